Background: an optimization exercise with open tools, aiming at small area and a short achievable clock period. Do not read the settings as production practice.
Where RTL was checked, it was by simulation tests only, not by an equivalence proof against the original.
Order is by start time. A run may have started before the one above it ended, and the first run may already hold edits.
The series may have gaps, and a smaller design here may also do less where the tests do not look.
Function not checked in runs 5 to 8: the RTL went through the layout flow alone.
Power is estimated from default activity; no workload was simulated.

`config.mk`:
```
export PLATFORM = sky130hd
export DESIGN_NAME = arbiter
export DESIGN_NICKNAME = arbiter
export VERILOG_FILES = /design/flow/design.v
export SDC_FILE = /design/flow/constraint.sdc
export NUM_CORES = 4
export LEC_CHECK = 0
export CAP_MARGIN = 20
export CORE_MARGIN = 2
export CORE_UTILIZATION = 40
export SLEW_MARGIN = 20
```
`run.sh`:
```
#!/bin/bash
# synth_recipe.tcl (not shown) runs the flow's synth.tcl, then flattens the netlist and writes it again
# the make line also repeats each setting of config.mk as NAME=value (left out here)
make -C /OpenROAD-flow-scripts/flow DESIGN_CONFIG=/design/flow/config.mk WORK_HOME=/design/flow/orfs CLKGATE_MAP_FILE= SYNTH_SCRIPT=/design/flow/synth_recipe.tcl finish
```
`design.v`:
```
module arbiter
  #(
 	parameter NUM_REQ = 64
   ) (
 	input clk,
 	input rst,
 	input [NUM_REQ-1:0] req,
 	output reg [NUM_REQ-1:0]grant
   );
  reg [$clog2(NUM_REQ)-1:0] grant_pointer;
  reg [$clog2(NUM_REQ)-1:0] grant_pointer_last;
  always @ (*) begin
  	grant_pointer = grant_pointer_last;
    	for (int i=0; i <= NUM_REQ-1; i++) begin
      	   if (req[((i + 1 + grant_pointer_last) % NUM_REQ)] == 1 &&
                  (grant_pointer == grant_pointer_last)) begin
   	          grant_pointer = (i + 1 + grant_pointer_last) % NUM_REQ;
      	   end
        	end	 
  end
  always @ (posedge clk) begin
	if (rst) begin
       	     grant_pointer_last <= 'b0;
	end
	else begin
    	     grant_pointer_last <= grant_pointer;
	end   	 
  end
  always @ (*) begin
    for (int i =0; i<= NUM_REQ-1; i++)begin
      grant[i]= 'b0;
    end
    if (|req) begin
      grant[grant_pointer] = 'b1;
    end
  end
endmodule
```
`constraint.sdc`:
```
create_clock -name core_clock -period 50.0 [get_ports {clk}]
set_input_delay 10.0000 -clock core_clock [delete_from_list [all_inputs] [get_ports {clk}]]
set_output_delay 10.0000 -clock core_clock [all_outputs]
set_load 0.01 [all_outputs]
```
==> results of run 1 <==
==> critical path, delay by kind of cell <==
family | cells | cell delay, ns
xor gates and xnor gates | 1 | 0.21
buffers and inverters | 7 | 2.09
muxes | 7 | 2.85
and+or+nand+nor | 33 | 11.12
AOI/OAI and AO/OA | 38 | 12.39
==> cells in the final DEF, fill, tap and decap left out, types with 13 or more instances in the layout <==
cell type and n:
a211oi_1 35, mux2_2 55, o31ai_1 25, nor2b_1 14, and3_1 35, o211ai_1 46
nor3_2 25, and4_1 13, nor2_1 261, o31a_1 21, o21a_1 20, nand4_1 43
ha_1 16, or3_1 24, o21ai_1 26, a211o_1 17, and2_1 36, nor4_1 40
mux4_2 66, a21o_1 22, mux2_1 35, or4_1 15, a22o_1 13, a21oi_1 160
clkdlybuf4s50_1 129, inv_1 38, buf_4 122, a22oi_1 16, nor3_1 92, mux2i_1 193
nand2_1 261, o22ai_1 19, o21ai_0 143, nand3_1 73, a31oi_1 23, xnor2_1 79
==> how the worst max path moves through the flow <==
stage,endpoint,slack [ns]
after floorplan,grant[47],6.80
after global placement,grant[51],1.18
after detailed placement,grant[49],0.84
after CTS,grant[20],0.77
after global routing,grant[20],-0.0001
final,grant[35],1.23
==> through the flow <==
step / instance area, sq um / utilization [%] / std cells
floorplan: 18600 / - / 2589
global placement: 20800 / 44.9 / 3267
detailed placement: 20800 / 44.9 / 3267
CTS: 20900 / 45.1 / 3271
global route: 21000 / 45.4 / 3279
finish: 21000 / 45.4 / 3280
==> kinds of logic after synthesis <==
| family | count (synthesis) |
|---|---|
| adder cells (fa/ha/maj) | 17 |
| AND/OR/NAND/NOR | 1053 |
| multiplexers | 353 |
| buffers and inverters | 219 |
| AO/OA/AOI/OAI | 848 |
| XOR/XNOR | 93 |
| flip-flops | 6 |
==> layer usage <==
metal	share of wire (%)	wire length [um]
met1	39	44600
met2	41	46400
met3	11	12400
met4	8.8	9960
met5	0.049	56
==> final cells by class <==
class | count | area (sq um)
diodes | 1 | 2.50
fillers | 4749 | 25200
flip-flops and latches | 6 | 133
well taps | 607 | 759
clock buffers | 4 | 78.8
repair buffers | 251 | 2210
multi-input cells | 2364 | 17700
inverters | 47 | 176
==> repair_timing <==
action / 4_1_cts / 5_1_grt
setup endpoints to repair: 0 / 64
setup buffers: 0 / 7
gates resized for setup: 0 / 18
==> key figures, run 1 <==
Outcome
  • Status: finished clean

GRT
  • Vias in the first global route: 22300
  • GR Util met3: 9.48%
  • Met1 Usage GRT: between 50% and 60%
  • Grt ovf: 0
  • First-pass GRT wire length: 159000 um
  • Pin count of the biggest net entering global routing: between 60 and 70
  • Met2 Usage GRT: 67.4%
  • Initial antenna violation count: 6
  • Most Crowded Layer GR: met2
  • GRT Resource Usage Total: 45.4%

Hold path
  • Hold depth: 3
  • Worst Hold Launch: grant_pointer_last[0]
  • Hold endpoint: grant_pointer_last[0]
  • Hold Crit Class: register to register

Clock network
  • CTS Hold Bufs: 0
  • H-tree levels: 1
  • Sink Count: 6
  • Clock latency (worst-skew pair): roughly 0.23 ns
  • CTS max path bufs: 2
  • CTS tree: done
  • Root buffer cell: clkbuf_16
  • Clock slew at reported path FFs: about 0.040 ns
  • Clock buffer count from CTS: 3

Timing
  • Final Skew: a little under 0.003 ns
  • Final Max Tran Viols: 0
  • Worst-Margin Slew: about 1.3 ns
  • Period utilization: 97.5%
  • Max-slew headroom: around a tenth
  • Setup_tns: 0 ns
  • Hold WS: between 1 and 1.5 ns
  • FMAX: slightly above 20 MHz
  • Setup violators final: 0
  • Worst setup margin: between 1 and 1.5 ns
  • Final min period: 48.77 ns
  • Hold Vio Cnt, Final: 0

Synth
  • Seq/Total Area, Yosys: less than 1%
  • Xor and xnor area share after synthesis: 4.63%
  • Synth warn: 1
  • Simple-gate area share of the yosys netlist: about 30%
  • Synth cell count leaders: nor2_1, nand2_1, mux2i_1, a21oi_1, o21ai_0
  • Mapped Area: 18600 sq um
  • Top-count cell post-synth: nor2_1
  • Share of the synthesized area in the top cell type: between 10% and 20%
  • Compound-cell area share of the yosys netlist: roughly a third
  • Syn Nets: roughly 2700
  • Post-synthesis cell type count: 138
  • Post-Syn Instances: approximately 2600
  • Most used DFF post-synth: dfxtp_1
  • Mean Syn Cell Area: about 7.2 sq um
  • Asr flop ratio synth: 0%
  • Area contributors post-synth: mux2i_1, mux4_2, nor2_1
  • Post-synthesis mux area share: roughly 24%
  • FF+latch count, synth: 6
  • Adder-cell area share of the yosys netlist: ~1.1%
  • Number of flops mapped to enable cells by yosys: 0
  • Largest family of logic cells by synthesized area: compound AO/OA/AOI/OAI gates
  • Synth area leader: mux2i_1

Layout
  • Max FFs per register: 6
  • Layout Nets: 2756
  • Biggest register: grant_pointer_last
  • Layout cells sized above 1: roughly 17%
  • Top flop regs: grant_pointer_last: 6 flops
  • Area delta synth->final: 12.7%

Worst setup path
  • Required @ worst endpoint: 40.00 ns
  • R2r endpoint: grant_pointer_last[4]
  • R2R Setup Slk: 20.46 ns
  • Cells on worst reg2reg path: slightly below 90
  • CP max-delay cell: or4_1
  • Critical Path Start: req[3]
  • CP max FO: 16
  • Crit. End Element: primary output
  • WS Path Type: primary input to primary output
  • Delay of the slowest critical-path stage: roughly 0.9 ns
  • Crit path DAT: about 39 ns
  • R2R Path Start: grant_pointer_last[3]
  • CP Launch Type: primary input

Routing
  • Initial DRC Count: 3375
  • Drt pass-1 iters: 8
  • Final antenna-violating net count: 0
  • Vias/cell: 7.41
  • DRT Wirelength: around 110000 um
  • DR WL/cell: around 35 um
  • DRC errors left: 0
  • Vias: between 20000 and 25000

Floorplanning
  • Die W: 220 um
  • Full die area: 48400 sq um
  • Die height: around 220 um
  • Starting Density: between 40% and 50%
  • Core box area: 46300 sq um
  • FP Rows: slightly below 80
  • I/O pin cnt: between 100 and 150

Placement
  • Quantity of I/O buffers inserted on ports: 129
  • Detailed placer's ending HPWL: ~90000 um
  • Place WS: 0.840 ns
  • RD Place Congestion: approximately 1.1

Flow run
  • Max-cap violations: 0
Power of run 1 is not shown: default switching activity piles up to over one toggle a cycle in this logic, so the estimate is an artifact.
==> run 2, diff against run 1 <==
==> design.v (replaced) <==
module arbiter
  #(
    parameter NUM_REQ = 64
  ) (
    input clk,
    input rst,
    input [NUM_REQ-1:0] req,
    output reg [NUM_REQ-1:0] grant
  );
  localparam W  = $clog2(NUM_REQ);
  localparam BW = 3;                
  localparam B  = 1 << BW;          
  localparam NB = NUM_REQ / B;      
  reg [W-1:0] last;
  wire [W-1:0] st = last + 1'b1;    
  wire [W-BW-1:0] sh = st[W-1:BW];
  wire [BW-1:0]   sl = st[BW-1:0];
  reg [NUM_REQ-1:0] e;      
  reg [NUM_REQ-1:0] kin;    
  reg [NUM_REQ-1:0] sloc;   
  reg [NB-1:0] g, k;        
  reg [NB:0] c;             
  reg [NB:0] a;             
  reg any_hi;
  reg [NB-1:0] bg;
  reg [B-1:0] lg;
  reg any;
  reg [W-1:0] nxt;
  integer i, b, j;
  always @(*) begin
    for (i = 0; i < NUM_REQ; i = i + 1) begin
      e[i]   = (i[W-1:BW] == sh) && (i[BW-1:0] == sl);
      kin[i] = (i[W-1:BW] == sh) && (i[BW-1:0] >= sl);
    end
    for (b = 0; b < NB; b = b + 1) begin
      sloc[b*B] = 1'b0;
      for (j = 1; j < B; j = j + 1)
        sloc[b*B+j] = (sloc[b*B+j-1] | req[b*B+j-1]) & ~e[b*B+j];
      g[b] = (sloc[b*B+B-1] | req[b*B+B-1]);
      k[b] = kin[b*B+B-1];
    end
    a[0] = 1'b0;
    for (b = 0; b < NB; b = b + 1)
      a[b+1] = g[b] | (a[b] & ~k[b]);
    any_hi = a[NB];
    c[0] = any_hi;
    for (b = 0; b < NB; b = b + 1)
      c[b+1] = g[b] | (c[b] & ~k[b]);
    for (i = 0; i < NUM_REQ; i = i + 1)
      grant[i] = req[i] & ~sloc[i] & ~(c[i/B] & ~kin[i]);
    for (b = 0; b < NB; b = b + 1)
      bg[b] = |grant[b*B +: B];
    for (j = 0; j < B; j = j + 1) begin
      lg[j] = 1'b0;
      for (b = 0; b < NB; b = b + 1)
        lg[j] = lg[j] | grant[b*B+j];
    end
    any = |bg;
    nxt = '0;
    for (b = 0; b < NB; b = b + 1)
      if (bg[b]) nxt[W-1:BW] = nxt[W-1:BW] | b[W-BW-1:0];
    for (j = 0; j < B; j = j + 1)
      if (lg[j]) nxt[BW-1:0] = nxt[BW-1:0] | j[BW-1:0];
  end
  always @(posedge clk) begin
    if (rst) last <= '0;
    else if (any) last <= nxt;
  end
endmodule
--- a/config.mk
+++ b/config.mk
@@ -5,6 +5,7 @@
 export SDC_FILE = /design/flow/constraint.sdc
 export NUM_CORES = 4
 export LEC_CHECK = 0
+export ABC_AREA = 1
 export CAP_MARGIN = 20
 export CORE_MARGIN = 2
 export CORE_UTILIZATION = 40
==> key figures, run 2 <==
Worst setup path
  • Crit path DAT: 14.22 ns (was 38.77 ns)
  • CP Launch Type: primary input (unchanged)
  • Critical Path Start: req[24] (was req[3])
  • CP max FO: 8 (was 16)
  • Delay of the slowest critical-path stage: 0.54 ns (was 0.88 ns)
  • Most used cell along the critical path: nand2_1
  • Cells on worst reg2reg path: 43 (was 88)
  • R2R Path Start: last[0] (was grant_pointer_last[3])
  • WS Path Type: primary input to primary output (unchanged)
  • Crit. End Element: primary output (unchanged)
  • CP max-delay cell: clkdlybuf4s50_1 (was or4_1)
  • Required @ worst endpoint: 40.00 ns (about the same)

Synth
  • Seq/Total Area, Yosys: 3.88% (was 0.644%)
  • Mean Syn Cell Area: 4.87 sq um (was 7.20 sq um)
  • Synth cell count leaders: nand2_1, inv_1, nand3_1, nor2_1, nand2_4 (was nor2_1, nand2_1, mux2i_1, a21oi_1, o21ai_0)
  • Most used DFF post-synth: dfxtp_1 (unchanged)
  • Syn Nets: 706 (was 2672)
  • Synth warn: 1 (unchanged)
  • FF+latch count, synth: 6 (unchanged)
  • Synth area leader: nand2_1 (was mux2i_1)
  • Post-synthesis cell type count: 39 (was 138)
  • Top-count cell post-synth: nand2_1 (was nor2_1)
  • Post-Syn Instances: 636 (was 2589)
  • Area contributors post-synth: nand2_1, inv_1, nand3_1 (was mux2i_1, mux4_2, nor2_1)
  • Share of the synthesized area in the top cell type: 29.1% (was 10.4%)
  • Mapped Area: 3100 sq um (was 18600 sq um)
  • Asr flop ratio synth: 0% (unchanged)
  • Number of flops mapped to enable cells by yosys: 0 (unchanged)

Layout
  • Layout cells sized above 1: 9.29% (was 16.9%)
  • Antenna diodes: 0 (was 1)
  • Layout Nets: 836 (was 2756)
  • Max FFs per register: 6 (unchanged)
  • Finished Cell Area: 4520 sq um (was 21000 sq um)
  • Area delta synth->final: 46.0% (was 12.7%)
  • Biggest register: last (was grant_pointer_last)
  • Most frequent cells in the layout: nand2_1, inv_1, clkdlybuf4s50_1 (was nand2_1, nor2_1, mux2i_1)
  • Most common cell after layout, fill and taps aside: nand2_1
  • Top flop regs: last: 6 flops (was grant_pointer_last: 6 flops)

Placement
  • RD Place Congestion: 0.983 (was 1.12)
  • Quantity of I/O buffers inserted on ports: 129 (unchanged)
  • Detailed placer's ending HPWL: 11900 um (was 89900 um)
  • Instance area at placement: 4480 sq um (was 20800 sq um)
  • Place WS: 25.85 ns (was 0.840 ns)

Timing
  • Final Skew: 0.000334 ns (was 0.00292 ns)
  • Hold WS: 0.554 ns (was 1.16 ns)
  • Period utilization: 48.4% (was 97.5%)
  • Setup_tns: 0 ns (unchanged)
  • Hold Vio Cnt, Final: 0 (unchanged)
  • Worst-Margin Slew: 0.887 ns (was 1.33 ns)
  • RSZ-0062 raised after global routing: false
  • Final min period: 24.22 ns (was 48.77 ns)
  • Max-slew headroom: 40.6% (was 10.5%)
  • Worst setup margin: 25.78 ns (was 1.23 ns)
  • Setup violators final: 0 (unchanged)
  • FMAX: 41.3 MHz (was 20.5 MHz)
  • Final Max Tran Viols: 0 (unchanged)

Clock network
  • H-tree levels: 1 (unchanged)
  • CTS tree: done (unchanged)
  • CTS Hold Bufs: 0 (unchanged)
  • Clock latency (worst-skew pair): 0.23 ns (about the same)
  • Clock buffer count from CTS: 3 (unchanged)
  • Root buffer cell: clkbuf_8 (was clkbuf_16)
  • Clock slew at reported path FFs: 0.04 ns (about the same)
  • CTS max path bufs: 2 (unchanged)
  • Post-CTS Setup Inserts: 0 (unchanged)
  • CTS-repair resized insts: 0 (unchanged)
  • Sink Count: 6 (unchanged)

Floorplanning
  • FP Rows: 32 (was 79)
  • Die height: 92.0 um (was 220 um)
  • I/O pin cnt: 130 (unchanged)
  • Full die area: 8470 sq um (was 48400 sq um)
  • Die W: 92.0 um (was 220 um)
  • Core box area: 7610 sq um (was 46300 sq um)
  • Starting Density: 40.7% (was 40.3%)

Hold path
  • Hold depth: 2 (was 3)
  • Hold Crit Class: register to register (unchanged)
  • Worst Hold Launch: last[4] (was grant_pointer_last[0])

GRT
  • Pin count of the biggest net entering global routing: 13 (was 66)
  • Most Crowded Layer GR: met2 (unchanged)
  • Initial antenna violation count: 1 (was 6)
  • Met1 Usage GRT: 42.3% (was 58.1%)
  • GRT Resource Usage Total: 34.1% (was 45.4%)
  • Vias in the first global route: 4267 (was 22300)
  • GR Util met3: 6.24% (was 9.48%)
  • First-pass GRT wire length: 22600 um (was 159000 um)
  • Grt ovf: 0 (unchanged)
  • Met2 Usage GRT: 60.5% (was 67.4%)

Routing
  • Vias/cell: 5.22 (was 7.41)
  • Drt pass-1 iters: 5 (was 8)
  • Final antenna-violating net count: 0 (unchanged)
  • DR WL/cell: 16.6 um (was 34.6 um)
  • Vias: 4517 (was 24300)
  • DRC errors left: 0 (unchanged)
  • Initial DRC Count: 298 (was 3375)
  • DRT Wirelength: 14400 um (was 113000 um)

Flow run
  • Max-cap violations: 0 (unchanged)

Pwr
  • Pwr/cell area: between 20 and 25 nW/um^2
  • Worst VDD drop: roughly 27 uV
  • Pleak: slightly below 3 nW

Outcome
  • Status: finished clean (unchanged)
==> run 2: layout make-up <==
cell class,instances,area (sq um)
flip-flops and latches,6,120
repair buffers,129,1290
well taps,102,128
inverters,151,569
multi-input cells,475,2370
clock buffers,3,41.3
fillers,783,3080
==> run 2: worst paths after layout <==
check             slack, ns         to
hold reg to reg        0.55    last[4]
setup reg to reg      44.26    last[0]
setup / recovery      25.78  grant[62]
hold / removal         0.55    last[4]
==> run 2: report_power, final <==
group | internal, mW | switching, mW
sequential | 0.00633 | 0.00276
combinational | 0.0294 | 0.0636
clock | 0.00519 | 0.00233
total | 0.0409 | 0.0687
==> run 2: routing by layer <==
layer	vias to the layer above	routed length, um	part of all wire (%)
met5	-	15	0.10
met3	41	1460	10
met1	1993	5770	40
met4	2	458	3.2
li1	2215	-	-
met2	266	6680	46
==> run 2: cell families after synthesis <==
family,after synthesis,synth area share (%)
DFF,6,3.88
buffers and inverters,155,19.5
adders and majority gates,4,1.61
and+or+nand+nor,402,61.5
AOI/OAI and AO/OA,69,13.5
==> run 2: stage by stage <==
step	cells	power [mW]	util, %
floorplan	636	0.0669	-
global placement	863	0.0986	58.9
detailed placement	863	0.0997	58.9
CTS	866	0.108	59.5
global route	866	0.119	59.5
finish	866	0.110	59.5
==> run 2: worst max-delay path: cells and delay by family <==
family                 cells  cell delay, ns
AOI/OAI and AO/OA          6            0.78
buffers and inverters      4            1.11
and+or+nand+nor           31            2.31
==> run 3, diff against run 2 <==
==> flow/run.sh (new file) <==
#!/bin/bash
# Own layout flow: the standard ORFS flow, with two changes:
#  - synthesis maps the logic with an area-oriented ABC script (flow/area.abc)
#    instead of ORFS's speed/area scripts; everything else in synthesis is the
#    standard script (synth_recipe.tcl), so registers keep their names and cells;
#  - port buffers use the smallest buffer, sky130_fd_sc_hd__buf_1.
# Each step's output goes to a log file in the work folder.
set -euo pipefail
here=$(pwd)
flowdir=$here/flow
# synthesis script: synth_recipe.tcl with the abc call pointed at our script
{
  echo "proc abc {args} {"
  echo "  set i [lsearch -exact \$args -script]"
  echo "  if {\$i >= 0} { set args [lreplace \$args \$i [expr {\$i+1}] -script $flowdir/area.abc] }"
  echo "  set i [lsearch -exact \$args -D]"
  echo "  if {\$i >= 0} { set args [lreplace \$args \$i [expr {\$i+1}]] }"
  echo "  yosys abc {*}\$args"
  echo "}"
  cat "$here/synth_recipe.tcl"
} > "$here/own_synth.tcl"
sed "s#SYNTH_SCRIPT=[^ ]*#SYNTH_SCRIPT=$here/own_synth.tcl#" "$here/standard.sh" > "$here/own_standard.sh"
export BUFFER_PORTS_ARGS="-buffer_cell sky130_fd_sc_hd__buf_1"
bash "$here/own_standard.sh" synth > "$here/synth.log" 2>&1
bash "$here/own_standard.sh" floorplan > "$here/floorplan.log" 2>&1
bash "$here/own_standard.sh" place > "$here/place.log" 2>&1
bash "$here/own_standard.sh" cts > "$here/cts.log" 2>&1
bash "$here/own_standard.sh" route > "$here/route.log" 2>&1
bash "$here/own_standard.sh" finish > "$here/finish.log" 2>&1
==> flow/area.abc (new file) <==
strash
dc2
&get -n
&dch -f
&nf -R 1000
&put
==> standard.sh (new file) <==
#!/bin/bash
# synth_recipe.tcl (not shown) runs the flow's synth.tcl, then flattens the netlist and writes it again
# the make line also repeats each setting of config.mk as NAME=value (left out here)
make -C /OpenROAD-flow-scripts/flow DESIGN_CONFIG=/design/flow/config.mk WORK_HOME=/design/flow/orfs CLKGATE_MAP_FILE= SYNTH_SCRIPT=/design/flow/synth_recipe.tcl "${@:-finish}"
--- a/config.mk
+++ b/config.mk
@@ -5,7 +5,6 @@
 export SDC_FILE = /design/flow/constraint.sdc
 export NUM_CORES = 4
 export LEC_CHECK = 0
-export ABC_AREA = 1
 export CAP_MARGIN = 20
 export CORE_MARGIN = 2
 export CORE_UTILIZATION = 40
removed: run.sh
==> key figures, run 3 <==
Clock network
  • Clock slew at reported path FFs: 0.04 ns (about the same)
  • CTS max path bufs: 2 (unchanged)
  • Clock buffer count from CTS: 3 (unchanged)
  • Clock latency (worst-skew pair): 0.22 ns (was 0.23 ns)
  • CTS tree: done (unchanged)
  • Post-CTS Setup Inserts: 0 (unchanged)
  • H-tree levels: 1 (unchanged)
  • CTS-repair resized insts: 0 (unchanged)
  • CTS Hold Bufs: 0 (unchanged)
  • Sink Count: 6 (unchanged)
  • Root buffer cell: clkbuf_8 (unchanged)

GRT
  • GRT Resource Usage Total: 35.5% (was 34.1%)
  • Pin count of the biggest net entering global routing: 18 (was 13)
  • Vias in the first global route: 3164 (was 4267)
  • Initial antenna violation count: 0 (was 1)
  • First-pass GRT wire length: 16600 um (was 22600 um)
  • Grt ovf: 0 (unchanged)

Layout
  • Antenna diodes: 0 (unchanged)
  • Max FFs per register: 6 (unchanged)
  • Fin util: 54.1% (was 59.5%)
  • Area delta synth->final: 28.6% (was 46.0%)
  • Final cell count without fillers: 543 (was 866)
  • Most common cell after layout, fill and taps aside: buf_1 (was nand2_1)
  • Top flop regs: last: 6 flops (unchanged)
  • Most frequent cells in the layout: buf_1, o21ai_0, nand2_1, o22a_1, and3b_1 (was nand2_1, inv_1, clkdlybuf4s50_1)
  • Layout cells sized above 1: 1.06% (was 9.29%)
  • Biggest register: last (unchanged)
  • Layout Nets: 545 (was 836)
  • # fillers: 550 (was 783)

Timing
  • FMAX: 38.2 MHz (was 41.3 MHz)
  • Setup violators final: 0 (unchanged)
  • Setup_tns: 0 ns (unchanged)
  • Final Skew: 0.000148 ns (was 0.000334 ns)
  • Final min period: 26.15 ns (was 24.22 ns)
  • Hold Vio Cnt, Final: 0 (unchanged)
  • Final Max Tran Viols: 0 (unchanged)
  • Worst setup margin: 23.85 ns (was 25.78 ns)
  • RSZ-0062 raised after global routing: false (unchanged)
  • Worst-Margin Slew: 1.07 ns (was 0.887 ns)
  • Max-slew headroom: 27.9% (was 40.6%)
  • Hold WS: 0.517 ns (was 0.554 ns)
  • Period utilization: 52.3% (was 48.4%)

Synth
  • Post-synthesis cell type count: 35 (was 39)
  • Top-count cell post-synth: o21ai_0 (was nand2_1)
  • Mean Syn Cell Area: 6.44 sq um (was 4.87 sq um)
  • Seq/Total Area, Yosys: 5.48% (was 3.88%)
  • Syn Nets: 410 (was 706)
  • Synth area leader: o22a_1 (was nand2_1)
  • Asr flop ratio synth: 0% (unchanged)
  • Mapped Area: 2190 sq um (was 3100 sq um)
  • Share of the synthesized area in the top cell type: 15.2% (was 29.1%)
  • FF+latch count, synth: 6 (unchanged)
  • Most used DFF post-synth: dfxtp_1 (unchanged)
  • Synth warn: 1 (unchanged)
  • Post-Syn Instances: 340 (was 636)
  • Synth cell count leaders: o21ai_0, nand2_1, o22a_1, and3b_1, nor2_1 (was nand2_1, inv_1, nand3_1, nor2_1, nand2_4)
  • Area contributors post-synth: o22a_1, and3b_1, o21ai_0 (was nand2_1, inv_1, nand3_1)
  • Number of flops mapped to enable cells by yosys: 0 (unchanged)

Pwr
  • Psw: 49.6 uW (was 68.7 uW)
  • Switching share of power: 62.1% (was 62.7%)
  • Int Pwr: 30.2 uW (was 40.9 uW)
  • Combinational share of power: 79.2% (was 84.9%)
  • Pwr/cell area: 28.3 nW/um^2 (was 24.2 nW/um^2)
  • Worst VDD drop: 35.7 uV (was 27.0 uV)
  • Pleak: 1.16 nW (was 2.88 nW)
  • Clk network pwr share: 9.1% (was 6.9%)
  • Share of power burned in registers: 11.7% (was 8.3%)

Floorplanning
  • I/O pin cnt: 130 (unchanged)
  • Die height: 78.0 um (was 92.0 um)
  • Full die area: 6080 sq um (was 8470 sq um)
  • FP Rows: 26 (was 32)
  • Starting Density: 42.1% (was 40.7%)
  • Die W: 78.0 um (was 92.0 um)
  • Core box area: 5200 sq um (was 7610 sq um)

Routing
  • Vias/cell: 6.53 (was 5.22)
  • DR WL/cell: 20.9 um (was 16.6 um)
  • Drt pass-1 iters: 5 (unchanged)
  • DRT Wirelength: 11400 um (was 14400 um)
  • Vias: 3544 (was 4517)
  • Initial DRC Count: 444 (was 298)
  • DRC errors left: 0 (unchanged)
  • Final antenna-violating net count: 0 (unchanged)

Worst setup path
  • Crit path DAT: 16.15 ns (was 14.22 ns)
  • R2R Path Start: last[0] (unchanged)
  • Delay of the slowest critical-path stage: 0.48 ns (was 0.54 ns)
  • Required @ worst endpoint: 40.00 ns (about the same)
  • Top delay family on crit path: simple AND/OR/NAND/NOR gates (unchanged)
  • Most used cell along the critical path: nand2_1 (unchanged)
  • CP max-delay cell: or3_1 (was clkdlybuf4s50_1)
  • Critical Path Start: req[0] (was req[24])
  • CP max FO: 9 (was 8)
  • WS Path Type: primary input to primary output (unchanged)
  • Worst path bufs/invs: 3 (was 4)
  • Crit. End Element: primary output (unchanged)
  • CP Launch Type: primary input (unchanged)

Placement
  • RD Place Congestion: 0.960 (was 0.983)
  • Detailed placer's ending HPWL: 8650 um (was 11900 um)
  • Quantity of I/O buffers inserted on ports: 129 (unchanged)
  • Placed cell count: 540 (was 863)
  • Place WS: 24.07 ns (was 25.85 ns)

Hold path
  • Worst Hold Launch: last[4] (unchanged)
  • Hold Crit Class: register to register (unchanged)

Outcome
  • Status: finished clean (unchanged)

Flow run
  • Max-cap violations: 0 (unchanged)
==> run 3: cell count changes after synthesis, sizes merged, moves of 7 or more <==
cell,change
a21oi,-10
and2,+7
and3b,+33
clkinv,+9
inv,-149
nand2,-232
nand3,-39
nand4,-8
nor2,-19
nor4,+12
o21ai,+21
o22a,+38
==> run 3: kinds of logic (layout without fill, tap and decap cells) <==
| group | after synthesis | after routing | synth area share [%] |
|---|---|---|---|
| xor gates and xnor gates | 8 | 8 | 3.20 |
| and+or+nand+nor | 186 | 186 | 49.1 |
| buffers and inverters | 11 | 144 | 1.88 |
| AOI/OAI and AO/OA | 125 | 125 | 38.1 |
| DFF | 6 | 6 | 5.48 |
| adders and majority gates | 4 | 4 | 2.28 |
==> run 3: power by group through the flow <==
stage	sequential, mW	combinational [mW]	clock (mW)
after global routing	0.00933	0.0663	0.00760
after CTS	0.00914	0.0605	0.00728
after floorplan	0.00796	0.0376	0
after detailed placement	0.00916	0.0601	0
after global placement	0.00914	0.0602	0
final	0.00932	0.0632	0.00730
==> run 3: layout make-up <==
cell class | count | area (sq um) | share of cell area (%)
repair buffers | 130 | 492 | 17.5
flip-flops and latches | 6 | 120 | 4.26
clock buffers | 3 | 41.3 | 1.47
inverters | 11 | 41.3 | 1.47
multi-input cells | 323 | 2040 | 72.2
well taps | 70 | 87.6 | 3.11
==> run 3: final timing paths <==
| kind | endpoint | slack (ns) | depth (start not counted) |
|---|---|---|---|
| worst max-delay path | grant[62] | 23.85 | 34 |
| worst min-delay path | last[4] | 0.52 | 2 |
| worst min register to register | last[4] | 0.52 | 2 |
| worst max register to register | last[3] | 40.32 | 42 |
==> run 3: metrics by stage <==
step,power (mW),area [sq um]
4_1_cts,0.0769,2820
3_5_place_dp,0.0692,2780
5_1_grt,0.0833,2820
2_1_floorplan,0.0456,2190
6_report,0.0798,2820
3_3_place_gp,0.0694,2780
==> run 3: worst min-delay path: stages (launching register included) <==
cell	delay (ns)
dfxtp_1	0.34
nand2_1	0.07
a21oi_1	0.06
==> run 3: layer usage <==
layer	vias up	GRT usage, %	part of all wire [%]
met3	50	4.07	10
met2	275	59.7	45
met5	-	0	0
met4	0	12.1	3.0
li1	1607	-	-
met1	1612	46.6	42
==> run 4, diff against run 3 <==
==> flow/area.abc (replaced) <==
strash
&get -n
&st
&dch -f
&nf -R 1000
&put
==> key figures, run 4 <==
Outcome
  • Status: finished clean (unchanged)

Synth
  • Mapped Area: 2180 sq um (was 2190 sq um)
  • Number of flops mapped to enable cells by yosys: 0 (unchanged)
  • Asr flop ratio synth: 0% (unchanged)
  • Xor and xnor area share after synthesis: 3.22% (was 3.20%)
  • Synth warn: 1 (unchanged)
  • Largest family of logic cells by synthesized area: simple AND/OR/NAND/NOR gates (unchanged)
  • Adder-cell area share of the yosys netlist: 2.30% (was 2.28%)
  • Post-synthesis cell type count: 28 (was 35)
  • FF+latch count, synth: 6 (unchanged)
  • Synth area leader: and3b_1 (was o22a_1)
  • Most used DFF post-synth: dfxtp_1 (unchanged)
  • Area contributors post-synth: and3b_1, o22a_1, o21ai_0 (was o22a_1, and3b_1, o21ai_0)
  • Post-Syn Instances: 324 (was 340)
  • Compound-cell area share of the yosys netlist: 39.2% (was 38.1%)
  • Syn Nets: 394 (was 410)
  • Share of the synthesized area in the top cell type: 18.5% (was 15.2%)
  • Post-synthesis mux area share: 0% (unchanged)
  • Simple-gate area share of the yosys netlist: 48.9% (was 49.1%)
  • Seq/Total Area, Yosys: 5.51% (was 5.48%)
  • Top-count cell post-synth: o21ai_0 (unchanged)
  • Mean Syn Cell Area: 6.72 sq um (was 6.44 sq um)
  • Synth cell count leaders: o21ai_0, and3b_1, o22a_1, nand2_1, nor4_1 (was o21ai_0, nand2_1, o22a_1, and3b_1, nor2_1)

Layout
  • Most common cell after layout, fill and taps aside: buf_1 (unchanged)
  • # fillers: 557 (was 550)
  • Area delta synth->final: 28.7% (was 28.6%)
  • Layout Nets: 529 (was 545)
  • Biggest register: last (unchanged)
  • Most frequent cells in the layout: buf_1, o21ai_0, and3b_1 (was buf_1, o21ai_0, nand2_1, o22a_1, and3b_1)
  • Antenna diodes: 0 (unchanged)
  • Top flop regs: last: 6 flops (unchanged)
  • Max FFs per register: 6 (unchanged)
  • Layout cells sized above 1: 1.09% (was 1.06%)

Timing
  • Final Max Tran Viols: 0 (unchanged)
  • Period utilization: 51.4% (was 52.3%)
  • Max-slew headroom: 57.2% (was 27.9%)
  • Final min period: 25.71 ns (was 26.15 ns)
  • RSZ-0062 raised after global routing: false (unchanged)
  • Final Skew: 0.00313 ns (was 0.000148 ns)
  • FMAX: 38.9 MHz (was 38.2 MHz)
  • Hold Vio Cnt, Final: 0 (unchanged)
  • Setup_tns: 0 ns (unchanged)
  • Worst-Margin Slew: 0.638 ns (was 1.07 ns)
  • Worst setup margin: 24.29 ns (was 23.85 ns)
  • Setup violators final: 0 (unchanged)

Clock network
  • Clock slew at reported path FFs: 0.04 ns (about the same)
  • H-tree levels: 1 (unchanged)
  • Clock buffer count from CTS: 3 (unchanged)
  • Post-CTS Setup Inserts: 0 (unchanged)
  • CTS-repair resized insts: 0 (unchanged)
  • Root buffer cell: clkbuf_8 (unchanged)
  • CTS tree: done (unchanged)
  • CTS max path bufs: 2 (unchanged)
  • Clock latency (worst-skew pair): 0.22 ns (about the same)
  • CTS Hold Bufs: 0 (unchanged)
  • Sink Count: 6 (unchanged)

GRT
  • First-pass GRT wire length: 15900 um (was 16600 um)
  • Initial antenna violation count: 0 (unchanged)
  • Grt ovf: 0 (unchanged)
  • Vias in the first global route: 3125 (was 3164)
  • GRT Resource Usage Total: 33.3% (was 35.5%)
  • Pin count of the biggest net entering global routing: 16 (was 18)

Worst setup path
  • Cells on worst reg2reg path: 43 (was 42)
  • CP max-delay cell: nand3b_1 (was or3_1)
  • Crit path DAT: 15.71 ns (was 16.15 ns)
  • WS Path Type: primary input to primary output (unchanged)
  • Worst path bufs/invs: 3 (unchanged)
  • Top delay family on crit path: simple AND/OR/NAND/NOR gates (unchanged)
  • CP Launch Type: primary input (unchanged)
  • Most used cell along the critical path: nand2_1 (unchanged)
  • Required @ worst endpoint: 40.00 ns (about the same)
  • Crit. End Element: primary output (unchanged)
  • CP max FO: 8 (was 9)
  • WP depth: 34 (unchanged)
  • Delay of the slowest critical-path stage: 0.29 ns (was 0.48 ns)

Hold path
  • Hold depth: 2 (unchanged)
  • Hold Crit Class: register to register (unchanged)

Routing
  • DRT Wirelength: 10600 um (was 11400 um)
  • Met2 WL: 4900 um (was 5120 um)
  • Met3 wire len: 884 um (was 1150 um)
  • DR WL/cell: 20.1 um (was 20.9 um)
  • Vias: 3412 (was 3544)
  • Wl on met1: 4510 um (was 4760 um)
  • Initial DRC Count: 344 (was 444)
  • DRC errors left: 0 (unchanged)
  • Highest Signal Layer: met4 (unchanged)
  • Final antenna-violating net count: 0 (unchanged)
  • Vias/cell: 6.47 (was 6.53)
  • Drt pass-1 iters: 5 (unchanged)

Floorplanning
  • Core box area: 5170 sq um (was 5200 sq um)
  • Die W: 77.8 um (was 78.0 um)
  • FP Rows: 26 (unchanged)
  • Die height: 77.8 um (was 78.0 um)
  • Full die area: 6050 sq um (was 6080 sq um)
  • Starting Density: 42.1% (about the same)
  • I/O pin cnt: 130 (unchanged)

Placement
  • Detailed placer's ending HPWL: 8750 um (was 8650 um)
  • Place WS: 24.51 ns (was 24.07 ns)
  • RD Place Congestion: 1.01 (was 0.960)
  • Quantity of I/O buffers inserted on ports: 129 (unchanged)

Pwr
  • Worst VDD drop: 21.3 uV (was 35.7 uV)
  • Pwr/cell area: 28.5 nW/um^2 (was 28.3 nW/um^2)
  • Pleak: 1.23 nW (was 1.16 nW)

Flow run
  • Max-cap violations: 0 (unchanged)
-- run 4: cell types whose count changed in the layout (fill, tap and decap cells not counted), sizes merged, moves of 6 or more --
| cell | previous run | this run |
|---|---|---|
| a21oi | 8 | 2 |
| and2 | 8 | 2 |
| o31a | 6 | 0 |
| nor3b | 6 | 0 |
| clkinv | 11 | 5 |
| nor2 | 32 | 13 |
| a21boi | 3 | 11 |
| and3b | 33 | 46 |
| o21a | 1 | 8 |
| nand3 | 5 | 14 |
-- run 4: final timing paths --
path / endpoint / slack, ns / start
hold / removal: last[5] / 0.58 / last[5]
hold reg to reg: last[5] / 0.58 / last[5]
setup / recovery: grant[58] / 24.29 / req[0]
setup reg to reg: last[1] / 41.38 / last[0]
-- run 4: metal layers --
layer	vias to the layer above	track usage [%]
met5	-	0
li1	1572	-
met4	0	10.2
met2	204	55.5
met3	29	4.65
met1	1607	44.1
-- run 4: report_power, final --
| group | leakage [nW] | internal [mW] | switching, mW |
|---|---|---|---|
| registers | 0.0491 | 0.00614 | 0.00281 |
| logic | 1.16 | 0.0196 | 0.0442 |
| clock network | 0.0216 | 0.00516 | 0.00197 |
| total | 1.23 | 0.0309 | 0.0490 |
-- run 4: through the flow --
step	utilization, %	std cells	hold WS (ns)	cell area, sq um	total power, mW
global route	54.2	527	0.619	2800	0.0853
detailed placement	53.3	524	0.566	2760	0.0695
floorplan	-	324	0.485	2180	0.0480
global placement	53.3	524	0.565	2760	0.0702
CTS	54.1	527	0.573	2800	0.0770
finish	54.2	527	0.577	2800	0.0799
-- run 4: logic make-up (layout without fill, tap and decap cells) --
logic type      count (synthesis)  count (layout)
flops                           6               6
buf+inv                         5             138
compound gates                127             127
simple gates                  174             174
xor+xnor                        8               8
fa+ha+maj                       4               4
-- run 4: final cells by class --
| cell class | count | area, sq um | area share (%) |
|---|---|---|---|
| tap | 70 | 87.6 | 3.12 |
| sequential | 6 | 120 | 4.28 |
| inverter | 5 | 18.8 | 0.669 |
| multi-input combinational | 313 | 2040 | 72.9 |
| timing repair buffer | 130 | 492 | 17.5 |
| clock buffer | 3 | 41.3 | 1.47 |
-- run 4: worst min-delay path, cell delays in order (launching register included) --
cell	delay, ns
dfxtp_1	0.34
a21oi_1	0.14
nor2_1	0.05
==> run 5, diff against run 4 <==
==> design.v (replaced) <==
module arbiter
  #(
    parameter NUM_REQ = 64
  ) (
    input clk,
    input rst,
    input [NUM_REQ-1:0] req,
    output reg [NUM_REQ-1:0] grant
  );
  localparam W  = $clog2(NUM_REQ);
  localparam BW = 3;                
  localparam B  = 1 << BW;          
  localparam NB = NUM_REQ / B;      
  reg [W-1:0] last;
  wire [W-BW-1:0] wh = last[W-1:BW];
  wire [BW-1:0]   wl = last[BW-1:0];
  reg [NB-1:0] h;           
  reg [B-1:0]  l;           
  reg [B-1:0]  le;          
  reg [NB-1:0] mt;          
  reg [NUM_REQ:0] x;        
  reg [NB-1:0] g;           
  reg [NB:0] pg, pm;        
  reg [NB-1:0] cb;          
  reg cw;
  reg [NB-1:0] a;
  reg [B-1:0] z;
  reg [NB-1:0] bg;
  reg [B-1:0] lg;
  reg any;
  reg [W-1:0] nxt;
  integer i, b, k;
  always @(*) begin
    for (b = 0; b < NB; b = b + 1) begin
      h[b]  = (wh == b);
      mt[b] = (b >= wh);
    end
    for (k = 0; k < B; k = k + 1) begin
      l[k]  = (wl == k);
      le[k] = (k <= wl);
    end
    for (b = 0; b < NB; b = b + 1) begin
      x[b*B] = 1'b0;
      for (k = 0; k < B; k = k + 1)
        x[b*B+k+1] = (x[b*B+k] | req[b*B+k]) & ~(h[b] & l[k]);
      g[b] = x[b*B+B];
    end
    pg[0] = 1'b0;
    pm[0] = 1'b0;
    for (b = 0; b < NB; b = b + 1) begin
      pg[b+1] = pg[b] | g[b];
      pm[b+1] = pm[b] | (g[b] & mt[b]);
    end
    cw = pg[NB];
    for (b = 0; b < NB; b = b + 1)
      cb[b] = mt[b] ? pm[b] : (pm[NB] | pg[b]);
    for (b = 0; b < NB; b = b + 1)
      a[b] = cb[b] & ~h[b];
    for (k = 0; k < B; k = k + 1)
      z[k] = cw & le[k];
    for (b = 0; b < NB; b = b + 1)
      for (k = 0; k < B; k = k + 1)
        grant[b*B+k] = req[b*B+k] & ~x[b*B+k] & ~a[b] & ~(h[b] & z[k]);
    for (b = 0; b < NB; b = b + 1)
      bg[b] = |grant[b*B +: B];
    for (k = 0; k < B; k = k + 1) begin
      lg[k] = 1'b0;
      for (b = 0; b < NB; b = b + 1)
        lg[k] = lg[k] | grant[b*B+k];
    end
    any = |req;
    nxt = '0;
    for (b = 0; b < NB; b = b + 1)
      if (bg[b]) nxt[W-1:BW] = nxt[W-1:BW] | b[W-BW-1:0];
    for (k = 0; k < B; k = k + 1)
      if (lg[k]) nxt[BW-1:0] = nxt[BW-1:0] | k[BW-1:0];
  end
  always @(posedge clk) begin
    if (rst) last <= '0;
    else if (any) last <= nxt;
  end
endmodule
==> key figures, run 5 <==
Worst setup path
  • R2R Path Start: last[4] (was last[0])
  • R2R Setup Slk: 43.22 ns (was 41.38 ns)
  • Most used cell along the critical path: o22a_1 (was nand2_1)
  • Crit. End Element: primary output (unchanged)
  • CP Launch Type: primary input (unchanged)
  • Crit path DAT: 15.27 ns (was 15.71 ns)
  • WS Path Type: primary input to primary output (unchanged)
  • CP max-delay cell: a2111oi_0 (was nand3b_1)
  • CP cell instances: buf_1 > o21a_1 > o22a_1 > o22a_1 > o22a_1 > o22a_1 > o22a_1 > o22a_1 > o22ai_1 > o32ai_1 > a21oi_1 > o21ai_0 > o21bai_1 > a21oi_1 > o21ai_0 > nor2b_1 > o22ai_1 > a2111oi_0 > buf_1
  • Required @ worst endpoint: 40.00 ns (about the same)
  • R2r endpoint: last[0] (was last[1])
  • Cells on worst reg2reg path: 22 (was 43)
  • Delay of the slowest critical-path stage: 1.07 ns (was 0.29 ns)
  • CP max FO: 9 (was 8)

Clock network
  • Clock slew at reported path FFs: 0.04 ns (about the same)
  • Post-CTS Setup Inserts: 0 (unchanged)
  • CTS tree: done (unchanged)
  • Root buffer cell: clkbuf_8 (unchanged)
  • CTS Hold Bufs: 0 (unchanged)
  • Clock latency (worst-skew pair): 0.23 ns (was 0.22 ns)
  • CTS max path bufs: 2 (unchanged)
  • Sink Count: 6 (unchanged)
  • Clock buffer count from CTS: 3 (unchanged)
  • CTS-repair resized insts: 0 (unchanged)
  • H-tree levels: 1 (unchanged)

Routing
  • DRC errors left: 0 (unchanged)
  • Vias: 3874 (was 3412)
  • Final antenna-violating net count: 0 (unchanged)
  • DR WL/cell: 21.1 um (was 20.1 um)
  • DRT Wirelength: 11700 um (was 10600 um)
  • Vias/cell: 6.98 (was 6.47)
  • Initial DRC Count: 487 (was 344)
  • Drt pass-1 iters: 5 (unchanged)

Placement
  • Quantity of I/O buffers inserted on ports: 129 (unchanged)
  • RD Place Congestion: 0.990 (was 1.01)
  • Detailed placer's ending HPWL: 8950 um (was 8750 um)
  • Placed cell count: 552 (was 524)

Synth
  • Mean Syn Cell Area: 6.40 sq um (was 6.72 sq um)
  • Mapped Area: 2220 sq um (was 2180 sq um)
  • FF+latch count, synth: 6 (unchanged)
  • Synth area leader: o22a_1 (was and3b_1)
  • Most used DFF post-synth: dfxtp_1 (unchanged)
  • Syn Nets: 413 (was 394)
  • Area contributors post-synth: o22a_1, nor4b_1, nor4_1 (was and3b_1, o22a_1, o21ai_0)
  • Top-count cell post-synth: nor2_1 (was o21ai_0)
  • Synth warn: 1 (unchanged)
  • Post-Syn Instances: 347 (was 324)
  • Synth cell count leaders: nor2_1, o22a_1, nor4b_1, nor4_1, nand2_1 (was o21ai_0, and3b_1, o22a_1, nand2_1, nor4_1)
  • Asr flop ratio synth: 0% (unchanged)
  • Number of flops mapped to enable cells by yosys: 0 (unchanged)
  • Share of the synthesized area in the top cell type: 19.3% (was 18.5%)
  • Seq/Total Area, Yosys: 5.41% (was 5.51%)
  • Post-synthesis cell type count: 32 (was 28)

Pwr
  • Worst VDD drop: 16.1 uV (was 21.3 uV)
  • Pwr/cell area: 22.1 nW/um^2 (was 28.5 nW/um^2)
  • Pleak: 0.703 nW (was 1.23 nW)

Layout
  • Layout cells sized above 1: 1.45% (was 1.09%)
  • Area of the multi-input gates: 2060 sq um (was 2040 sq um)
  • Most common cell after layout, fill and taps aside: buf_1 (unchanged)
  • Layout Nets: 551 (was 529)
  • # fillers: 601 (was 557)
  • Area delta synth->final: 29.1% (was 28.7%)
  • Storage cell area: 120 sq um (unchanged)
  • Final cell count without fillers: 555 (was 527)
  • Most frequent cells in the layout: buf_1, nor2_1, o22a_1 (was buf_1, o21ai_0, and3b_1)
  • Top flop regs: last: 6 flops (unchanged)
  • Max FFs per register: 6 (unchanged)
  • Biggest register: last (unchanged)
  • Antenna diodes: 0 (unchanged)

Timing
  • FMAX: 39.6 MHz (was 38.9 MHz)
  • Hold Vio Cnt, Final: 0 (unchanged)
  • Final Skew: 0.000881 ns (was 0.00313 ns)
  • Final Max Tran Viols: 0 (unchanged)
  • Max-slew headroom: 21.1% (was 57.2%)
  • Setup violators final: 0 (unchanged)
  • Period utilization: 50.5% (was 51.4%)
  • Worst-Margin Slew: 1.15 ns (was 0.638 ns)
  • Final min period: 25.27 ns (was 25.71 ns)
  • Setup_tns: 0 ns (unchanged)
  • RSZ-0062 raised after global routing: false (unchanged)

Hold path
  • Hold depth: 2 (unchanged)
  • Hold Crit Class: register to register (unchanged)
  • Worst Hold Launch: last[1] (was last[5])
  • Hold endpoint: last[1] (was last[5])

Floorplanning
  • Die height: 78.5 um (was 77.8 um)
  • Full die area: 6160 sq um (was 6050 sq um)
  • Die W: 78.5 um (was 77.8 um)
  • I/O pin cnt: 130 (unchanged)
  • FP Rows: 27 (was 26)
  • Starting Density: 40.8% (was 42.1%)
  • Core box area: 5440 sq um (was 5170 sq um)

GRT
  • Initial antenna violation count: 0 (unchanged)
  • Pin count of the biggest net entering global routing: 18 (was 16)
  • Grt ovf: 0 (unchanged)
  • First-pass GRT wire length: 17400 um (was 15900 um)
  • GRT Resource Usage Total: 36.3% (was 33.3%)
  • Vias in the first global route: 3292 (was 3125)

Outcome
  • Status: finished clean (unchanged)

Flow run
  • Max-cap violations: 0 (unchanged)
run 5: cell types whose count changed in the layout (fill, tap and decap cells not counted), sizes merged, moves of 22 or more:
cell   change
nor4      +22
and3b     -46
nor4b     +40
nor2      +49
o21ai     -32
run 5: metrics by stage:
step / area, sq um / setup WS, ns / hold WS (ns) / total power [mW] / util (%)
3_3_place_gp: 2830 / 24.93 / 0.565 / 0.0535 / 51.9
3_5_place_dp: 2830 / 24.90 / 0.572 / 0.0535 / 52.0
5_1_grt: 2870 / 24.47 / 0.625 / 0.0652 / 52.7
6_report: 2870 / 24.73 / 0.589 / 0.0632 / 52.7
4_1_cts: 2870 / 24.88 / 0.576 / 0.0608 / 52.7
2_1_floorplan: 2220 / 25.94 / 0.518 / 0.0327 / -
run 5: per-layer routing:
| metal | vias up | track usage, % | share of wire [%] |
|---|---|---|---|
| met5 | - | 0 | 0 |
| met1 | 1775 | 49.4 | 39 |
| met3 | 48 | 2.87 | 12 |
| li1 | 1737 | - | - |
| met4 | 0 | 11.9 | 4.0 |
| met2 | 314 | 60.3 | 45 |
run 5: layout make-up:
class / count / share of cell area (%)
Multi-Input combinational cell: 330 / 71.9
Timing Repair Buffer: 133 / 17.9
Tap cell: 72 / 3.14
Clock buffer: 3 / 1.44
Inverter: 11 / 1.44
Sequential cell: 6 / 4.19
run 5: where the power goes:
part | switching [mW] | internal [mW] | leakage [nW]
sequential | 0.00288 | 0.00599 | 0.0490
clock | 0.00218 | 0.00518 | 0.0216
combinational | 0.0336 | 0.0134 | 0.632
run 5: worst max-delay path: cells and delay by family:
| kind | cells | cell delay, ns |
|---|---|---|
| compound gates | 16 | 4.33 |
| buf+inv | 2 | 0.32 |
| simple gates | 1 | 0.62 |
run 5: worst max-delay path by stage:
stage | from | end | slack (ns) | cells past startpoint
2_1_floorplan | req[0] | grant[11] | 25.94 | 17
3_3_place_gp | req[0] | grant[11] | 24.93 | 19
3_5_place_dp | req[0] | grant[11] | 24.90 | 19
4_1_cts | req[0] | grant[11] | 24.88 | 19
5_1_grt | req[0] | grant[11] | 24.47 | 19
6_report | req[0] | grant[11] | 24.73 | 19
run 5: cells by family after synthesis:
family / Yosys count / share of synthesized area (%)
and+or+nand+nor: 220 / 56.6
AOI/OAI and AO/OA: 110 / 36.1
buffers and inverters: 11 / 1.86
DFF: 6 / 5.41
==> run 6, diff against run 5 <==
--- a/design.v
+++ b/design.v
@@ -11,6 +11,7 @@
   localparam BW = 3;                
   localparam B  = 1 << BW;          
   localparam NB = NUM_REQ / B;      
+  localparam LNB = W - BW;
   reg [W-1:0] last;
   wire [W-BW-1:0] wh = last[W-1:BW];
   wire [BW-1:0]   wl = last[BW-1:0];
@@ -19,17 +20,16 @@
   reg [B-1:0]  le;          
   reg [NB-1:0] mt;          
   reg [NUM_REQ:0] x;        
-  reg [NB-1:0] g;           
-  reg [NB:0] pg, pm;        
+  reg [NB-1:0] g, gm;       
+  reg [NB-1:0] sg [0:LNB];  
+  reg [NB-1:0] sm [0:LNB];  
   reg [NB-1:0] cb;          
-  reg cw;
-  reg [NB-1:0] a;
-  reg [B-1:0] z;
+  reg cw, mall;
   reg [NB-1:0] bg;
   reg [B-1:0] lg;
   reg any;
   reg [W-1:0] nxt;
-  integer i, b, k;
+  integer i, b, k, s;
   always @(*) begin
     for (b = 0; b < NB; b = b + 1) begin
       h[b]  = (wh == b);
@@ -44,23 +44,27 @@
       for (k = 0; k < B; k = k + 1)
         x[b*B+k+1] = (x[b*B+k] | req[b*B+k]) & ~(h[b] & l[k]);
       g[b] = x[b*B+B];
+      gm[b] = g[b] & mt[b];
     end
-    pg[0] = 1'b0;
-    pm[0] = 1'b0;
-    for (b = 0; b < NB; b = b + 1) begin
-      pg[b+1] = pg[b] | g[b];
-      pm[b+1] = pm[b] | (g[b] & mt[b]);
+    sg[0] = g;
+    sm[0] = gm;
+    for (s = 0; s < LNB; s = s + 1) begin
+      sg[s+1] = sg[s];
+      sm[s+1] = sm[s];
+      for (b = 0; b < NB; b = b + 1)
+        if (b & (1 << s)) begin
+          sg[s+1][b] = sg[s][b] | sg[s][(b >> s << s) - 1];
+          sm[s+1][b] = sm[s][b] | sm[s][(b >> s << s) - 1];
+        end
     end
-    cw = pg[NB];
-    for (b = 0; b < NB; b = b + 1)
-      cb[b] = mt[b] ? pm[b] : (pm[NB] | pg[b]);
-    for (b = 0; b < NB; b = b + 1)
-      a[b] = cb[b] & ~h[b];
-    for (k = 0; k < B; k = k + 1)
-      z[k] = cw & le[k];
+    cw = sg[LNB][NB-1];
+    mall = sm[LNB][NB-1];
+    cb[0] = mall;
+    for (b = 1; b < NB; b = b + 1)
+      cb[b] = mt[b] ? sm[LNB][b-1] : (mall | sg[LNB][b-1]);
     for (b = 0; b < NB; b = b + 1)
       for (k = 0; k < B; k = k + 1)
-        grant[b*B+k] = req[b*B+k] & ~x[b*B+k] & ~a[b] & ~(h[b] & z[k]);
+        grant[b*B+k] = req[b*B+k] & ~x[b*B+k] & ~(h[b] ? (cw & le[k]) : cb[b]);
     for (b = 0; b < NB; b = b + 1)
       bg[b] = |grant[b*B +: B];
     for (k = 0; k < B; k = k + 1) begin
==> flow/area.abc (replaced) <==
strash
&get -n
&fraig -x
&put
scorr
dc2
dretime
strash
&get -n
&dch -f
&nf -R 1000
&put
==> key figures, run 6 <==
Outcome
  • Status: finished clean (unchanged)

Worst setup path
  • CP Launch Type: primary input (unchanged)
  • CP max-delay cell: nor3b_1 (was a2111oi_0)
  • CP cell instances: buf_1 > a21boi_0 > o22a_1 > o22a_1 > o22a_1 > o22a_1 > o22a_1 > o22a_1 > o22ai_1 > or2_0 > o31ai_1 > o21bai_1 > o21bai_1 > a21oi_1 > nor2b_1 > o21ai_0 > nor2b_1 > nand3_1 > a21oi_1 > o21ai_0 > nor3b_1 > buf_1 (was buf_1 > o21a_1 > o22a_1 > o22a_1 > o22a_1 > o22a_1 > o22a_1 > o22a_1 > o22ai_1 > o32ai_1 > a21oi_1 > o21ai_0 > o21bai_1 > a21oi_1 > o21ai_0 > nor2b_1 > o22ai_1 > a2111oi_0 > buf_1)
  • Delay of the slowest critical-path stage: 0.57 ns (was 1.07 ns)
  • Worst path bufs/invs: 2 (unchanged)
  • Crit path DAT: 15.43 ns (was 15.27 ns)
  • WS Path Type: primary input to primary output (unchanged)
  • Required @ worst endpoint: 40.00 ns (about the same)
  • Crit. End Element: primary output (unchanged)
  • Most used cell along the critical path: o22a_1 (unchanged)
  • CP max FO: 9 (unchanged)
  • Top delay family on crit path: compound AO/OA/AOI/OAI gates (unchanged)

Timing
  • Period utilization: 50.9% (was 50.5%)
  • RSZ-0062 raised after global routing: false (unchanged)
  • Final min period: 25.43 ns (was 25.27 ns)
  • Hold Vio Cnt, Final: 0 (unchanged)
  • Final Max Tran Viols: 0 (unchanged)
  • FMAX: 39.3 MHz (was 39.6 MHz)
  • Worst-Margin Slew: 0.979 ns (was 1.15 ns)
  • Hold WS: 1.04 ns (was 0.589 ns)
  • Setup_tns: 0 ns (unchanged)
  • Final Skew: 0.000610 ns (was 0.000881 ns)
  • Setup violators final: 0 (unchanged)
  • Max-slew headroom: 34.1% (was 21.1%)
  • Worst setup margin: 24.57 ns (was 24.73 ns)

Clock network
  • Clock slew at reported path FFs: 0.04 ns (about the same)
  • Post-CTS Setup Inserts: 0 (unchanged)
  • CTS Hold Bufs: 0 (unchanged)
  • Root buffer cell: clkbuf_8 (unchanged)
  • CTS-repair resized insts: 0 (unchanged)
  • Clock buffer count from CTS: 3 (unchanged)
  • CTS tree: done (unchanged)
  • Sink Count: 6 (unchanged)
  • Clock latency (worst-skew pair): 0.23 ns (about the same)
  • CTS max path bufs: 2 (unchanged)
  • H-tree levels: 1 (unchanged)

Placement
  • Quantity of I/O buffers inserted on ports: 129 (unchanged)
  • Detailed placer's ending HPWL: 9860 um (was 8950 um)
  • Place WS: 24.92 ns (was 24.90 ns)
  • Instance area at placement: 2900 sq um (was 2830 sq um)
  • Placed cell count: 576 (was 552)
  • RD Place Congestion: 1.04 (was 0.990)

Routing
  • Vias: 4104 (was 3874)
  • Final antenna-violating net count: 0 (unchanged)
  • Vias/cell: 7.09 (was 6.98)
  • Initial DRC Count: 468 (was 487)
  • DRT Wirelength: 13000 um (was 11700 um)
  • DR WL/cell: 22.4 um (was 21.1 um)
  • DRC errors left: 0 (unchanged)
  • Drt pass-1 iters: 14 (was 5)

Layout
  • Layout Nets: 575 (was 551)
  • Finished Cell Area: 2940 sq um (was 2870 sq um)
  • Area delta synth->final: 27.4% (was 29.1%)
  • Top flop regs: last: 6 flops (unchanged)
  • Most common cell after layout, fill and taps aside: buf_1 (unchanged)
  • Final cell count without fillers: 579 (was 555)
  • Fin util: 53.1% (was 52.7%)
  • Antenna diodes: 0 (unchanged)
  • Most frequent cells in the layout: buf_1, o22a_1, nor2_1 (was buf_1, nor2_1, o22a_1)
  • Biggest register: last (unchanged)
  • Layout cells sized above 1: 0.986% (was 1.45%)
  • Max FFs per register: 6 (unchanged)

Synth
  • FF+latch count, synth: 6 (unchanged)
  • Share of the synthesized area in the top cell type: 16.3% (was 19.3%)
  • Mean Syn Cell Area: 6.19 sq um (was 6.40 sq um)
  • Syn Nets: 439 (was 413)
  • Mapped Area: 2310 sq um (was 2220 sq um)
  • Synth area leader: o22a_1 (unchanged)
  • Asr flop ratio synth: 0% (unchanged)
  • Synth warn: 3 (was 1)
  • Area contributors post-synth: o22a_1, nor4_1, nor2_1 (was o22a_1, nor4b_1, nor4_1)
  • Number of flops mapped to enable cells by yosys: 0 (unchanged)
  • Most used DFF post-synth: dfxtp_1 (unchanged)
  • Top-count cell post-synth: o22a_1 (was nor2_1)
  • Post-Syn Instances: 373 (was 347)
  • Post-synthesis cell type count: 36 (was 32)
  • Synth cell count leaders: o22a_1, nor2_1, nand2_1, clkinv_1, nor4_1 (was nor2_1, o22a_1, nor4b_1, nor4_1, nand2_1)
  • Seq/Total Area, Yosys: 5.20% (was 5.41%)

Pwr
  • Total power: 65.2 uW (was 63.2 uW)
  • Pleak: 0.905 nW (was 0.703 nW)
  • Worst VDD drop: 12.1 uV (was 16.1 uV)
  • Pwr/cell area: 22.2 nW/um^2 (was 22.1 nW/um^2)

Floorplanning
  • Starting Density: 41.7% (was 40.8%)
  • Core box area: 5540 sq um (was 5440 sq um)
  • Die height: 80.0 um (was 78.5 um)
  • Die W: 80.0 um (was 78.5 um)
  • Full die area: 6400 sq um (was 6160 sq um)
  • I/O pin cnt: 130 (unchanged)
  • FP Rows: 27 (unchanged)

GRT
  • Grt ovf: 0 (unchanged)
  • Initial antenna violation count: 0 (unchanged)
  • First-pass GRT wire length: 19000 um (was 17400 um)
  • Pin count of the biggest net entering global routing: 20 (was 18)
  • Vias in the first global route: 3538 (was 3292)
  • GRT Resource Usage Total: 38.5% (was 36.3%)

Flow run
  • Max-cap violations: 0 (unchanged)

Hold path
  • Hold Crit Class: register to register (unchanged)
## run 6: kinds of logic after synthesis
group	Yosys count	share of synthesized area, %
AO/OA/AOI/OAI	132	40.4
AND/OR/NAND/NOR	207	49.9
buffers and inverters	28	4.55
flip-flops	6	5.20
## run 6: report_power, final
group	internal (mW)	leakage [nW]	switching (mW)
Sequential	0.00596	0.0489	0.00451
Combinational	0.0128	0.834	0.0345
Clock	0.00518	0.0216	0.00223
## run 6: final cells by class
| cell class | count | area [sq um] |
|---|---|---|
| tap | 72 | 90.1 |
| fill | 625 | 2600 |
| multi-input combinational | 339 | 2090 |
| timing repair buffer | 131 | 499 |
| inverter | 28 | 105 |
| sequential | 6 | 120 |
| clock buffer | 3 | 41.3 |
## run 6: routing by layer
metal	vias up	GRT usage (%)	wire length (um)
li1	1810	-	-
met1	1854	51.1	5050
met2	370	59.2	5420
met3	70	8.94	1800
met4	0	16.6	680
met5	-	0	0
## run 6: tightest hold or removal path, cell delays in order (launching register included)
cell and delay, ns:
dfxtp_1 0.50, nand2_1 0.15, and4_1 0.23, a31oi_1 0.10
## run 6: final timing paths
path / from / endpoint / slack (ns) / depth (start not counted)
min: last[3] / last[3] / 1.04 / 3
max: req[0] / grant[38] / 24.57 / 22
min reg2reg: last[3] / last[3] / 1.04 / 3
max reg2reg: last[5] / last[1] / 42.89 / 26
==> run 7, diff against run 6 <==
==> flow/area.abc (replaced) <==
strash
&get -n
&st
&dch -f
&nf -R 1000
&put
==> key figures, run 7 <==
Outcome
  • Status: finished clean (unchanged)

Timing
  • Worst-Margin Slew: 1.15 ns (was 0.979 ns)
  • Worst setup margin: 25.55 ns (was 24.57 ns)
  • Max-slew headroom: 22.7% (was 34.1%)
  • RSZ-0062 raised after global routing: false (unchanged)
  • Setup violators final: 0 (unchanged)
  • Final Max Tran Viols: 0 (unchanged)
  • Hold Vio Cnt, Final: 0 (unchanged)
  • Setup_tns: 0 ns (unchanged)
  • Final min period: 24.45 ns (was 25.43 ns)
  • Hold WS: 0.584 ns (was 1.04 ns)
  • FMAX: 40.9 MHz (was 39.3 MHz)
  • Final Skew: 0.000158 ns (was 0.000610 ns)
  • Period utilization: 48.9% (was 50.9%)

Worst setup path
  • Cells on worst reg2reg path: 20 (was 26)
  • CP max FO: 8 (was 9)
  • Required @ worst endpoint: 40.00 ns (about the same)
  • Critical Path Sink: grant[30] (was grant[38])
  • R2r endpoint: last[3] (was last[1])
  • Top delay family on crit path: compound AO/OA/AOI/OAI gates (unchanged)
  • Worst path bufs/invs: 3 (was 2)
  • WP depth: 17 (was 22)
  • WS Path Type: primary input to primary output (unchanged)
  • CP max-delay cell: nor4b_1 (was nor3b_1)
  • R2R Setup Slk: 43.99 ns (was 42.89 ns)
  • Critical Path Start: req[0] (unchanged)
  • CP Launch Type: primary input (unchanged)
  • Most used cell along the critical path: o22a_1 (unchanged)
  • Crit path DAT: 14.45 ns (was 15.43 ns)
  • R2R Path Start: last[5] (unchanged)
  • Delay of the slowest critical-path stage: 0.85 ns (was 0.57 ns)
  • Crit. End Element: primary output (unchanged)
  • CP cell instances: buf_1 > o21a_1 > o22a_1 > o22a_1 > o22a_1 > o22a_1 > o22a_1 > o22a_1 > o22ai_1 > o32a_1 > o211ai_1 > nor3_1 > clkinv_1 > o21ai_0 > nand3_1 > nor4b_1 > buf_1 (was buf_1 > a21boi_0 > o22a_1 > o22a_1 > o22a_1 > o22a_1 > o22a_1 > o22a_1 > o22ai_1 > or2_0 > o31ai_1 > o21bai_1 > o21bai_1 > a21oi_1 > nor2b_1 > o21ai_0 > nor2b_1 > nand3_1 > a21oi_1 > o21ai_0 > nor3b_1 > buf_1)

Routing
  • DRT Wirelength: 11200 um (was 13000 um)
  • DRC errors left: 0 (unchanged)
  • DR WL/cell: 20.2 um (was 22.4 um)
  • Final antenna-violating net count: 0 (unchanged)
  • Initial DRC Count: 345 (was 468)
  • Vias/cell: 6.79 (was 7.09)
  • Vias: 3771 (was 4104)
  • Drt pass-1 iters: 5 (was 14)

Pwr
  • Pwr/cell area: 20.2 nW/um^2 (was 22.2 nW/um^2)
  • Worst VDD drop: 9.35 uV (was 12.1 uV)
  • Int Pwr: 23.3 uW (was 24.0 uW)
  • Pleak: 0.712 nW (was 0.905 nW)
  • Switching share of power: 59.7% (was 63.3%)
  • Share of power burned in registers: 15.1% (was 16.1%)
  • Psw: 34.5 uW (was 41.3 uW)
  • Combinational share of power: 71.7% (was 72.6%)
  • Clk network pwr share: 13.1% (was 11.4%)
  • Total power: 57.8 uW (was 65.2 uW)

GRT
  • Grt ovf: 0 (unchanged)
  • GRT Resource Usage Total: 34.5% (was 38.5%)
  • Initial antenna violation count: 0 (unchanged)
  • Vias in the first global route: 3282 (was 3538)
  • Pin count of the biggest net entering global routing: 19 (was 20)
  • First-pass GRT wire length: 16800 um (was 19000 um)

Synth
  • Post-Syn Instances: 349 (was 373)
  • Synth warn: 3 (unchanged)
  • Compound-cell area share of the yosys netlist: 31.9% (was 40.4%)
  • Mapped Area: 2240 sq um (was 2310 sq um)
  • Asr flop ratio synth: 0% (unchanged)
  • Adder-cell area share of the yosys netlist: 0% (unchanged)
  • Synth cell count leaders: nor2_1, nor4b_1, o22a_1, nor4_1, nand2_1 (was o22a_1, nor2_1, nand2_1, clkinv_1, nor4_1)
  • Area contributors post-synth: nor4b_1, o22a_1, nor2_1 (was o22a_1, nor4_1, nor2_1)
  • Largest family of logic cells by synthesized area: simple AND/OR/NAND/NOR gates (unchanged)
  • Xor and xnor area share after synthesis: 0% (unchanged)
  • Number of flops mapped to enable cells by yosys: 0 (unchanged)
  • Share of the synthesized area in the top cell type: 18.8% (was 16.3%)
  • Top-count cell post-synth: nor2_1 (was o22a_1)
  • Mean Syn Cell Area: 6.41 sq um (was 6.19 sq um)
  • Syn Nets: 415 (was 439)
  • Synth area leader: nor4b_1 (was o22a_1)
  • Most used DFF post-synth: dfxtp_1 (unchanged)
  • Seq/Total Area, Yosys: 5.37% (was 5.20%)
  • Post-synthesis cell type count: 32 (was 36)
  • Post-synthesis mux area share: 0% (unchanged)
  • FF+latch count, synth: 6 (unchanged)
  • Simple-gate area share of the yosys netlist: 61.0% (was 49.9%)

Clock network
  • CTS Hold Bufs: 0 (unchanged)
  • Clock slew at reported path FFs: 0.04 ns (about the same)
  • Clock latency (worst-skew pair): 0.23 ns (about the same)
  • CTS tree: done (unchanged)
  • CTS-repair resized insts: 0 (unchanged)
  • Root buffer cell: clkbuf_8 (unchanged)
  • Clock buffer count from CTS: 3 (unchanged)
  • CTS max path bufs: 2 (unchanged)
  • H-tree levels: 1 (unchanged)
  • Sink Count: 6 (unchanged)
  • Post-CTS Setup Inserts: 0 (unchanged)

Placement
  • Detailed placer's ending HPWL: 8980 um (was 9860 um)
  • Quantity of I/O buffers inserted on ports: 129 (unchanged)
  • Placed cell count: 552 (was 576)
  • Place WS: 25.69 ns (was 24.92 ns)
  • Instance area at placement: 2830 sq um (was 2900 sq um)
  • RD Place Congestion: 1.01 (was 1.04)

Layout
  • Area delta synth->final: 28.2% (was 27.4%)
  • Finished Cell Area: 2870 sq um (was 2940 sq um)
  • Layout Nets: 551 (was 575)
  • Max FFs per register: 6 (unchanged)
  • Most common cell after layout, fill and taps aside: buf_1 (unchanged)
  • Fin util: 52.7% (was 53.1%)
  • Top flop regs: last: 6 flops (unchanged)
  • Biggest register: last (unchanged)
  • Layout cells sized above 1: 1.04% (was 0.986%)
  • Most frequent cells in the layout: buf_1, nor2_1, nor4b_1 (was buf_1, o22a_1, nor2_1)
  • Antenna diodes: 0 (unchanged)
  • Final cell count without fillers: 555 (was 579)

Floorplanning
  • FP Rows: 27 (unchanged)
  • I/O pin cnt: 130 (unchanged)
  • Core box area: 5440 sq um (was 5540 sq um)
  • Die W: 78.8 um (was 80.0 um)
  • Die height: 78.8 um (was 80.0 um)
  • Starting Density: 41.2% (was 41.7%)
  • Full die area: 6210 sq um (was 6400 sq um)

Flow run
  • Max-cap violations: 0 (unchanged)

Hold path
  • Hold depth: 2 (was 3)
  • Hold Crit Class: register to register (unchanged)
run 7: cell count changes after synthesis, sizes merged, moves of 6 or more:
cell and delta:
nand3 -8, a21oi -17, clkinv -18, nand2 -7
a21boi -7, nor4 +10, nor4b +33, nor2 +36
and3 -15, nor3 -6, nand4 -6, a31oi -15
run 7: cell families (layout without fill, tap and decap cells):
group	Yosys count	in the layout
buffers and inverters	10	144
AND/OR/NAND/NOR	237	237
flip-flops	6	6
AO/OA/AOI/OAI	96	96
run 7: final cells by class:
class                      count  area [sq um]
sequential                     6           120
tap                           72          90.1
clock buffer                   3          41.3
fill                         621          2570
timing repair buffer         131           499
multi-input combinational    333          2080
inverter                      10          37.5
run 7: worst register-to-register path, delay by kind of cell, from the launching register on:
| kind | cells | cell delay [ns] |
|---|---|---|
| buffers and inverters | 1 | 0.19 |
| and+or+nand+nor | 7 | 2.71 |
| DFF | 1 | 0.45 |
| AOI/OAI and AO/OA | 12 | 2.59 |
run 7: worst min path at each step:
stage,start,to,slack [ns]
4_1_cts,last[1],last[1],0.58
6_report,last[1],last[1],0.58
3_5_place_dp,last[1],last[1],0.57
5_1_grt,last[0],last[0],0.63
3_3_place_gp,last[0],last[0],0.55
2_1_floorplan,last[0],last[0],0.50
run 7: power by group through the flow:
stage / combinational [mW] / sequential [mW] / clock, mW
after floorplan: 0.0251 / 0.00805 / 0
after CTS: 0.0398 / 0.00867 / 0.00749
after detailed placement: 0.0397 / 0.00872 / 0
after global routing: 0.0442 / 0.00914 / 0.00774
final: 0.0415 / 0.00876 / 0.00759
after global placement: 0.0396 / 0.00867 / 0
run 7: routing by layer:
metal / GRT usage, % / wire length, um
met5: 0 / 0
met4: 10.0 / 325
met3: 3.52 / 1220
met2: 57.9 / 5080
met1: 46.7 / 4590
==> run 8, diff against run 7 <==
--- a/flow/run.sh
+++ b/flow/run.sh
@@ -20,6 +20,7 @@
   cat "$here/synth_recipe.tcl"
 } > "$here/own_synth.tcl"
 sed "s#SYNTH_SCRIPT=[^ ]*#SYNTH_SCRIPT=$here/own_synth.tcl#" "$here/standard.sh" > "$here/own_standard.sh"
+export SETUP_SLACK_MARGIN=26
 export BUFFER_PORTS_ARGS="-buffer_cell sky130_fd_sc_hd__buf_1"
 bash "$here/own_standard.sh" synth > "$here/synth.log" 2>&1
 bash "$here/own_standard.sh" floorplan > "$here/floorplan.log" 2>&1
==> key figures, run 8 <==
Pwr
  • Worst VDD drop: 9.86 uV (was 9.35 uV)
  • Combinational share of power: 72.3% (was 71.7%)
  • Share of power burned in registers: 15.2% (was 15.1%)
  • Total power: 61.1 uW (was 57.8 uW)
  • Switching share of power: 58.4% (was 59.7%)
  • Psw: 35.7 uW (was 34.5 uW)
  • Int Pwr: 25.4 uW (was 23.3 uW)
  • Pleak: 0.810 nW (was 0.712 nW)
  • Clk network pwr share: 12.5% (was 13.1%)
  • Pwr/cell area: 19.0 nW/um^2 (was 20.2 nW/um^2)

Layout
  • Antenna diodes: 0 (unchanged)
  • Layout Nets: 562 (was 551)
  • Area of the multi-input gates: 2350 sq um (was 2080 sq um)
  • Most frequent cells in the layout: buf_1, nor2_1, o22a_1 (was buf_1, nor2_1, nor4b_1)
  • Storage cell area: 120 sq um (unchanged)
  • # fillers: 588 (was 621)
  • Most common cell after layout, fill and taps aside: buf_1 (unchanged)
  • Layout cells sized above 1: 11.7% (was 1.04%)
  • Biggest register: last (unchanged)
  • Final cell count without fillers: 566 (was 555)
  • Area delta synth->final: 43.9% (was 28.2%)
  • Max FFs per register: 6 (unchanged)
  • Top flop regs: last: 6 flops (unchanged)

GRT
  • GRT Resource Usage Total: 35.1% (was 34.5%)
  • Pin count of the biggest net entering global routing: 19 (unchanged)
  • First-pass GRT wire length: 17100 um (was 16800 um)
  • Initial antenna violation count: 0 (unchanged)
  • Grt ovf: 0 (unchanged)
  • Vias in the first global route: 3322 (was 3282)

Routing
  • Drt pass-1 iters: 5 (unchanged)
  • DR WL/cell: 20.7 um (was 20.2 um)
  • DRT Wirelength: 11700 um (was 11200 um)
  • Vias/cell: 6.82 (was 6.79)
  • Vias: 3862 (was 3771)
  • DRC errors left: 0 (unchanged)
  • Final antenna-violating net count: 0 (unchanged)
  • Initial DRC Count: 332 (was 345)

Synth
  • Top-count cell post-synth: nor2_1 (unchanged)
  • Most used DFF post-synth: dfxtp_1 (unchanged)
  • Post-synthesis cell type count: 32 (unchanged)
  • Mapped Area: 2240 sq um (unchanged)
  • Seq/Total Area, Yosys: 5.37% (unchanged)
  • Post-Syn Instances: 349 (unchanged)
  • Synth area leader: nor4b_1 (unchanged)
  • Synth cell count leaders: nor2_1, nor4b_1, o22a_1, nor4_1, nand2_1 (unchanged)
  • Area contributors post-synth: nor4b_1, o22a_1, nor2_1 (unchanged)
  • Synth warn: 3 (unchanged)
  • Share of the synthesized area in the top cell type: 18.8% (unchanged)
  • Asr flop ratio synth: 0% (unchanged)
  • Syn Nets: 415 (unchanged)
  • Mean Syn Cell Area: 6.41 sq um (unchanged)
  • FF+latch count, synth: 6 (unchanged)
  • Number of flops mapped to enable cells by yosys: 0 (unchanged)

Worst setup path
  • Crit path DAT: 14.00 ns (was 14.45 ns)
  • Cells on worst reg2reg path: 19 (was 20)
  • Critical Path Sink: grant[46] (was grant[30])
  • Delay of the slowest critical-path stage: 0.59 ns (was 0.85 ns)
  • Required @ worst endpoint: 40.00 ns (about the same)
  • WS Path Type: primary input to primary output (unchanged)
  • CP Launch Type: primary input (unchanged)
  • CP max FO: 8 (unchanged)
  • Most used cell along the critical path: o22a_1 (unchanged)
  • Worst path bufs/invs: 2 (was 3)
  • R2R Path Start: last[5] (unchanged)
  • R2r endpoint: last[0] (was last[3])
  • R2R Setup Slk: 44.02 ns (was 43.99 ns)
  • CP max-delay cell: nor4b_2 (was nor4b_1)
  • Top delay family on crit path: compound AO/OA/AOI/OAI gates (unchanged)
  • Critical Path Start: req[8] (was req[0])
  • CP cell instances: buf_1 > o21a_1 > o22a_1 > o22a_1 > o22a_1 > o22a_1 > o22a_1 > o22a_1 > o22ai_1 > o32a_1 > o211ai_1 > nor3_2 > a31oi_1 > or3_1 > nor4b_2 > buf_1 (was buf_1 > o21a_1 > o22a_1 > o22a_1 > o22a_1 > o22a_1 > o22a_1 > o22a_1 > o22ai_1 > o32a_1 > o211ai_1 > nor3_1 > clkinv_1 > o21ai_0 > nand3_1 > nor4b_1 > buf_1)
  • WP depth: 16 (was 17)
  • Crit. End Element: primary output (unchanged)

Outcome
  • Status: finished clean (unchanged)

Floorplanning
  • Full die area: 6210 sq um (unchanged)
  • Core box area: 5440 sq um (unchanged)
  • Die W: 78.8 um (unchanged)
  • I/O pin cnt: 130 (unchanged)
  • FP Rows: 27 (unchanged)
  • Die height: 78.8 um (unchanged)
  • Starting Density: 41.2% (unchanged)

Placement
  • Placed cell count: 552 (unchanged)
  • Detailed placer's ending HPWL: 8980 um (unchanged)
  • RD Place Congestion: 1.01 (unchanged)
  • Quantity of I/O buffers inserted on ports: 129 (unchanged)
  • Place WS: 25.69 ns (unchanged)

Clock network
  • CTS tree: done (unchanged)
  • H-tree levels: 1 (unchanged)
  • Clock latency (worst-skew pair): 0.23 ns (about the same)
  • Clock slew at reported path FFs: 0.04 ns (about the same)
  • CTS max path bufs: 2 (unchanged)
  • Sink Count: 6 (unchanged)
  • Clock buffer count from CTS: 3 (unchanged)
  • Root buffer cell: clkbuf_8 (unchanged)

Timing
  • Worst setup margin: 26.00 ns (was 25.55 ns)
  • Setup_tns: 0 ns (unchanged)
  • RSZ-0062 raised after global routing: true (was false)
  • Final Skew: 0.000359 ns (was 0.000158 ns)
  • Period utilization: 48.0% (was 48.9%)
  • Max-slew headroom: 23.3% (was 22.7%)
  • FMAX: 41.7 MHz (was 40.9 MHz)
  • Worst-Margin Slew: 1.14 ns (was 1.15 ns)
  • Final min period: 24.00 ns (was 24.45 ns)
  • Final Max Tran Viols: 0 (unchanged)
  • Setup violators final: 0 (unchanged)
  • Hold Vio Cnt, Final: 0 (unchanged)

Flow run
  • Max-cap violations: 0 (unchanged)

Hold path
  • Hold Crit Class: register to register (unchanged)
## run 8: power groups by stage
| stage | Sequential [mW] | Clock, mW | Combinational [mW] |
|---|---|---|---|
| after floorplan | 0.00805 | 0 | 0.0251 |
| after global placement | 0.00867 | 0 | 0.0396 |
| after detailed placement | 0.00872 | 0 | 0.0397 |
| after CTS | 0.00867 | 0.00749 | 0.0399 |
| after global routing | 0.00961 | 0.00774 | 0.0471 |
| final | 0.00928 | 0.00766 | 0.0442 |
## run 8: cells by family (layout without fill, tap and decap cells)
| group | after synthesis | after routing | share of synthesized area, % |
|---|---|---|---|
| simple gates | 237 | 237 | 61.0 |
| buf+inv | 10 | 155 | 1.68 |
| flops | 6 | 6 | 5.37 |
| compound gates | 96 | 96 | 31.9 |
## run 8: worst min-delay path by stage
stage / from / end / slack, ns / depth (start not counted)
after floorplan: last[0] / last[0] / 0.50 / 2
after global placement: last[0] / last[0] / 0.55 / 2
after detailed placement: last[1] / last[1] / 0.57 / 2
after CTS: last[1] / last[1] / 0.58 / 2
after global routing: last[0] / last[0] / 0.64 / 2
final: last[0] / last[0] / 0.61 / 2
## run 8: timing repair
action / in CTS / in global routing
endpoints found under the setup margin: 26 / 55
gates resized for setup: 14 / 35
setup buffers: 2 / 9
hold buffers: 0 / 0
pin swaps: 2 / 4
## run 8: worst min-delay path: stages, from the launching register on
cell	delay [ns]
dfxtp_1	0.38
nand2_1	0.09
a21oi_1	0.08
## run 8: through the flow
stage                     utilization, %  area (sq um)  hold slack, ns
after floorplan                        -          2240           0.504
after global placement              52.0          2830           0.549
after detailed placement            52.0          2830           0.573
after CTS                           54.6          2970           0.577
after global routing                59.2          3220           0.639
final                               59.2          3220           0.610
## run 8: routing by layer
metal	share of wire, %	global-route usage [%]	vias up	wire length (um)
met1	41	47.0	1806	4780
met3	9.5	3.64	40	1120
met4	3.6	10.0	0	417
met2	46	59.4	261	5420
met5	0	0	-	0
li1	-	-	1755	-
## run 8: cell type report
cell class	instances	area share (%)
repair buffers	142	18.1
well taps	72	2.80
multi-input cells	333	73.0
clock buffers	3	1.28
inverters	10	1.17
flip-flops and latches	6	3.73
==> run 9, diff against run 8 <==
--- a/design.v
+++ b/design.v
@@ -66,21 +66,27 @@
       for (k = 0; k < B; k = k + 1)
         grant[b*B+k] = req[b*B+k] & ~x[b*B+k] & ~(h[b] ? (cw & le[k]) : cb[b]);
     for (b = 0; b < NB; b = b + 1)
-      bg[b] = |grant[b*B +: B];
+      bg[b] = g[b] & ~(cb[b] & ~h[b]);
     for (k = 0; k < B; k = k + 1) begin
       lg[k] = 1'b0;
       for (b = 0; b < NB; b = b + 1)
         lg[k] = lg[k] | grant[b*B+k];
     end
-    any = |req;
-    nxt = '0;
-    for (b = 0; b < NB; b = b + 1)
-      if (bg[b]) nxt[W-1:BW] = nxt[W-1:BW] | b[W-BW-1:0];
-    for (k = 0; k < B; k = k + 1)
-      if (lg[k]) nxt[BW-1:0] = nxt[BW-1:0] | k[BW-1:0];
+    any = |lg;
+    nxt = last;
+    if (|bg) begin
+      nxt[W-1:BW] = '0;
+      for (b = 0; b < NB; b = b + 1)
+        if (bg[b]) nxt[W-1:BW] = nxt[W-1:BW] | b[W-BW-1:0];
+    end
+    if (any) begin
+      nxt[BW-1:0] = '0;
+      for (k = 0; k < B; k = k + 1)
+        if (lg[k]) nxt[BW-1:0] = nxt[BW-1:0] | k[BW-1:0];
+    end
   end
   always @(posedge clk) begin
     if (rst) last <= '0;
-    else if (any) last <= nxt;
+    else last <= nxt;
   end
 endmodule
--- a/flow/run.sh
+++ b/flow/run.sh
@@ -20,7 +20,6 @@
   cat "$here/synth_recipe.tcl"
 } > "$here/own_synth.tcl"
 sed "s#SYNTH_SCRIPT=[^ ]*#SYNTH_SCRIPT=$here/own_synth.tcl#" "$here/standard.sh" > "$here/own_standard.sh"
-export SETUP_SLACK_MARGIN=26
 export BUFFER_PORTS_ARGS="-buffer_cell sky130_fd_sc_hd__buf_1"
 bash "$here/own_standard.sh" synth > "$here/synth.log" 2>&1
 bash "$here/own_standard.sh" floorplan > "$here/floorplan.log" 2>&1
==> flow/area.abc (replaced) <==
&get -n
&st
&syn2
&if -g -K 6
&synch2
&nf -R 1000
&put
==> key figures, run 9 <==
Floorplanning
  • Full die area: 7160 sq um (was 6210 sq um)
  • Core box area: 6310 sq um (was 5440 sq um)
  • Starting Density: 41.2% (about the same)
  • I/O pin cnt: 130 (unchanged)
  • Die height: 84.6 um (was 78.8 um)
  • Die W: 84.6 um (was 78.8 um)
  • FP Rows: 29 (was 27)

Timing
  • Final Skew: 0.00704 ns (was 0.000359 ns)
  • Final Max Tran Viols: 0 (unchanged)
  • Period utilization: 48.9% (was 48.0%)
  • Hold WS: 0.782 ns (was 0.610 ns)
  • Final min period: 24.44 ns (was 24.00 ns)
  • Max-slew headroom: 24.5% (was 23.3%)
  • Worst-Margin Slew: 1.12 ns (was 1.14 ns)
  • Worst setup margin: 25.56 ns (was 26.00 ns)
  • Hold Vio Cnt, Final: 0 (unchanged)
  • Setup_tns: 0 ns (unchanged)
  • RSZ-0062 raised after global routing: false (was true)
  • Setup violators final: 0 (unchanged)
  • FMAX: 40.9 MHz (was 41.7 MHz)

Synth
  • Syn Nets: 525 (was 415)
  • Xor and xnor area share after synthesis: 0% (unchanged)
  • Synth warn: 3 (unchanged)
  • Adder-cell area share of the yosys netlist: 0% (unchanged)
  • Share of the synthesized area in the top cell type: 12.6% (was 18.8%)
  • Area contributors post-synth: nand2_1, nor2_1, o21ai_0 (was nor4b_1, o22a_1, nor2_1)
  • Asr flop ratio synth: 0% (unchanged)
  • Number of flops mapped to enable cells by yosys: 0 (unchanged)
  • Top-count cell post-synth: nand2_1 (was nor2_1)
  • Post-synthesis cell type count: 45 (was 32)
  • Mean Syn Cell Area: 5.66 sq um (was 6.41 sq um)
  • Post-synthesis mux area share: 0% (unchanged)
  • Seq/Total Area, Yosys: 4.62% (was 5.37%)
  • Post-Syn Instances: 459 (was 349)
  • FF+latch count, synth: 6 (unchanged)
  • Synth cell count leaders: nand2_1, nor2_1, o21ai_0, a21oi_1, a211oi_1 (was nor2_1, nor4b_1, o22a_1, nor4_1, nand2_1)
  • Synth area leader: nand2_1 (was nor4b_1)
  • Compound-cell area share of the yosys netlist: 41.5% (was 31.9%)
  • Mapped Area: 2600 sq um (was 2240 sq um)
  • Simple-gate area share of the yosys netlist: 51.9% (was 61.0%)
  • Largest family of logic cells by synthesized area: simple AND/OR/NAND/NOR gates (unchanged)
  • Most used DFF post-synth: dfxtp_1 (unchanged)

Routing
  • Vias: 4492 (was 3862)
  • Drt pass-1 iters: 5 (unchanged)
  • Vias/cell: 6.68 (was 6.82)
  • Initial DRC Count: 452 (was 332)
  • DR WL/cell: 20.3 um (was 20.7 um)
  • DRC errors left: 0 (unchanged)
  • Final antenna-violating net count: 0 (unchanged)
  • DRT Wirelength: 13700 um (was 11700 um)

Clock network
  • Sink Count: 6 (unchanged)
  • Clock buffer count from CTS: 3 (unchanged)
  • H-tree levels: 1 (unchanged)
  • Root buffer cell: clkbuf_8 (unchanged)
  • Post-CTS Setup Inserts: 0 (was 2)
  • CTS-repair resized insts: 0 (was 14)
  • Clock slew at reported path FFs: 0.04 ns (about the same)
  • CTS Hold Bufs: 0 (unchanged)
  • Clock latency (worst-skew pair): 0.23 ns (about the same)
  • CTS tree: done (unchanged)
  • CTS max path bufs: 2 (unchanged)

Placement
  • Place WS: 25.79 ns (was 25.69 ns)
  • RD Place Congestion: 0.993 (was 1.01)
  • Quantity of I/O buffers inserted on ports: 129 (unchanged)
  • Detailed placer's ending HPWL: 11200 um (was 8980 um)
  • Placed cell count: 669 (was 552)

Worst setup path
  • Crit path DAT: 14.44 ns (was 14.00 ns)
  • Crit. End Element: primary output (unchanged)
  • R2R Setup Slk: 43.19 ns (was 44.02 ns)
  • WS Path Type: primary input to primary output (unchanged)
  • Required @ worst endpoint: 40.00 ns (about the same)
  • CP Launch Type: primary input (unchanged)
  • R2r endpoint: last[0] (unchanged)
  • CP max FO: 9 (was 8)
  • Cells on worst reg2reg path: 24 (was 19)
  • R2R Path Start: last[0] (was last[5])
  • Critical Path Sink: grant[21] (was grant[46])
  • Critical Path Start: req[8] (unchanged)

Outcome
  • Status: finished clean (unchanged)

Layout
  • Top flop regs: last: 6 flops (unchanged)
  • Layout cells sized above 1: 1.18% (was 11.7%)
  • Max FFs per register: 6 (unchanged)
  • Final cell count without fillers: 672 (was 566)
  • Fin util: 51.5% (was 59.2%)
  • Most frequent cells in the layout: buf_1, nand2_1, nor2_1 (was buf_1, nor2_1, o22a_1)
  • Area delta synth->final: 25.1% (was 43.9%)
  • Biggest register: last (unchanged)
  • Layout Nets: 663 (was 562)
  • Most common cell after layout, fill and taps aside: buf_1 (unchanged)
  • Antenna diodes: 0 (unchanged)

Pwr
  • Pleak: 0.929 nW (was 0.810 nW)
  • Worst VDD drop: 22.6 uV (was 9.86 uV)
  • Pwr/cell area: 32.8 nW/um^2 (was 19.0 nW/um^2)

GRT
  • GRT Resource Usage Total: 37.4% (was 35.1%)
  • Vias in the first global route: 4095 (was 3322)
  • Pin count of the biggest net entering global routing: 28 (was 19)
  • Initial antenna violation count: 0 (unchanged)
  • Grt ovf: 0 (unchanged)
  • First-pass GRT wire length: 21600 um (was 17100 um)

Flow run
  • Max-cap violations: 0 (unchanged)

Hold path
  • Hold Crit Class: register to register (unchanged)
run 9: layout make-up:
cell class / count / area (sq um)
fillers: 734 / 3060
multi-input cells: 439 / 2430
repair buffers: 133 / 514
flip-flops and latches: 6 / 120
well taps: 77 / 96.3
inverters: 14 / 52.6
clock buffers: 3 / 41.3
run 9: metrics by stage:
stage                     power, mW  area (sq um)
final                         0.107          3250
after detailed placement     0.0948          3210
after global placement       0.0956          3210
after floorplan              0.0639          2600
after global routing          0.115          3250
after CTS                     0.103          3250
run 9: worst max-delay path, stage by stage:
cell      delay, ns
buf_1          0.09
a21o_1         0.16
a221o_1        0.33
o21ai_0        0.13
clkinv_1       0.16
a21oi_1        0.28
a21oi_1        0.16
or2_0          0.29
o22ai_1        0.36
o31a_1         0.35
and2_0         0.33
nand2_1        0.11
o31a_1         0.20
o21ai_0        0.90
and4_1         0.41
buf_1          0.17
run 9: how the worst min path moves through the flow:
stage | from | end | slack, ns | cells after the start
after floorplan | last[2] | last[2] | 0.61 | 2
after global placement | last[2] | last[2] | 0.75 | 2
after detailed placement | last[2] | last[2] | 0.76 | 2
after CTS | last[2] | last[2] | 0.77 | 2
after global routing | last[2] | last[2] | 0.81 | 2
final | last[2] | last[2] | 0.78 | 2
run 9: kinds of logic after synthesis:
| group | Yosys count |
|---|---|
| and+or+nand+nor | 275 |
| AOI/OAI and AO/OA | 164 |
| buffers and inverters | 14 |
| DFF | 6 |
run 9: routing by layer:
layer  up-vias  share of wire (%)  GRT usage, %
met1      2090                 42          52.6
li1       2029                  -             -
met5         -                  0             0
met3        44                 11          5.01
met2       329                 43          56.9
met4         0                4.3          16.3
run 9: report_power, final:
part | switching (mW) | internal, mW | total, mW | leakage (nW)
Clock | 0.00255 | 0.00522 | 0.00776 | 0.0216
Combinational | 0.0555 | 0.0241 | 0.0796 | 0.858
Sequential | 0.0124 | 0.00683 | 0.0193 | 0.0494
Total | 0.0705 | 0.0361 | 0.107 | 0.929
==> run 10, diff against run 9 <==
==> flow/area.abc (replaced) <==
&get -n
&st
&dch
&nf
&st
&syn2
&if -g -K 6
&synch2
&nf
&st
&syn2
&if -g -K 6
&synch2
&nf
&put
==> key figures, run 10 <==
Worst setup path
  • R2R Setup Slk: 44.01 ns (was 43.19 ns)
  • Crit path DAT: 14.35 ns (was 14.44 ns)
  • CP max FO: 16 (was 9)
  • Critical Path Sink: grant[27] (was grant[21])
  • Required @ worst endpoint: 40.00 ns (about the same)
  • R2R Path Start: last[2] (was last[0])
  • Cells on worst reg2reg path: 14 (was 24)
  • R2r endpoint: last[0] (unchanged)
  • CP Launch Type: primary input (unchanged)
  • Crit. End Element: primary output (unchanged)
  • Critical Path Start: req[33] (was req[8])
  • WS Path Type: primary input to primary output (unchanged)

Layout
  • Layout cells sized above 1: 2.54% (was 1.18%)
  • Most frequent cells in the layout: buf_1, nor2_1, nand2_1 (was buf_1, nand2_1, nor2_1)
  • Top flop regs: last: 6 flops (unchanged)
  • Biggest register: last (unchanged)
  • Area delta synth->final: 24.0% (was 25.1%)
  • Max FFs per register: 6 (unchanged)
  • Finished Cell Area: 3940 sq um (was 3250 sq um)
  • Final cell count without fillers: 772 (was 672)
  • Fin util: 50.9% (was 51.5%)
  • # fillers: 870 (was 734)
  • Layout Nets: 737 (was 663)
  • Most common cell after layout, fill and taps aside: buf_1 (unchanged)

Timing
  • RSZ-0062 raised after global routing: false (unchanged)
  • Worst setup margin: 25.65 ns (was 25.56 ns)
  • Worst-Margin Slew: 1.04 ns (was 1.12 ns)
  • Final Skew: 0.000291 ns (was 0.00704 ns)
  • FMAX: 41.1 MHz (was 40.9 MHz)
  • Max-slew headroom: 30.4% (was 24.5%)
  • Hold WS: 0.780 ns (was 0.782 ns)
  • Final min period: 24.35 ns (was 24.44 ns)
  • Final Max Tran Viols: 0 (unchanged)
  • Period utilization: 48.7% (was 48.9%)
  • Setup_tns: 0 ns (unchanged)
  • Hold Vio Cnt, Final: 0 (unchanged)
  • Setup violators final: 0 (unchanged)

Synth
  • Asr flop ratio synth: 0% (unchanged)
  • Post-Syn Instances: 523 (was 459)
  • Post-synthesis cell type count: 57 (was 45)
  • Mapped Area: 3180 sq um (was 2600 sq um)
  • Area contributors post-synth: nor2_1, nand2_1, o21ai_0 (was nand2_1, nor2_1, o21ai_0)
  • Most used DFF post-synth: dfxtp_1 (unchanged)
  • Synth area leader: nor2_1 (was nand2_1)
  • Share of the synthesized area in the top cell type: 7.57% (was 12.6%)
  • Synth cell count leaders: nor2_1, nand2_1, o21ai_0, a21oi_1, clkinv_1 (was nand2_1, nor2_1, o21ai_0, a21oi_1, a211oi_1)
  • Number of flops mapped to enable cells by yosys: 0 (unchanged)
  • Top-count cell post-synth: nor2_1 (was nand2_1)
  • FF+latch count, synth: 6 (unchanged)
  • Mean Syn Cell Area: 6.07 sq um (was 5.66 sq um)
  • Seq/Total Area, Yosys: 3.78% (was 4.62%)
  • Syn Nets: 589 (was 525)
  • Synth warn: 3 (unchanged)

Routing
  • Vias/cell: 6.93 (was 6.68)
  • Vias: 5347 (was 4492)
  • Final antenna-violating net count: 0 (unchanged)
  • DRC errors left: 0 (unchanged)
  • DR WL/cell: 23.3 um (was 20.3 um)
  • DRT Wirelength: 18000 um (was 13700 um)
  • Initial DRC Count: 598 (was 452)
  • Drt pass-1 iters: 6 (was 5)

Clock network
  • CTS-repair resized insts: 0 (unchanged)
  • CTS max path bufs: 2 (unchanged)
  • Sink Count: 6 (unchanged)
  • CTS tree: done (unchanged)
  • Post-CTS Setup Inserts: 0 (unchanged)
  • Clock latency (worst-skew pair): 0.22 ns (was 0.23 ns)
  • Clock buffer count from CTS: 3 (unchanged)
  • Clock slew at reported path FFs: 0.03 ns (was 0.04 ns)
  • CTS Hold Bufs: 0 (unchanged)
  • Root buffer cell: clkbuf_8 (unchanged)
  • H-tree levels: 1 (unchanged)

Placement
  • Detailed placer's ending HPWL: 14000 um (was 11200 um)
  • RD Place Congestion: 0.994 (was 0.993)
  • Quantity of I/O buffers inserted on ports: 129 (unchanged)
  • Place WS: 25.97 ns (was 25.79 ns)
  • Instance area at placement: 3890 sq um (was 3210 sq um)
  • Placed cell count: 768 (was 669)

GRT
  • First-pass GRT wire length: 27300 um (was 21600 um)
  • Grt ovf: 0 (unchanged)
  • Vias in the first global route: 4910 (was 4095)
  • GRT Resource Usage Total: 40.2% (was 37.4%)
  • Initial antenna violation count: 1 (was 0)
  • Pin count of the biggest net entering global routing: 36 (was 28)

Floorplanning
  • Die W: 93.1 um (was 84.6 um)
  • Full die area: 8670 sq um (was 7160 sq um)
  • FP Rows: 32 (was 29)
  • Starting Density: 41.1% (was 41.2%)
  • Die height: 93.1 um (was 84.6 um)
  • I/O pin cnt: 130 (unchanged)
  • Core box area: 7730 sq um (was 6310 sq um)

Pwr
  • Pwr/cell area: 25.8 nW/um^2 (was 32.8 nW/um^2)
  • Worst VDD drop: 11.6 uV (was 22.6 uV)
  • Total power: 102 uW (was 107 uW)
  • Pleak: 1.15 nW (was 0.929 nW)

Flow run
  • Max-cap violations: 0 (unchanged)

Outcome
  • Status: finished clean (unchanged)

Hold path
  • Hold Crit Class: register to register (unchanged)
## run 10: metal layers
| metal | GRT usage [%] | routed length [um] |
|---|---|---|
| met5 | 0 | 0 |
| met1 | 54.2 | 7290 |
| met2 | 65.3 | 8120 |
| met4 | 15.9 | 677 |
| met3 | 4.75 | 1910 |
## run 10: cell families (layout without fill, tap and decap cells)
group,after synthesis,count (layout),share of synthesized area (%)
DFF,6,6,3.78
and+or+nand+nor,270,270,44.7
buffers and inverters,25,171,2.96
AOI/OAI and AO/OA,222,222,48.6
other,0,1,0
## run 10: how the worst min path moves through the flow
stage               slack (ns)     from  depth (start not counted)       to
finish                    0.78  last[5]                          3  last[5]
global route              0.81  last[5]                          3  last[5]
CTS                       0.78  last[5]                          3  last[5]
detailed placement        0.77  last[5]                          3  last[5]
global placement          0.77  last[4]                          3  last[4]
floorplan                 0.73  last[4]                          2  last[4]
## run 10: layout make-up
class                   count  area (sq um)  share of cell area (%)
clock buffers               3          41.3                    1.05
multi-input cells         492          2960                    75.2
diodes                      1          2.50                  0.0636
repair buffers            143           589                    15.0
inverters                  25          93.8                    2.38
well taps                 102           128                    3.24
flip-flops and latches      6           120                    3.05
## run 10: worst max-delay path, cell delays in order
cell and delay (ns):
buf_1 0.11, nor2b_1 0.14, o32a_1 0.34, a221oi_1 0.56, o211ai_1 0.33, a221oi_1 0.66, nand4_1 0.58, buf_4 0.40
nand2_1 0.23, nor2_1 0.07, nor4b_1 0.70, buf_1 0.22
## run 10: report_power, final
group,total [mW],switching [mW],internal [mW]
clock network,0.00695,0.00181,0.00515
registers,0.00669,0.000404,0.00629
logic,0.0879,0.0636,0.0243
==> run 11, diff against run 10 <==
==> flow/area.abc (replaced) <==
strash
&get -n
&st
&dch -f
&nf -R 1000
&put
==> key figures, run 11 <==
Flow run
  • Max-cap violations: 0 (unchanged)

Floorplanning
  • Core box area: 5010 sq um (was 7730 sq um)
  • FP Rows: 26 (was 32)
  • I/O pin cnt: 130 (unchanged)
  • Die W: 75.5 um (was 93.1 um)
  • Full die area: 5700 sq um (was 8670 sq um)
  • Starting Density: 40.8% (was 41.1%)
  • Die height: 75.5 um (was 93.1 um)

Synth
  • Xor and xnor area share after synthesis: 0% (unchanged)
  • Area contributors post-synth: nor4b_1, o22a_1, nor2_1 (was nor2_1, nand2_1, o21ai_0)
  • Compound-cell area share of the yosys netlist: 34.1% (was 48.6%)
  • Synth area leader: nor4b_1 (was nor2_1)
  • Most used DFF post-synth: dfxtp_1 (unchanged)
  • Adder-cell area share of the yosys netlist: 0% (unchanged)
  • Mean Syn Cell Area: 6.26 sq um (was 6.07 sq um)
  • Largest family of logic cells by synthesized area: simple AND/OR/NAND/NOR gates (was compound AO/OA/AOI/OAI gates)
  • Post-synthesis mux area share: 0% (unchanged)
  • FF+latch count, synth: 6 (unchanged)
  • Asr flop ratio synth: 0% (unchanged)
  • Post-synthesis cell type count: 30 (was 57)
  • Syn Nets: 393 (was 589)
  • Mapped Area: 2050 sq um (was 3180 sq um)
  • Seq/Total Area, Yosys: 5.87% (was 3.78%)
  • Share of the synthesized area in the top cell type: 21.8% (was 7.57%)
  • Synth cell count leaders: nor2_1, nor4b_1, o22a_1, nand2_1, nor4_1 (was nor2_1, nand2_1, o21ai_0, a21oi_1, clkinv_1)
  • Simple-gate area share of the yosys netlist: 58.0% (was 44.7%)
  • Top-count cell post-synth: nor2_1 (unchanged)
  • Post-Syn Instances: 327 (was 523)
  • Number of flops mapped to enable cells by yosys: 0 (unchanged)
  • Synth warn: 3 (unchanged)

Timing
  • FMAX: 40.7 MHz (was 41.1 MHz)
  • Period utilization: 49.1% (was 48.7%)
  • Hold Vio Cnt, Final: 0 (unchanged)
  • Final Max Tran Viols: 0 (unchanged)
  • Setup violators final: 0 (unchanged)
  • Worst-Margin Slew: 1.17 ns (was 1.04 ns)
  • Max-slew headroom: 22.3% (was 30.4%)
  • RSZ-0062 raised after global routing: false (unchanged)
  • Final Skew: 0.000186 ns (was 0.000291 ns)
  • Setup_tns: 0 ns (unchanged)
  • Final min period: 24.57 ns (was 24.35 ns)

Layout
  • Fin util: 53.5% (was 50.9%)
  • Layout cells sized above 1: 1.30% (was 2.54%)
  • Top flop regs: last: 6 flops (unchanged)
  • Max FFs per register: 6 (unchanged)
  • Most common cell after layout, fill and taps aside: buf_1 (unchanged)
  • Antenna diodes: 0 (was 1)
  • Most frequent cells in the layout: buf_1, nor2_1, nor4b_1 (was buf_1, nor2_1, nand2_1)
  • Biggest register: last (unchanged)
  • Area delta synth->final: 31.1% (was 24.0%)
  • Layout Nets: 530 (was 737)

Routing
  • DR WL/cell: 18.2 um (was 23.3 um)
  • Vias: 3435 (was 5347)
  • DRC errors left: 0 (unchanged)
  • Vias/cell: 6.46 (was 6.93)
  • Initial DRC Count: 285 (was 598)
  • DRT Wirelength: 9670 um (was 18000 um)
  • Drt pass-1 iters: 5 (was 6)
  • Final antenna-violating net count: 0 (unchanged)

Worst setup path
  • Top delay family on crit path: compound AO/OA/AOI/OAI gates (unchanged)
  • CP cell instances: buf_1 > o21ai_0 > a21oi_1 > o22a_1 > nor2_1 > a21oi_1 > o22a_1 > o22a_1 > o22ai_1 > clkinv_1 > o22ai_1 > nor2_1 > a21oi_1 > o211ai_1 > nor4b_1 > nor2b_1 > o21ai_0 > buf_4 > nor4b_1 > buf_1 (was buf_1 > nor2b_1 > o32a_1 > a221oi_1 > o211ai_1 > a221oi_1 > nand4_1 > buf_4 > nand2_1 > nor2_1 > nor4b_1 > buf_1)
  • Delay of the slowest critical-path stage: 0.96 ns (was 0.70 ns)
  • Worst path bufs/invs: 4 (was 3)
  • CP max FO: 7 (was 16)
  • WS Path Type: primary input to primary output (unchanged)
  • CP max-delay cell: nor4b_1 (unchanged)
  • CP Launch Type: primary input (unchanged)
  • R2R Setup Slk: 43.57 ns (was 44.01 ns)
  • Required @ worst endpoint: 40.00 ns (about the same)
  • Crit path DAT: 14.57 ns (was 14.35 ns)
  • R2r endpoint: last[2] (was last[0])
  • Cells on worst reg2reg path: 19 (was 14)
  • Crit. End Element: primary output (unchanged)
  • R2R Path Start: last[3] (was last[2])

Clock network
  • Sink Count: 6 (unchanged)
  • Clock slew at reported path FFs: 0.03 ns (about the same)
  • Root buffer cell: clkbuf_8 (unchanged)
  • H-tree levels: 1 (unchanged)
  • CTS tree: done (unchanged)
  • Clock buffer count from CTS: 3 (unchanged)
  • CTS max path bufs: 2 (unchanged)
  • Post-CTS Setup Inserts: 0 (unchanged)
  • CTS Hold Bufs: 0 (unchanged)
  • Clock latency (worst-skew pair): 0.22 ns (about the same)
  • CTS-repair resized insts: 0 (unchanged)

Outcome
  • Status: finished clean (unchanged)

Pwr
  • Worst VDD drop: 10.0 uV (was 11.6 uV)
  • Pleak: 0.666 nW (was 1.15 nW)
  • Pwr/cell area: 21.2 nW/um^2 (was 25.8 nW/um^2)

GRT
  • Initial antenna violation count: 0 (was 1)
  • GRT Resource Usage Total: 31.6% (was 40.2%)
  • Vias in the first global route: 2864 (was 4910)
  • Grt ovf: 0 (unchanged)
  • Pin count of the biggest net entering global routing: 17 (was 36)
  • First-pass GRT wire length: 13900 um (was 27300 um)

Placement
  • Detailed placer's ending HPWL: 7450 um (was 14000 um)
  • Quantity of I/O buffers inserted on ports: 129 (unchanged)
  • RD Place Congestion: 0.913 (was 0.994)

Hold path
  • Hold depth: 2 (was 3)
  • Hold Crit Class: register to register (unchanged)
  • Worst Hold Launch: last[4] (was last[5])
  • Hold endpoint: last[4] (was last[5])
[run 11: cell count changes in the layout (fill, tap and decap cells not counted), sizes merged, moves of 18 or more]
cell / change
a211oi: -18
nor4b: +42
nand2: -30
o21ai: -29
o22a: +42
[run 11: worst max-delay path by stage]
stage	slack (ns)	to	from	depth (start not counted)
finish	25.43	grant[50]	req[0]	20
global route	25.02	grant[38]	req[0]	19
CTS	25.60	grant[50]	req[0]	20
detailed placement	25.62	grant[50]	req[0]	20
global placement	25.67	grant[50]	req[0]	20
floorplan	26.50	grant[49]	req[0]	17
[run 11: kinds of logic after synthesis]
logic type	after synthesis
compound gates	95
simple gates	215
flops	6
buf+inv	11
[run 11: area by class of cell]
class                           count  area [sq um]
Clock buffer                        3          41.3
Fill cell                         550          2330
Inverter                           11          41.3
Multi-Input combinational cell    310          1880
Sequential cell                     6           120
Tap cell                           70          87.6
Timing Repair Buffer              132           507
[run 11: stage by stage]
stage | setup slack [ns] | cell area [sq um] | power (mW) | instances | hold WS, ns
4_1_cts | 25.60 | 2680 | 0.0557 | 532 | 0.597
3_5_place_dp | 25.62 | 2640 | 0.0485 | 529 | 0.587
2_1_floorplan | 26.50 | 2050 | 0.0360 | 327 | 0.508
5_1_grt | 25.02 | 2680 | 0.0611 | 532 | 0.622
6_report | 25.43 | 2680 | 0.0567 | 532 | 0.600
3_3_place_gp | 25.67 | 2640 | 0.0483 | 529 | 0.590
[run 11: layer usage]
metal / vias to the layer above / routed length (um) / part of all wire, % / GRT usage [%]
li1: 1580 / - / - / -
met1: 1589 / 4060 / 42 / 43.7
met2: 246 / 4430 / 46 / 54.8
met3: 20 / 986 / 10 / 1.72
met4: 0 / 180 / 1.9 / 6.04
met5: - / 0 / 0 / 0
[run 11: worst min-delay path, stage by stage, from the launching register on]
cell	delay, ns
dfxtp_1	0.37
nand2_1	0.09
a31oi_1	0.08
[run 11: report_power, final]
group	switching, mW	total (mW)	internal [mW]	leakage (nW)
sequential	0.00367	0.00979	0.00611	0.0490
clock	0.00180	0.00695	0.00515	0.0216
combinational	0.0270	0.0400	0.0130	0.595
total	0.0325	0.0567	0.0242	0.666
==> run 12, diff against run 11 <==
--- a/config.mk
+++ b/config.mk
@@ -8,4 +8,5 @@
 export CAP_MARGIN = 20
 export CORE_MARGIN = 2
 export CORE_UTILIZATION = 40
+export CTS_BUF_LIST = sky130_fd_sc_hd__clkbuf_1
 export SLEW_MARGIN = 20
==> key figures, run 12 <==
Outcome
  • Status: finished clean (unchanged)

Clock network
  • H-tree levels: 1 (unchanged)
  • Sink Count: 6 (unchanged)
  • Root buffer cell: clkbuf_1 (was clkbuf_8)
  • Clock latency (worst-skew pair): 0.24 ns (was 0.22 ns)
  • CTS-repair resized insts: 0 (unchanged)
  • Clock buffer count from CTS: 3 (unchanged)
  • Clock slew at reported path FFs: 0.10 ns (was 0.03 ns)
  • CTS Hold Bufs: 0 (unchanged)
  • Post-CTS Setup Inserts: 0 (unchanged)
  • CTS max path bufs: 2 (unchanged)
  • CTS tree: done (unchanged)

Worst setup path
  • Top delay family on crit path: compound AO/OA/AOI/OAI gates (unchanged)
  • CP max-delay cell: nor4b_1 (unchanged)
  • Crit. End Element: primary output (unchanged)
  • CP max FO: 7 (unchanged)
  • CP cell instances: buf_1 > o21ai_0 > a21oi_1 > o22a_1 > nor2_1 > a21oi_1 > o22a_1 > o22a_1 > o22ai_1 > clkinv_1 > o22ai_1 > nor2_1 > a21oi_1 > o211ai_1 > nor4b_1 > nor2b_1 > o21ai_0 > buf_4 > nor4b_1 > buf_1 (unchanged)
  • Crit path DAT: 14.61 ns (was 14.57 ns)
  • Required @ worst endpoint: 40.00 ns (about the same)
  • Delay of the slowest critical-path stage: 0.96 ns (about the same)
  • Worst path bufs/invs: 4 (unchanged)
  • CP Launch Type: primary input (unchanged)
  • WS Path Type: primary input to primary output (unchanged)

Floorplanning
  • I/O pin cnt: 130 (unchanged)
  • Full die area: 5700 sq um (unchanged)
  • FP Rows: 26 (unchanged)
  • Die W: 75.5 um (unchanged)
  • Starting Density: 40.8% (unchanged)
  • Die height: 75.5 um (unchanged)
  • Core box area: 5010 sq um (unchanged)

Placement
  • Detailed placer's ending HPWL: 7450 um (unchanged)
  • RD Place Congestion: 0.913 (unchanged)
  • Quantity of I/O buffers inserted on ports: 129 (unchanged)

Layout
  • Most common cell after layout, fill and taps aside: buf_1 (unchanged)
  • Most frequent cells in the layout: buf_1, nor2_1, nor4b_1 (unchanged)
  • Top flop regs: last: 6 flops (unchanged)
  • Area delta synth->final: 29.6% (was 31.1%)
  • Max FFs per register: 6 (unchanged)
  • Antenna diodes: 0 (unchanged)
  • Biggest register: last (unchanged)
  • Layout Nets: 530 (unchanged)
  • Layout cells sized above 1: 0.649% (was 1.30%)
  • # fillers: 553 (was 550)

Synth
  • Area contributors post-synth: nor4b_1, o22a_1, nor2_1 (unchanged)
  • Number of flops mapped to enable cells by yosys: 0 (unchanged)
  • Synth cell count leaders: nor2_1, nor4b_1, o22a_1, nand2_1, nor4_1 (unchanged)
  • Simple-gate area share of the yosys netlist: 58.0% (unchanged)
  • Post-synthesis mux area share: 0% (unchanged)
  • Synth warn: 3 (unchanged)
  • Xor and xnor area share after synthesis: 0% (unchanged)
  • Post-Syn Instances: 327 (unchanged)
  • Compound-cell area share of the yosys netlist: 34.1% (unchanged)
  • FF+latch count, synth: 6 (unchanged)
  • Largest family of logic cells by synthesized area: simple AND/OR/NAND/NOR gates (unchanged)
  • Top-count cell post-synth: nor2_1 (unchanged)
  • Most used DFF post-synth: dfxtp_1 (unchanged)
  • Syn Nets: 393 (unchanged)
  • Synth area leader: nor4b_1 (unchanged)
  • Adder-cell area share of the yosys netlist: 0% (unchanged)
  • Asr flop ratio synth: 0% (unchanged)
  • Mapped Area: 2050 sq um (unchanged)
  • Seq/Total Area, Yosys: 5.87% (unchanged)
  • Share of the synthesized area in the top cell type: 21.8% (unchanged)
  • Mean Syn Cell Area: 6.26 sq um (unchanged)
  • Post-synthesis cell type count: 30 (unchanged)

GRT
  • Most Crowded Layer GR: met2 (unchanged)
  • Vias in the first global route: 2857 (was 2864)
  • Pin count of the biggest net entering global routing: 17 (unchanged)
  • Grt ovf: 0 (unchanged)
  • Met2 Usage GRT: 54.7% (was 54.8%)
  • Initial antenna violation count: 0 (unchanged)
  • GRT Resource Usage Total: 31.6% (about the same)
  • GR Util met3: 1.72% (unchanged)
  • First-pass GRT wire length: 13900 um (about the same)
  • Met1 Usage GRT: 43.6% (was 43.7%)

Routing
  • Final antenna-violating net count: 0 (unchanged)
  • DRT Wirelength: 9630 um (was 9670 um)
  • DR WL/cell: 18.1 um (was 18.2 um)
  • Drt pass-1 iters: 5 (unchanged)
  • Vias: 3434 (was 3435)
  • DRC errors left: 0 (unchanged)
  • Initial DRC Count: 345 (was 285)
  • Vias/cell: 6.45 (was 6.46)

Timing
  • Setup violators final: 0 (unchanged)
  • Period utilization: 49.2% (was 49.1%)
  • Hold Vio Cnt, Final: 0 (unchanged)
  • Final Max Tran Viols: 0 (unchanged)
  • Final Skew: 0.00108 ns (was 0.000186 ns)
  • Worst-Margin Slew: 1.14 ns (was 1.17 ns)
  • Setup_tns: 0 ns (unchanged)
  • Final min period: 24.61 ns (was 24.57 ns)
  • FMAX: 40.6 MHz (was 40.7 MHz)
  • Max-slew headroom: 24.3% (was 22.3%)
  • RSZ-0062 raised after global routing: false (unchanged)
  • Hold WS: 0.616 ns (was 0.600 ns)

Pwr
  • Total power: 52.3 uW (was 56.7 uW)
  • Pleak: 0.648 nW (was 0.666 nW)
  • Pwr/cell area: 19.7 nW/um^2 (was 21.2 nW/um^2)
  • Worst VDD drop: 10.0 uV (about the same)

Hold path
  • Hold Crit Class: register to register (unchanged)

Flow run
  • Max-cap violations: 0 (unchanged)
==> run 12: cell counts after synthesis <==
Identical to the previous run, type by type.
==> run 12: logic make-up after synthesis <==
logic type | after synthesis
buffers and inverters | 11
and+or+nand+nor | 215
DFF | 6
AOI/OAI and AO/OA | 95
==> run 12: path summary, 6_finish.rpt <==
check / from / cells past startpoint / end / slack [ns]
setup / recovery: req[0] / 20 / grant[50] / 25.39
hold / removal: last[4] / 2 / last[4] / 0.62
hold reg to reg: last[4] / 2 / last[4] / 0.62
setup reg to reg: last[3] / 21 / last[2] / 43.52
==> run 12: layer usage <==
metal / vias up / part of all wire [%]
li1: 1591 / -
met1: 1575 / 42
met2: 248 / 45
met3: 20 / 11
met4: 0 / 2.0
met5: - / 0
==> run 12: stage by stage <==
step	instances	area [sq um]	utilization [%]	setup WS, ns
after floorplan	327	2050	-	26.50
after global placement	529	2640	52.7	25.67
after detailed placement	529	2640	52.7	25.62
after CTS	532	2650	52.9	25.60
after global routing	532	2650	52.9	25.02
final	532	2650	52.9	25.39
==> run 12: cell type report <==
type	instances	area (sq um)	share of cell area (%)
Timing Repair Buffer	132	507	19.1
Inverter	11	41.3	1.56
Tap cell	70	87.6	3.30
Sequential cell	6	120	4.53
Clock buffer	3	11.3	0.425
Multi-Input combinational cell	310	1880	71.1
==> run 12: worst reg2reg max path: stages, from the launching register on <==
cell      delay, ns
dfxtp_1        0.58
nand3b_1       0.60
o21a_1         0.40
o22a_1         0.24
o22a_1         0.23
o22a_1         0.23
o22a_1         0.24
o22a_1         0.23
o22a_1         0.23
o22ai_1        0.29
o211ai_1       0.22
nor4b_1        0.96
nor2b_1        0.22
o21ai_0        0.31
buf_4          0.31
nor4b_1        0.46
nor4_1         0.10
nand2_1        0.11
nor4_1         0.07
and3_1         0.18
nand2_1        0.07
a31oi_1        0.08
==> run 12: power breakdown <==
group	switching [mW]	internal (mW)	total (mW)
Combinational	0.0271	0.0130	0.0401
Sequential	0.00367	0.00606	0.00973
Clock	0.00150	0.000987	0.00249
==> run 13, diff against run 12 <==
--- a/config.mk
+++ b/config.mk
@@ -9,4 +9,4 @@
 export CORE_MARGIN = 2
 export CORE_UTILIZATION = 40
 export CTS_BUF_LIST = sky130_fd_sc_hd__clkbuf_1
-export SLEW_MARGIN = 20
+export SLEW_MARGIN = 85
==> key figures, run 13 <==
Synth
  • Seq/Total Area, Yosys: 5.87% (unchanged)
  • Synth warn: 3 (unchanged)
  • Asr flop ratio synth: 0% (unchanged)
  • Synth area leader: nor4b_1 (unchanged)
  • Post-Syn Instances: 327 (unchanged)
  • Post-synthesis cell type count: 30 (unchanged)
  • Mean Syn Cell Area: 6.26 sq um (unchanged)
  • Area contributors post-synth: nor4b_1, o22a_1, nor2_1 (unchanged)
  • FF+latch count, synth: 6 (unchanged)
  • Mapped Area: 2050 sq um (unchanged)
  • Most used DFF post-synth: dfxtp_1 (unchanged)
  • Share of the synthesized area in the top cell type: 21.8% (unchanged)
  • Synth cell count leaders: nor2_1, nor4b_1, o22a_1, nand2_1, nor4_1 (unchanged)
  • Top-count cell post-synth: nor2_1 (unchanged)
  • Syn Nets: 393 (unchanged)
  • Number of flops mapped to enable cells by yosys: 0 (unchanged)

Floorplanning
  • FP Rows: 26 (unchanged)
  • Die height: 75.5 um (unchanged)
  • Die W: 75.5 um (unchanged)
  • Starting Density: 40.8% (unchanged)
  • I/O pin cnt: 130 (unchanged)

Outcome
  • First error in the log: [ERROR DPL-0038] Utilization greater than 100%, impossible to legalize
  • Status: did not finish (was finished clean)
  • Last stage: detailed placement

Placement
  • Quantity of I/O buffers inserted on ports: 129 (unchanged)
  • RD Place Congestion: 0.913 (unchanged)
## run 13: cell counts after synthesis
Identical to the previous run, type by type.
## run 13: how the worst max path moves through the flow
stage,from,end,depth (start not counted)
2_1_floorplan,req[0],grant[49],17
3_3_place_gp,req[0],grant[50],20
## run 13: kinds of logic after synthesis
family | synth area share [%]
simple gates | 58.0
compound gates | 34.1
buf+inv | 2.02
flops | 5.87
## run 13: per-stage QoR
step	cells	hold slack, ns
2_1_floorplan	327	0.508
3_3_place_gp	529	0.590
==> run 14, diff against run 13 <==
--- a/config.mk
+++ b/config.mk
@@ -9,4 +9,4 @@
 export CORE_MARGIN = 2
 export CORE_UTILIZATION = 40
 export CTS_BUF_LIST = sky130_fd_sc_hd__clkbuf_1
-export SLEW_MARGIN = 85
+export SLEW_MARGIN = 70
==> key figures, run 14 <==
Outcome
  • Status: finished clean (was did not finish)

Layout
  • Top flop regs: last: 6 flops
  • Layout Nets: 540
  • Final cell count without fillers: about 540
  • Max FFs per register: 6
  • Biggest register: last
  • Most frequent cells in the layout: buf_1, nor2_1, o22a_1
  • Antenna diodes: 0
  • Finished Cell Area: between 3000 and 4000 sq um
  • Area delta synth->final: 47.3%
  • Layout cells sized above 1: ~14%
  • Most common cell after layout, fill and taps aside: buf_1

Synth
  • Top-count cell post-synth: nor2_1 (unchanged)
  • Most used DFF post-synth: dfxtp_1 (unchanged)
  • Post-synthesis cell type count: 30 (unchanged)
  • Synth cell count leaders: nor2_1, nor4b_1, o22a_1, nand2_1, nor4_1 (unchanged)
  • Post-Syn Instances: 327 (unchanged)
  • FF+latch count, synth: 6 (unchanged)
  • Area contributors post-synth: nor4b_1, o22a_1, nor2_1 (unchanged)
  • Synth area leader: nor4b_1 (unchanged)
  • Asr flop ratio synth: 0% (unchanged)
  • Syn Nets: 393 (unchanged)
  • Mapped Area: 2050 sq um (unchanged)
  • Mean Syn Cell Area: 6.26 sq um (unchanged)
  • Seq/Total Area, Yosys: 5.87% (unchanged)
  • Synth warn: 3 (unchanged)
  • Number of flops mapped to enable cells by yosys: 0 (unchanged)
  • Share of the synthesized area in the top cell type: 21.8% (unchanged)

Flow run
  • Max-cap violations: 0

Floorplanning
  • Core box area: approximately 5000 sq um
  • I/O pin cnt: 130 (unchanged)
  • Full die area: 5700 sq um
  • Starting Density: 40.8% (unchanged)
  • FP Rows: 26 (unchanged)
  • Die height: 75.5 um (unchanged)
  • Die W: 75.5 um (unchanged)

Pwr
  • Combinational share of power: ~78%
  • Total power: between 50 and 60 uW
  • Int Pwr: around 22 uW
  • Psw: 34.8 uW
  • Clk network pwr share: approximately 4.6%
  • Share of power burned in registers: 17.9%
  • Switching share of power: between 60% and 70%
  • Worst VDD drop: 10.5 uV
  • Pwr/cell area: around 19 nW/um^2
  • Pleak: 0.728 nW

Clock network
  • Clock buffer count from CTS: 3
  • Post-CTS Setup Inserts: 0
  • CTS Hold Bufs: 0
  • CTS max path bufs: 2
  • CTS tree: done
  • H-tree levels: 1
  • Sink Count: 6
  • Root buffer cell: clkbuf_1
  • Clock latency (worst-skew pair): 0.26 ns
  • CTS-repair resized insts: 0
  • Clock slew at reported path FFs: approximately 0.10 ns

Worst setup path
  • Most used cell along the critical path: buf_1
  • Required @ worst endpoint: around 40 ns
  • CP max-delay cell: nor4b_2
  • WS Path Type: primary input to primary output
  • Delay of the slowest critical-path stage: ~0.38 ns
  • Top delay family on crit path: compound AO/OA/AOI/OAI gates
  • Crit. End Element: primary output
  • Crit path DAT: 14.26 ns
  • CP cell instances: buf_1 > o21ai_0 > a21oi_1 > o22a_1 > nor2_1 > a21oi_1 > o22a_1 > o22a_1 > o22ai_1 > clkinv_1 > o22ai_1 > nor2_1 > a21oi_1 > o211ai_1 > nor4b_2 > buf_1 > buf_1 > buf_1 > o22ai_4 > buf_4 > nor4b_2 > buf_1
  • CP max FO: 5
  • Worst path bufs/invs: 7
  • CP Launch Type: primary input

Placement
  • Detailed placer's ending HPWL: roughly 7700 um
  • Instance area at placement: between 2000 and 3000 sq um
  • Placed cell count: 537
  • Quantity of I/O buffers inserted on ports: 129 (unchanged)
  • RD Place Congestion: 0.913 (unchanged)

Timing
  • Setup_tns: 0 ns
  • FMAX: 41.2 MHz
  • Max-slew headroom: between 70% and 80%
  • Final min period: around 24 ns
  • Worst-Margin Slew: around 0.44 ns
  • Hold Vio Cnt, Final: 0
  • Final Max Tran Viols: 0
  • Setup violators final: 0
  • RSZ-0062 raised after global routing: false
  • Period utilization: 48.5%
  • Final Skew: a little under 0.01 ns
  • Hold WS: between 0.5 and 0.6 ns

GRT
  • Initial antenna violation count: 0
  • Grt ovf: 0
  • Pin count of the biggest net entering global routing: 17
  • GRT Resource Usage Total: around 32%
  • First-pass GRT wire length: 14200 um
  • Vias in the first global route: just under 3000

Routing
  • DRT Wirelength: between 10000 and 15000 um
  • DRC errors left: 0
  • Drt pass-1 iters: 5
  • Vias/cell: between 6 and 7
  • Final antenna-violating net count: 0
  • Initial DRC Count: ~290
  • DR WL/cell: ~19 um
  • Vias: around 3500

Hold path
  • Hold Crit Class: register to register
[run 14: cell counts after synthesis]
No cell type changed its count.
[run 14: worst register-to-register path: cells and delay by family (launching register included)]
kind            cells  cell delay, ns
compound gates     12            2.39
simple gates       10            2.18
buf+inv             5            0.88
flops               1            0.40
[run 14: power by group through the flow]
| stage | sequential (mW) | clock [mW] | combinational, mW |
|---|---|---|---|
| global route | 0.0105 | 0.00291 | 0.0480 |
| floorplan | 0.00853 | 0 | 0.0275 |
| CTS | 0.00993 | 0.00265 | 0.0414 |
| finish | 0.0102 | 0.00260 | 0.0442 |
| detailed placement | 0.0101 | 0 | 0.0412 |
| global placement | 0.00956 | 0 | 0.0387 |
[run 14: cell families after synthesis]
group	count (synthesis)	synth area share [%]
AND/OR/NAND/NOR	215	58.0
AO/OA/AOI/OAI	95	34.1
buffers and inverters	11	2.02
flip-flops	6	5.87
[run 14: layout make-up]
class / count / area, sq um
clock buffers: 3 / 11.3
fillers: 523 / 2000
inverters: 11 / 41.3
multi-input cells: 310 / 2190
flip-flops and latches: 6 / 124
well taps: 70 / 87.6
repair buffers: 142 / 564
[run 14: per-layer routing]
layer / wire [um] / vias up / track usage, %
met5: 0 / - / 0
met4: 202 / 0 / 9.55
met3: 847 / 18 / 3.04
met2: 4680 / 218 / 54.5
met1: 4340 / 1660 / 44.0
li1: - / 1595 / -
[run 14: stage by stage]
step,utilization [%],setup slack (ns)
6_report,60.2,25.74
5_1_grt,60.2,25.34
4_1_cts,56.8,25.91
3_5_place_dp,56.5,25.94
3_3_place_gp,52.7,25.67
2_1_floorplan,-,26.50
[run 14: worst paths after layout]
path | slack (ns) | from | to | cells past startpoint
max | 25.74 | req[0] | grant[12] | 22
min | 0.59 | last[5] | last[5] | 2
max reg2reg | 44.03 | last[5] | last[1] | 27
min reg2reg | 0.59 | last[5] | last[5] | 2

## separate check: timing with driven ports
Ports are ideal in the flow. The routed layouts listed here were re-timed in OpenROAD.
Step 1 (the two cells are an assumption about what drives the block):
set clk [get_ports {clk}]
set_driving_cell -lib_cell sky130_fd_sc_hd__clkbuf_16 $clk
set_driving_cell -lib_cell sky130_fd_sc_hd__buf_2 [delete_from_list [all_inputs] $clk]
Step 2 times the ports against the registers' clock, not the clock port: input delays grow and output delays shrink by t, the midpoint of the rising clock arrivals with the driver on.
Three values: no drivers, after step 1, after step 2; two values: the first two.
run | t (ns) | slack for setup (ns) | worst setup path at the end | clock arrival spread, ns | cell pins on the clock port's net
run 1 | 0.259 | 1.228 / 1.207 / 1.207 | input to output | 0.003 / 0.003 | 1
run 2 | 0.247 | 25.775 / 25.734 / 25.734 | input to output | 0.000 / 0.000 | 1
run 3 | 0.246 | 23.852 / 23.831 / 23.831 | input to output | 0.000 / 0.000 | 1
run 4 | 0.237 | 24.293 / 24.271 / 24.271 | input to output | 0.003 / 0.004 | 1
run 5 | 0.243 | 24.729 / 24.709 / 24.709 | input to output | 0.001 / 0.001 | 1
run 6 | 0.244 | 24.571 / 24.550 / 24.550 | input to output | 0.001 / 0.000 | 1
run 7 | 0.251 | 25.545 / 25.524 / 25.524 | input to output | 0.000 / 0.000 | 1
run 8 | 0.252 | 26.001 / 25.982 / 25.982 | input to output | 0.000 / 0.001 | 1
run 9 | 0.253 | 25.560 / 25.537 / 25.537 | input to output | 0.007 / 0.007 | 1
run 10 | 0.236 | 25.651 / 25.630 / 25.630 | input to output | 0.000 / 0.000 | 1
run 11 | 0.234 | 25.429 / 25.405 / 25.405 | input to output | 0.000 / 0.000 | 1
run 12 | 0.254 | 25.388 / 25.365 / 25.365 | input to output | 0.001 / 0.002 | 1
run 14 | 0.266 | 25.736 / 25.713 / 25.713 | input to output | 0.010 / 0.010 | 1
After both steps every run listed still meets setup and hold. The setup slack of run 2, which loses most, moves by -0.041 ns with the drivers and by -0.041 ns with both steps.
